This is an optimization exercise on Yosys and OpenROAD, whose aim is small area, not a production implementation.
Where RTL was checked, it was by simulation tests only, not by an equivalence proof against the original.
Runs are listed by start time; runs that overlapped did not see each other's results, and the first one shown may already differ from the original design.
The series may have gaps, and a smaller design here may also do less where the tests do not look.
No functional check of the RTL was part of runs 3 to 6, 11 and 13.
No activity file was given, so power comes from the tool's default toggle rates.

**design/flow/design.v**
```verilog
`timescale 1ns / 1ps
module controller (
    input     [31:0] IR,                 
    input            Overflow_out,       
    output           Jump,               
    output           Extend_sel,         
    output           Rd_addr_sel,        
    output           Rt_addr_sel,        
    output reg       ALU_Shift_sel,      
    output           Shift_amount_sel,   
    output     [1:0] B_in_sel,           
    output reg [3:0] ALU_op,             
    output reg [1:0] Shift_op,           
    output reg [2:0] condition,          
    output     [3:0] Rd_byte_w_en,       
    output           Rd_in_sel,           
    output           mem_w_en
);
wire [5:0] Op = IR[31:26];     
wire [5:0] Func = IR[5:0];   
parameter ALU   = 6'b000000;   
parameter BLG   = 6'b000001;   
parameter BEQ   = 6'b000100;   
parameter BNE   = 6'b000101;   
parameter BLE   = 6'b000110;   
parameter BGT   = 6'b000111;
parameter JMP   = 6'b000010;
parameter ADDI  = 6'b001000;   
parameter ADDIU = 6'b001001;   
parameter SLTI  = 6'b001010;   
parameter SLTIU = 6'b001011;   
parameter ANDI  = 6'b001100;   
parameter ORI   = 6'b001101;   
parameter XORI  = 6'b001110;   
parameter LUI   = 6'b001111;
parameter CLZ   = 6'b011100;   
parameter SE    = 6'b011111;   
parameter LW    = 6'b100011;
parameter SW    = 6'b101011;
parameter FUNC_ADD   = 6'b100000;
parameter FUNC_ADDU  = 6'b100001;
parameter FUNC_SUB   = 6'b100010;
parameter FUNC_SUBU  = 6'b100011;
parameter FUNC_AND   = 6'b100100;
parameter FUNC_OR    = 6'b100101;
parameter FUNC_XOR   = 6'b100110;
parameter FUNC_NOR   = 6'b100111;
parameter FUNC_SLT   = 6'b101010;
parameter FUNC_SLTU  = 6'b101011;
parameter FUNC_TLT   = 6'b110010;
parameter FUNC_TLTU  = 6'b110011;
parameter FUNC_CLZ   = 6'b100000;
parameter FUNC_CLO   = 6'b100001;
parameter FUNC_SEB   = 6'b100000;
parameter FUNC_SEH   = 6'b100000;
parameter FUNC_SLL   = 6'b000000;
parameter FUNC_SLLV  = 6'b000100;
parameter FUNC_SRA   = 6'b000011;
parameter FUNC_SRAV  = 6'b000111;
parameter FUNC_SRL   = 6'b000010;   
parameter FUNC_SRLV  = 6'b000110;   
parameter FUNC_ROTR  = 6'b000010;   
parameter FUNC_ROTRV = 6'b000110;   
wire [1:0] Rd_byte_en_sel;
assign Rd_byte_en_sel[1] = ((Op == ALU) && {Func[5:2], Func[0]})   
                           || (Op == LW)
                           || (Op == ADDI);   
assign Rd_byte_en_sel[0] = (Op[5:2] == 4'b0001)   
                           || (Op == BLG)         
                           || (Op == SW)
                           || (Op == JMP);        
assign Rd_byte_w_en = {4{Rd_byte_en_sel[1] & Overflow_out}}   
                    | {4{!Rd_byte_en_sel[1] & Rd_byte_en_sel[0]}};   
always @(Op, IR) begin
    case (Op)
    BLG: condition = {!IR[16], 1'b1, IR[16]};   
    BNE: condition = 3'b010;                    
    BEQ: condition = 3'b001;                    
    BLE: condition = 3'b101;                    
    BGT: condition = 3'b100;                    
    default: condition = 3'b000;                
    endcase
end
wire is_arith = !(|Op);
wire [5:0] arith_op_masked = is_arith ? Func : Op;
always @(arith_op_masked, IR[21], IR[6]) begin
    case (arith_op_masked)
    FUNC_SLL : Shift_op = 2'b00;
    FUNC_SLLV: Shift_op = 2'b00;
    FUNC_SRA : Shift_op = 2'b10;
    FUNC_SRAV: Shift_op = 2'b10;
    FUNC_SRL : Shift_op = {IR[21], 1'b1};   
    FUNC_SRLV: Shift_op = {IR[6],  1'b1};   
    default: Shift_op = 6'bxxxxxx;
    endcase
end
always @(*) begin
    case (arith_op_masked)
    FUNC_ADD:  ALU_op = 4'b1110;   
    FUNC_ADDU: ALU_op = 4'b0000;   
    FUNC_SUB:  ALU_op = 4'b1111;   
    FUNC_SUBU: ALU_op = (Op == LW) ? 4'b0000 : 4'b0001;   
    FUNC_AND:  ALU_op = 4'b0100;   
    FUNC_OR:   ALU_op = 4'b0110;   
    FUNC_XOR:  ALU_op = 4'b1001;   
    FUNC_NOR:  ALU_op = 4'b1000;   
    FUNC_SLT:  ALU_op = 4'b0101;   
    FUNC_SLTU: ALU_op = (Op == SW) ? 4'b0000 : 4'b0111;   
    FUNC_TLT:  ALU_op = 4'b0001;   
    FUNC_TLTU: ALU_op = 4'b0001;   
    BLG:       ALU_op = 4'b0001;   
    BEQ:       ALU_op = 4'b0001;   
    BNE:       ALU_op = 4'b0001;   
    BGT:       ALU_op = 4'b0001;   
    BLE:       ALU_op = 4'b0001;   
    ADDI:      ALU_op = 4'b1110;   
    ADDIU:     ALU_op = 4'b0000;   
    SLTI:      ALU_op = 4'b0101;   
    SLTIU:     ALU_op = 4'b0111;   
    ANDI:      ALU_op = 4'b0100;   
    ORI:       ALU_op = 4'b0110;   
    XORI:      ALU_op = 4'b1001;   
    LUI:       ALU_op = 4'b0000;   
    CLZ:       ALU_op = {3'b001, Func[0]};   
    SE:        ALU_op = {3'b101, IR[9]};     
    default:   ALU_op = 4'b0000;
    endcase
end
wire is_lui = &Op[2:0];   
assign B_in_sel = (Op == SW || Op == LW) ? 2'b01 :
                  (Op[5:3] != 3'b001) ? 2'b00 :   
                  (is_lui) ? 2'b10 :              
                  2'b01;                          
assign Shift_amount_sel = Func[2];
wire is_mem = Op == LW || Op == SW;
wire is_shift = !(|Func[5:3]);
wire is_arith_i = Op[5:3] == 3'b001;
wire is_alu = is_arith || is_arith_i || Op == CLZ || Op == SE || is_mem;
always @(*) begin
    case ({is_alu, is_shift & !is_arith_i & !is_mem})
    2'b00: ALU_Shift_sel = 1'bx;
    2'b01: ALU_Shift_sel = 1'bx;
    2'b10: ALU_Shift_sel = 1'b0;
    2'b11: ALU_Shift_sel = 1'b1;
    default: ALU_Shift_sel = 1'bx;
    endcase
end
assign Rt_addr_sel = (Op == BLG);   
assign Rd_addr_sel = (Op[4] || !Op[3]) && !is_mem;
assign Extend_sel = (Op[5:2] == 4'b0010) ||  
                    (Op[5:3] == 3'b001)  ||  
                    (Op == BLG)          ||  
                    (Op == SW)           ||  
                    (Op == LW);              
assign Jump = (Op[5:1] == 5'b00001);
assign Rd_in_sel = (Op == LW);
assign mem_w_en = (Op == SW);
endmodule
`timescale 1ns / 1ps
module mips32_adder #(parameter DATAWIDTH = 32) (
    input [DATAWIDTH - 1:0] A_in,
    input [DATAWIDTH - 1:0] B_in,
    input Cin,
    output Zero,
    output Carry,
    output Overflow,
    output Negative,
    output [DATAWIDTH - 1:0] O_out
);
reg [DATAWIDTH:0] result;
always @(A_in or B_in or Cin) begin
    result = {1'b0, A_in} + {1'b0, B_in} + Cin;
end
assign O_out = result[DATAWIDTH - 1:0];
assign Zero = ~(|O_out);
assign Carry = result[DATAWIDTH];
assign Overflow = ((~A_in[DATAWIDTH - 1]) & (~B_in[DATAWIDTH - 1]) & O_out[DATAWIDTH - 1])
                | (A_in[DATAWIDTH - 1] & B_in[DATAWIDTH - 1] & (~O_out[DATAWIDTH - 1]));
assign Negative = O_out[DATAWIDTH - 1];
endmodule
`timescale 1ns / 1ps
module clz #(parameter DATAWIDTH = 32, WIDTH = $clog2(DATAWIDTH)) (
    input [DATAWIDTH - 1:0] in,
    output [DATAWIDTH - 1:0] cnt
);
wire [WIDTH:0] count;
wire [DATAWIDTH - 1:0] x [WIDTH - 1:0];
wire [DATAWIDTH - 1:0] n [WIDTH - 1:0];
genvar i;
generate
    for (i = 0; i < WIDTH; i = i + 1) begin
        if (i == WIDTH - 1) begin
            assign x[i] = in[DATAWIDTH - 1 : 2**i];
            assign count[i] = (x[i] == 0);
            assign n[i-1] = (x[i] == 0) ? in[2**i - 1 : 0] : x[i]; 
        end
        else if (i == 0) begin
            assign x[i] = n[i][2**(i+1) - 1 : 2**i];
            assign count[i] = (x[i] == 0);
        end
        else begin
            assign x[i] = n[i][2**(i+1) - 1 : 2**i];
            assign count[i] = (x[i] == 0);
            assign n[i - 1] = (x[i] == 0) ? n[i][2**i - 1 : 0] : x[i];
        end
    end
endgenerate
assign count[WIDTH] = 1'b0;
assign cnt = (in == 0) ? 6'd32 : count;
endmodule
`timescale 1ns / 1ps
module mips32_alu_ctrl (
    input [3:0] ALU_op,
    output [2:0] ALU_ctr
);
assign ALU_ctr[2] = (!ALU_op[3] & !ALU_op[1]) | (!ALU_op[3] & ALU_op[2] & ALU_op[0]) | (ALU_op[3] & ALU_op[1]);
assign ALU_ctr[1] = (!ALU_op[3] & !ALU_op[2] & !ALU_op[1]) | (ALU_op[3] & !ALU_op[2] & !ALU_op[0]) | (ALU_op[2] & ALU_op[1] & !ALU_op[0]) | (ALU_op[3] & ALU_op[1]);
assign ALU_ctr[0] = (!ALU_op[2] & !ALU_op[1]) | (!ALU_op[3] & ALU_op[2] & ALU_op[0]) | (ALU_op[3] & ALU_op[2] & ALU_op[1]);
endmodule
`timescale 1ns / 1ps
module mips32_alu #(parameter DATAWIDTH = 32, SEB = 0, SEH = 1, WIDTH = $clog2(DATAWIDTH)) (
    input [3:0] ALU_op,
    input [DATAWIDTH - 1:0] A_in,
    input [DATAWIDTH - 1:0] B_in,
    output Zero,
    output Less,
    output Overflow_out,
    output reg [DATAWIDTH - 1:0] ALU_out
);
wire Negative, Overflow, Carry;
wire [DATAWIDTH - 1:0] Adder_out;
mips32_adder adder (
    .A_in(A_in),
    .B_in(B_in ^ {DATAWIDTH{ALU_op[0]}}),
    .Cin(ALU_op[0]),
    .Zero(Zero),
    .Negative(Negative),
    .Overflow(Overflow),
    .Carry(Carry),
    .O_out(Adder_out)
);
assign Overflow_out = &{ALU_op[3:1], Overflow};
wire less_out, less_sw;
assign less_sw = ~ALU_op[3] & ALU_op[2] & ALU_op[1] & ALU_op[0];
assign Less = less_sw ? ~Carry : (Overflow ^ Negative);
assign less_out = Less ? 32'd1 : 32'd0;
reg [DATAWIDTH - 1:0] sign_extend;
always @(ALU_op or B_in) begin
    case (ALU_op[0])
    SEB: sign_extend = {{(DATAWIDTH - DATAWIDTH / 4){B_in[DATAWIDTH / 4 - 1]}}, B_in[DATAWIDTH / 4 - 1:0]};
    SEH: sign_extend = {{(DATAWIDTH - DATAWIDTH / 2){B_in[DATAWIDTH / 2 - 1]}}, B_in[DATAWIDTH / 2 - 1:0]}; 
    endcase
end
wire [DATAWIDTH - 1:0] and_out, or_out, xor_out, nor_out;
assign and_out = A_in & B_in;
assign or_out = A_in | B_in;
assign xor_out = A_in ^ B_in;
assign nor_out = ~or_out;
wire [DATAWIDTH - 1:0] cntlz;
clz z0 (
    .in(A_in ^ {DATAWIDTH{ALU_op[0]}}),
    .cnt(cntlz)
);
wire [2:0] ALU_ctr;
mips32_alu_ctrl c0 (
    .ALU_op(ALU_op),
    .ALU_ctr(ALU_ctr)
);
always @(ALU_ctr or cntlz or and_out or or_out or xor_out or nor_out or Adder_out or sign_extend or less_out) begin
    case (ALU_ctr)
       3'd0: ALU_out = cntlz;
       3'd1: ALU_out = xor_out;
       3'd2: ALU_out = or_out;
       3'd3: ALU_out = nor_out;
       3'd4: ALU_out = and_out;
       3'd5: ALU_out = less_out;
       3'd6: ALU_out = sign_extend;
       3'd7: ALU_out = Adder_out;
    endcase
end
endmodule
`timescale 1ns / 1ps
module mips32_shift_mux #(parameter DATAWIDTH = 32) (
    input [1:0] switch,
    input [DATAWIDTH - 1:0] shift0,
    input [DATAWIDTH - 1:0] shift1,
    input [DATAWIDTH - 1:0] shift2,
    input [DATAWIDTH - 1:0] shift3,
    output reg [DATAWIDTH - 1:0] shift_out
);
always @(switch or shift0 or shift1 or shift2 or shift3)
begin
    case (switch)
        4'b00: 
            begin
                shift_out = shift0;
            end
        4'b01:
            begin
                shift_out = shift1;
            end
        4'b10:
            begin
                shift_out = shift2;
            end
        4'b11:
            begin
                shift_out = shift3;
            end
    endcase
end
endmodule
`timescale 1ns / 1ps
module mips32_shift (
    input [31:0] shift_in,
    input [4:0] shift_amount,
    input [1:0] shift_op,
    output [31:0] shift_out
);
wire [1:0] s [4:0];
wire [1:0] op;
wire [31:0] temp_result [5:0];
assign op = {shift_op[0] || shift_op[1], shift_op[0] ^~ shift_op[1]};
assign s[0]  = {op & {2{shift_amount[0]}}};
assign s[1]  = {op & {2{shift_amount[1]}}};
assign s[2]  = {op & {2{shift_amount[2]}}};
assign s[3]  = {op & {2{shift_amount[3]}}};
assign s[4] = {op & {2{shift_amount[4]}}};
reg sign;
always @(shift_op or shift_in)
begin
    case (shift_op)
        2'b10: sign = shift_in[31];
        default: sign = 1'b0;
    endcase
end
assign temp_result[0] = shift_in;
genvar i;
generate
    for (i = 0; i < 5; i = i + 1) begin
        mips32_shift_mux inst (
            .switch(s[i]),
            .shift0(temp_result[i]),
            .shift1({temp_result[i][32 - 1 - 2**i : 0], {2**i{1'b0}}}),
            .shift2({{2**i{sign}}, temp_result[i][32 - 1 : 2**i]}),
            .shift3({temp_result[i][2**i - 1 : 0], temp_result[i][32 - 1 : 2**i]}),
            .shift_out(temp_result[i + 1])
        );
    end
endgenerate
assign shift_out = temp_result[5];
endmodule
`timescale 1ns / 1ps
module register_mips32
#(parameter DATA_WIDTH=32, parameter ADDR_WIDTH=5)
(
    input [(ADDR_WIDTH-1):0] Rs_addr, Rt_addr, Rd_addr,
    input [(DATA_WIDTH-1):0] Rd_in,
    input [3:0] Rd_Byte_w_en,
    input clk,
    output [(DATA_WIDTH-1):0] Rs_out, Rt_out
);
    reg [DATA_WIDTH-1:0] register[2**ADDR_WIDTH-1:0];
    always @ (posedge clk) begin
        if (Rd_addr != 0) begin
            if (Rd_Byte_w_en[3] == 0) register[Rd_addr][31:24] <= Rd_in[31:24];
            if (Rd_Byte_w_en[2] == 0) register[Rd_addr][23:16] <= Rd_in[23:16];
            if (Rd_Byte_w_en[1] == 0) register[Rd_addr][15:8] <= Rd_in[15:8];
            if (Rd_Byte_w_en[0] == 0) register[Rd_addr][7:0] <= Rd_in[7:0];
        end
    end
    assign Rs_out = (Rs_addr == 0) ? {DATA_WIDTH{1'b0}} : register[Rs_addr];
    assign Rt_out = (Rt_addr == 0) ? {DATA_WIDTH{1'b0}} : register[Rt_addr];
endmodule
`timescale 1ns / 1ps
module misp_cpu_top (
    input clk,
    input reset,
    output [31:0] outp,
    output [31:0] pc_p,
    input  [31:0] instr,
    output [31:0] dmem_addr,
    output [31:0] dmem_wdata,
    output        dmem_we,
    input  [31:0] dmem_rdata
);
reg [31:0] PC;   
wire [31:0] PC_in;
always @(posedge clk or posedge reset)
    if (reset == 1)
        PC <= 32'd0;
    else
        PC <= PC_in;
assign pc_p = PC;
wire [31:0] IR = instr;    
wire [4:0] Rd_instr = IR[15:11];
wire [4:0] Rt_instr = IR[20:16];
wire [4:0] Rs_instr = IR[25:21];
wire Jump, Extend_sel, Rd_addr_sel, Rt_addr_sel, ALU_Shift_sel, Shift_amount_sel, Rd_in_sel, mem_w_en;
wire [1:0] B_in_sel, Shift_op;
wire [2:0] condition;
wire [3:0] ALU_op, Rd_byte_w_en;
wire Overflow_out;   
controller ctrl (
    .IR(IR),                               
    .Overflow_out(Overflow_out),           
    .Jump(Jump),                           
    .Extend_sel(Extend_sel),               
    .Rd_addr_sel(Rd_addr_sel),             
    .Rt_addr_sel(Rt_addr_sel),             
    .ALU_Shift_sel(ALU_Shift_sel),         
    .Shift_amount_sel(Shift_amount_sel),   
    .B_in_sel(B_in_sel),                   
    .ALU_op(ALU_op),                       
    .Shift_op(Shift_op),                   
    .condition(condition),                 
    .Rd_byte_w_en(Rd_byte_w_en),           
    .Rd_in_sel(Rd_in_sel),
    .mem_w_en(mem_w_en)
);
wire [4:0] Rt_real, Rd_real;
assign Rt_real = Rt_addr_sel ? 5'd0       
                             : Rt_instr;
assign Rd_real = Rd_addr_sel ? Rd_instr
                             : Rt_instr;  
wire [31:0] ALU_Shift_out,   
            Rs_out,
            Rt_out,
            mem_out,
            Rd_in;
assign Rd_in = Rd_in_sel ? mem_out : ALU_Shift_out;
register_mips32 regfile (
    .Rs_addr(Rs_instr),
    .Rt_addr(Rt_real),
    .Rd_addr(Rd_real),
    .Rd_in(Rd_in),   
    .Rd_Byte_w_en(Rd_byte_w_en),
    .clk(clk),
    .Rs_out(Rs_out),
    .Rt_out(Rt_out)
);
wire [31:0] Ex_offset = Extend_sel ? {{16{IR[15]}}, IR[15:0]}  
                                   : {16'd0, IR[15:0]};
wire [31:0] Imm_ex = {IR[15:0], 16'd0};   
reg [31:0] B_in;   
always @(B_in_sel, Rt_out, Ex_offset, Imm_ex) begin: select_b_in
    case (B_in_sel)
    2'd0: B_in = Rt_out;
    2'd1: B_in = Ex_offset;
    2'd2: B_in = Imm_ex;
    default: B_in = 32'dx;
    endcase
end
wire Less, Zero;
wire [31:0] ALU_out;
mips32_alu alu (
    .ALU_op(ALU_op),
    .A_in(Rs_out),
    .B_in(B_in),
    .Zero(Zero),
    .Less(Less),
    .Overflow_out(Overflow_out),
    .ALU_out(ALU_out)
);
wire [31:0] Shift_out;
wire [4:0] Shift_amount = Shift_amount_sel ? Rs_out[4:0]   
                                                          : IR[10:6];     
mips32_shift shifter (
    .shift_in(Rt_out),
    .shift_amount(Shift_amount),
    .shift_op(Shift_op),
    .shift_out(Shift_out)
);
assign ALU_Shift_out = ALU_Shift_sel ? Shift_out : ALU_out;   
reg cond_en;
always @(condition, Less, Zero) begin: select_condition
    case (condition)
    3'd0: cond_en = 1'b0;             
    3'd1: cond_en = Zero;             
    3'd2: cond_en = !Zero;            
    3'd3: cond_en = !Less;            
    3'd4: cond_en = !(Less || Zero);  
    3'd5: cond_en = Less || Zero;     
    3'd6: cond_en = Less;             
    3'd7: cond_en = 1'b1;             
    default: cond_en = 1'bx;
    endcase
end
wire [31:0] PC_normal = PC + 4;
wire [31:0] PC_branch = PC_normal + {Ex_offset[29:0], 2'd0};
wire [31:0] PC_jmp = {PC[31:28], IR[25:0], 2'd0};
assign PC_in = Jump ? PC_jmp                 
                    : cond_en ? PC_branch    
                              : PC_normal;   
assign outp = ALU_Shift_out;
assign dmem_addr = ALU_out;
assign dmem_wdata = Rt_out;
assign dmem_we = mem_w_en;
assign mem_out = dmem_rdata;
endmodule
```
**design/flow/run.sh**
```bash
#!/bin/bash
# synth_recipe.tcl (not shown) runs the flow's synth.tcl, then flattens the netlist and writes it again
# the make line also repeats each setting of config.mk as NAME=value (left out here)
make -C /OpenROAD-flow-scripts/flow DESIGN_CONFIG=/design/flow/config.mk WORK_HOME=/design/flow/orfs CLKGATE_MAP_FILE= SYNTH_SCRIPT=/design/flow/synth_recipe.tcl finish
```
**design/flow/config.mk**
```make
export PLATFORM = sky130hd
export DESIGN_NAME = misp_cpu_top
export DESIGN_NICKNAME = misp_cpu_top
export VERILOG_FILES = /design/flow/design.v
export SDC_FILE = /design/flow/constraint.sdc
export NUM_CORES = 8
export LEC_CHECK = 0
export CAP_MARGIN = 20
export CORE_MARGIN = 2
export CORE_UTILIZATION = 40
export SETUP_SLACK_MARGIN = 0.3
export SLEW_MARGIN = 20
```
**design/flow/constraint.sdc**
```tcl
create_clock -name core_clock -period 11.0 [get_ports {clk}]
set_input_delay 2.2000 -clock core_clock [delete_from_list [all_inputs] [get_ports {clk}]]
set_output_delay 2.2000 -clock core_clock [all_outputs]
set_load 0.01 [all_outputs]
```
==> run notes, run 1 <==
status: complete, no violations
slew of the pin with the lowest slew margin: 1.122 ns
critical path data arrival time: 8.42 ns
startpoint of the most critical register-to-register path: regfile.register[11][1]
Area growth, synth to finish: 27.49%
P per Cell Area: 187.3 nW/um^2
Avg Synthesized Cell Area: 12.48 sq um
Reg2Reg Capture Point: PC[2]
cell class contributing the biggest share of worst-path delay: buffers and inverters
Die Y: 399.1 microns
most used flip-flop cell after synthesis: edfxtp_1
gate count of the mapped netlist: 5,003
number of warnings issued by yosys: 8
standard cell with the maximum stage delay on the critical path: mux4_2
via density per instance: 6.551
gr usage total: 0.3387
hold_buf cts: 0
register-to-register path setup slack: 2.72 ns
critical hold path startpoint: PC[31]
# placed instances: 7,795
post-detailed-route DRC marker count: 0
post-route minimum period: 10.62 ns
Post-DP HPWL: 200,100 microns
startpoint-to-endpoint class of the critical path: in -> out
WP depth: 25
share of the clock period used by the worst path: 0.9658
CP Data Required Time: 8.80 ns
nets: 6,114
number of DRC markers after the initial detailed-route iteration: 6,987
static leakage power: 0.02897 uW
core box area: 155,700 sq um
num rows: 145
sequential cell area fraction in the yosys report: 0.5039
startpoint kind of the worst setup timing path: input port
share of post-route cells with drive strength above 1: 0.3015
most common library cell in the layout ignoring fill and taps: edfxtp_1
maximum net fanout on the critical path: 37
source of the critical timing path: instr[26]
number of setup violations in the final report: 0
routed length per instance: 34.13 microns
Detail Route Antenna Nets: 0
number of H-tree levels: 3
wire length of the first global-routing pass: 382,800 microns
commonest non-fill, non-tap cells in the layout: edfxtp_1 (1,023), buf_4 (803), nand2_1 (409)
r2r worst-path depth: 39
worst ir drop on vdd: 145.2 uV
number of global-route vias before repair: 50,970
x dimension of the die: 399.1 microns
total number of clock tree sinks: 1,053
Fmax: 94.13 MHz
number of max-cap violations: 0
synth top area cells: edfxtp_1 (49%), mux4_2 (13%), mux2i_1 (3.8%)
Reg clk slew, reported paths: 0.06 ns
number of CTS-inserted buffers: 112
total grt overflow: 0
clock buffer depth: 3
iteration count of the initial detailed-routing pass: 9
worst skew pair latency: 0.77 ns
number of storage elements in the synthesis netlist: 1,053
number of slew-limit violations in the final report: 0
starting density of the core: 0.4012
worst min path class: reg -> reg
most frequent cell on the critical path: buf_12
cell at the root of the clock tree: clkbuf_16
maximum number of pins on one net before global-route repair: 73
cell type with the largest total area after synthesis: edfxtp_1
die area: 159,300 sq um
fraction of registers with async set/reset: 0.02849
aggregate routed wire length: 275,700 microns
top cell type's share of synthesized area: 0.4919
final RePlAce weighted congestion: 1.019
final-report hold violation count: 0
Critical path destination: outp[17]
count of different cell masters after synthesis: 97
crit path buf inv count: 8
setup repair after global routing missed its margin: true
TritonCTS clock tree: built
via count: 52,910
Max-slew headroom: 0.2405
initial antenna violation count: 5
cell count of the worst hold path: 1
Critical Path Sink Type: primary output
Total Neg Setup Slack: 0 ns
post-layout util: 0.5115
Layout Skew: 0.07981 ns
final hold slack: 0.4815 ns
longest individual stage delay on the worst path: 0.58 ns
Post-Synthesis Cell Area: 62,450 sq um
count of placed standard cells in the final layout, fillers left out: 8,077
Total Power: 14,910 uW
PortBufs: 192
I/O Pins: 195
number of enable flip-flop cells after synthesis: 1,023
## cell families after synthesis
group / share of synthesized area
adders and majority gates: 0.02661
buffers and inverters: 0.03747
xor gates and xnor gates: 0.01416
other: 0.00006005
and+or+nand+nor: 0.08186
AOI/OAI and AO/OA: 0.1522
DFF: 0.5039
muxes: 0.1837
## power by group
| part | internal, uW | switching [uW] |
|---|---|---|
| Sequential | 5290 | 147 |
| Clock | 2210 | 1700 |
| Combinational | 2190 | 3370 |
## per-stage QoR
step	area (sq um)	setup slack, ns
2_1_floorplan	62590	0.3218
5_1_grt	79600	0.2511
3_3_place_gp	74500	-0.8201
6_report	79620	0.3764
3_5_place_dp	74500	-0.9761
4_1_cts	78950	0.1940
## how the worst min path moves through the flow
stage / slack [ns] / to
final: 0.48 / PC[31]
after CTS: 0.48 / PC[31]
after detailed placement: 0.47 / PC[31]
after global routing: 0.51 / PC[31]
after global placement: 0.48 / PC[31]
after floorplan: 0.51 / PC[31]
## routing by layer
layer	up-vias	wire (microns)	global-route usage
li1	21830	-	-
met1	26500	100800	0.4265
met2	3688	123000	0.5226
met3	895	30820	0.08100
met4	4	20970	0.2200
met5	-	31	0
## synthesized netlist by cell type, types with 12 or more instances
cell and count:
xnor2_1 82, o311ai_0 12, a22oi_1 22, buf_2 102, nand4_1 19, nor4_1 16, o32ai_1 14, a221o_1 26
o21ai_0 195, clkbuf_1 222, a31oi_1 45, mux2i_1 238, and2_1 26, a221oi_1 71, dfrtp_1 30, a21o_1 43
mux4_1 12, nor2_1 325, and3_1 28, nor3_1 70, nor2b_1 45, nand2b_1 24, mux2_2 66, edfxtp_1 1023
a2bb2oi_1 79, or3_1 25, xor2_1 19, o211ai_1 99, nand2_1 413, o221ai_1 68, nand3_1 83, o21a_1 34
ha_1 128, inv_1 160, o211a_1 18, a211o_1 13, a21oi_1 280, o22ai_1 81, mux4_2 356, a211oi_1 88
buf_1 50, o31ai_1 28, or2_2 18
## cell type report
class / count / area, sq um
diodes: 6 / 15.01
clock buffers: 129 / 2867
clock inverters: 81 / 913.4
fillers: 13360 / 76040
inverters: 162 / 608.1
multi-input cells: 3426 / 29990
flip-flops and latches: 1053 / 31470
well taps: 2058 / 2575
repair buffers: 1162 / 11180
## state kept, by name (all words and copies together) (netlist names)
register          count
regfile.register   1023
PC                   30
## repair_timing
item,CTS,global route
setup buffers,34,27
setup endpoints to repair,62,67
pin swaps,33,71
hold endpoints to repair,0,0
cloned,2,2
gates resized for setup,90,107
==> run 2: changes to the inputs <==
==> design/flow/design.v (replaced) <==
`timescale 1ns / 1ps
module controller (
    input  [31:0] IR,
    output        b_rt,
    output        b_imm,
    output        b_lui,
    output        inv,        
    output        uns,        
    output        k_sum,
    output        k_log,
    output        k_slt,
    output        k_sh,
    output        k_clz,
    output        k_ld,
    output [1:0]  lf,         
    output        lf_nor,
    output        wen_base,
    output        ovf_chk,
    output        wa_rd,
    output        sh_var,
    output        left,
    output        arith,
    output        rotf,
    output        is_se,
    output        is_j,
    output        is_br,
    output        mem_we
);
wire [5:0] op = IR[31:26];
wire [5:0] fn = IR[5:0];
wire op_R   = ~op[5] & ~op[3] & ~op[2] & ~op[1] & ~op[0];    
wire op_imm = ~op[5] & ~op[4] & op[3];                       
wire op_clz = op[4] & ~op[0];                                
assign is_se = op[4] & op[0];                                
wire op_lui = op_imm & op[2] & op[1] & op[0];                
wire r_sum = fn[5] & ~fn[3] & ~fn[2];     
wire r_log = fn[5] & ~fn[3] &  fn[2];     
wire r_slt = fn[5] &  fn[3];              
assign b_rt  = ~op[3] & ~op[5];
assign b_imm = (op_imm & ~op_lui) | op[5];
assign b_lui = op_lui;
assign inv = op_R   ? (fn[1] & ~fn[2]) :
             op_imm ? (op[1] & ~op[2]) :
             (op_clz & fn[0]);
assign uns = op_R ? fn[0] : op[0];
assign k_sum = (op_R & r_sum) | (op_imm & ~op[2] & ~op[1]);
assign k_slt = (op_R & r_slt) | (op_imm & ~op[2] &  op[1]);
assign k_log = (op_R & r_log) | (op_imm & op[2]);
assign k_sh  = (op_R & ~fn[5]) | is_se;
assign k_clz = op_clz;
assign k_ld  = op[5];
assign lf     = op_R ? fn[1:0] : op[1:0];
assign lf_nor = op_R;
assign wen_base = op[5] ? ~op[3] : (op[3] | (op[2:0] == 3'b000));
assign ovf_chk  = (op_R & fn[5] & ~fn[3] & ~fn[2] & ~fn[0]) |
                  (op_imm & ~op[2] & ~op[1] & ~op[0]);
assign wa_rd    = op[4] | ~(op[3] | op[5]);
assign sh_var = fn[2];
assign left   = ~fn[1] & ~op[4];
assign arith  = fn[0];
assign rotf   = fn[1] & ~fn[0] & (fn[2] ? IR[6] : IR[21]);
assign is_j   = ~op[5] & ~op[3] & ~op[2] & op[1];
assign is_br  = ~op[5] & ~op[3] & (op[2] | op[0]);
assign mem_we = op[5] & op[3];
endmodule
`timescale 1ns / 1ps
module mips32_adder (
    input  [31:0] g,
    input  [31:0] p,
    input         cin,
    output [32:0] c
);
assign c[0] = cin;
genvar i;
generate
    for (i = 0; i < 32; i = i + 1) begin : ch
        assign c[i+1] = g[i] | (p[i] & c[i]);
    end
endgenerate
endmodule
`timescale 1ns / 1ps
module clz (
    input  [31:0] in,
    output [5:0]  cnt
);
wire [15:0] z1;
wire [15:0] c1;
genvar i;
generate
    for (i = 0; i < 16; i = i + 1) begin : l1
        assign z1[i] = ~in[2*i+1] & ~in[2*i];
        assign c1[i] = ~in[2*i+1];
    end
endgenerate
wire [7:0] z2;
wire [15:0] c2;
generate
    for (i = 0; i < 8; i = i + 1) begin : l2
        assign z2[i] = z1[2*i+1] & z1[2*i];
        assign c2[2*i+1:2*i] = z1[2*i+1] ? {1'b1, c1[2*i]} : {1'b0, c1[2*i+1]};
    end
endgenerate
wire [3:0] z3;
wire [11:0] c3;
generate
    for (i = 0; i < 4; i = i + 1) begin : l3
        assign z3[i] = z2[2*i+1] & z2[2*i];
        assign c3[3*i+2:3*i] = z2[2*i+1] ? {1'b1, c2[4*i+1:4*i]} : {1'b0, c2[4*i+3:4*i+2]};
    end
endgenerate
wire [1:0] z4;
wire [7:0] c4;
generate
    for (i = 0; i < 2; i = i + 1) begin : l4
        assign z4[i] = z3[2*i+1] & z3[2*i];
        assign c4[4*i+3:4*i] = z3[2*i+1] ? {1'b1, c3[6*i+2:6*i]} : {1'b0, c3[6*i+5:6*i+3]};
    end
endgenerate
wire z5 = z4[1] & z4[0];
wire [4:0] c5 = z4[1] ? {1'b1, c4[3:0]} : {1'b0, c4[7:4]};
assign cnt = {z5, c5 & {5{~z5}}};
endmodule
`timescale 1ns / 1ps
`timescale 1ns / 1ps
module mips32_alu (
    input  [31:0] A,
    input  [31:0] B,
    input         inv,
    input         uns,
    input  [1:0]  lf,
    input         lf_nor,
    output [31:0] sum,
    output [31:0] logic_out,
    output        less,
    output        ovf,
    output [5:0]  cnt,
    output        eq
);
wire [31:0] Bx = B ^ {32{inv}};
wire [31:0] p = A ^ Bx;
wire [31:0] g = A & Bx;
wire [32:0] c;
mips32_adder add (
    .g(g),
    .p(p),
    .cin(inv),
    .c(c)
);
assign sum = p ^ c[31:0];
wire [31:0] o = p | g;
assign logic_out = (lf == 2'b00) ? g :
                   (lf == 2'b10) ? p :
                   (o ^ {32{lf[1] & lf[0] & lf_nor}});
assign less = p[31] ? ~c[31] : (A[31] ^ uns);
assign ovf  = ~p[31] & (c[31] ^ A[31]);
clz z (
    .in(p),
    .cnt(cnt)
);
assign eq = cnt[5];
endmodule
`timescale 1ns / 1ps
`timescale 1ns / 1ps
module mips32_shift (
    input  [31:0] shift_in,
    input  [4:0]  rot_amt,
    input  [4:0]  mask_t,
    input         left,
    input         keep_all,
    input         fill,
    output [31:0] shift_out
);
wire [31:0] s0 = rot_amt[0] ? {shift_in[0],    shift_in[31:1]}  : shift_in;
wire [31:0] s1 = rot_amt[1] ? {s0[1:0],   s0[31:2]}  : s0;
wire [31:0] s2 = rot_amt[2] ? {s1[3:0],   s1[31:4]}  : s1;
wire [31:0] s3 = rot_amt[3] ? {s2[7:0],   s2[31:8]}  : s2;
wire [31:0] s4 = rot_amt[4] ? {s3[15:0],  s3[31:16]} : s3;
wire [31:0] t;
genvar i;
generate
    for (i = 0; i < 32; i = i + 1) begin : m
        assign t[i] = (i <= mask_t);
    end
endgenerate
generate
    for (i = 0; i < 32; i = i + 1) begin : o
        wire keep = keep_all | (left ? t[31-i] : t[i]);
        assign shift_out[i] = keep ? s4[i] : fill;
    end
endgenerate
endmodule
`timescale 1ns / 1ps
module regfile_aoi3 (
    input  [2:0] s,
    input  [2:0] d,
    output       y
);
assign y = ~|(s & d);
endmodule
module regfile_rbit (
    input  [31:1] sel,
    input  [31:1] d,
    output        y
);
wire [10:0] n;
genvar j;
generate
    for (j = 0; j < 10; j = j + 1) begin : g
        regfile_aoi3 a (.s(sel[3*j+3:3*j+1]), .d(d[3*j+3:3*j+1]), .y(n[j]));
    end
endgenerate
assign n[10] = ~(sel[31] & d[31]);
assign y = ~&n;
endmodule
module register_mips32 (
    input         clk,
    input  [4:0]  ra1,
    input  [4:0]  ra2,
    input  [4:0]  wa,
    input         we,
    input  [31:0] wd,
    output [31:0] rd1,
    output [31:0] rd2
);
reg  [31:0] data [31:1];
wire [31:1] s1, s2;
genvar k, b;
generate
    for (k = 1; k < 32; k = k + 1) begin : r
        always @(posedge clk)
            if (we && wa == k)
                data[k] <= wd;
        assign s1[k] = (ra1 == k);
        assign s2[k] = (ra2 == k);
    end
    for (b = 0; b < 32; b = b + 1) begin : c
        wire [31:1] col;
        for (k = 1; k < 32; k = k + 1) begin : e
            assign col[k] = data[k][b];
        end
        regfile_rbit p1 (.sel(s1), .d(col), .y(rd1[b]));
        regfile_rbit p2 (.sel(s2), .d(col), .y(rd2[b]));
    end
endgenerate
endmodule
`timescale 1ns / 1ps
module misp_cpu_top (
    input clk,
    input reset,
    output [31:0] outp,
    output [31:0] pc_p,
    input  [31:0] instr,
    output [31:0] dmem_addr,
    output [31:0] dmem_wdata,
    output        dmem_we,
    input  [31:0] dmem_rdata
);
wire [31:0] IR = instr;
reg  [29:0] W;
wire [29:0] W_next;
always @(posedge clk or posedge reset)
    if (reset)
        W <= 30'd0;
    else
        W <= W_next;
assign pc_p = {W, 2'b00};
wire b_rt, b_imm, b_lui, inv, uns, k_sum, k_log, k_slt, k_sh, k_clz, k_ld;
wire [1:0] lf;
wire lf_nor, wen_base, ovf_chk, wa_rd, sh_var, left, arith, rotf, is_se;
wire is_j, is_br, mem_we;
controller ctrl (
    .IR(IR), .b_rt(b_rt), .b_imm(b_imm), .b_lui(b_lui), .inv(inv), .uns(uns),
    .k_sum(k_sum), .k_log(k_log), .k_slt(k_slt), .k_sh(k_sh), .k_clz(k_clz),
    .k_ld(k_ld), .lf(lf), .lf_nor(lf_nor), .wen_base(wen_base), .ovf_chk(ovf_chk),
    .wa_rd(wa_rd), .sh_var(sh_var), .left(left), .arith(arith), .rotf(rotf),
    .is_se(is_se), .is_j(is_j), .is_br(is_br), .mem_we(mem_we)
);
wire [31:0] A, T, res;
wire ovf;
wire [4:0] wa = wa_rd ? IR[15:11] : IR[20:16];
register_mips32 regfile (
    .clk(clk),
    .ra1(IR[25:21]),
    .ra2(IR[20:16]),
    .wa(wa),
    .we(wen_base & ~(ovf_chk & ovf)),
    .wd(res),
    .rd1(A),
    .rd2(T)
);
wire [31:0] B = ({32{b_rt}} & T) |
                ({32{b_imm}} & {{16{IR[15]}}, IR[15:0]}) |
                ({32{b_lui}} & {IR[15:0], 16'd0});
wire [31:0] sum, logic_out;
wire less, eq;
wire [5:0] cnt;
mips32_alu alu (
    .A(A), .B(B), .inv(inv), .uns(uns), .lf(lf), .lf_nor(lf_nor),
    .sum(sum), .logic_out(logic_out), .less(less), .ovf(ovf), .cnt(cnt), .eq(eq)
);
wire [4:0] sh = sh_var ? A[4:0] : IR[10:6];
wire [4:0] sh_r = left ? (5'd0 - sh) : sh;
wire [4:0] rot_amt = is_se ? 5'd0 : sh_r;
wire [4:0] mask_t = ~(sh ^ {1'b0, is_se, 3'b000});
wire fill = arith ? T[31] : is_se & (IR[9] ? T[15] : T[7]);
wire [31:0] sh_out;
mips32_shift shifter (
    .shift_in(T),
    .rot_amt(rot_amt),
    .mask_t(mask_t),
    .left(left),
    .keep_all(rotf),
    .fill(fill),
    .shift_out(sh_out)
);
assign res = ({32{k_sum}} & sum) |
             ({32{k_log}} & logic_out) |
             ({32{k_sh}}  & sh_out) |
             ({32{k_ld}}  & dmem_rdata) |
             {26'd0, {6{k_clz}} & cnt} |
             {31'd0, k_slt & less};
wire sign = A[31];
wire cond = IR[28] ? ((IR[27] ? (sign | eq) : eq) ^ IR[26]) : (sign ^ IR[16]);
wire taken = is_br & cond;
wire [29:0] inc = W + 30'd1;
wire [29:0] off = {{14{~IR[28] & IR[15]}}, IR[15:0]};
wire [29:0] tgt = W + off + 30'd1;
assign W_next = is_j  ? {W[29:26], IR[25:0]} :
                taken ? tgt : inc;
assign outp = res;
assign dmem_addr = sum;
assign dmem_wdata = T;
assign dmem_we = mem_we;
endmodule
--- a/design/flow/config.mk
+++ b/design/flow/config.mk
@@ -10,3 +10,4 @@
 export CORE_UTILIZATION = 40
 export SETUP_SLACK_MARGIN = 0.3
 export SLEW_MARGIN = 20
+export SYNTH_HIERARCHICAL = 1
==> run notes, run 2 <==
share of post-route cells with drive strength above 1: 0.2159
hold_buf cts: 0
static leakage power: 0.02202 uW
final RePlAce weighted congestion: 0.9695
die area: 129,000 sq um
final hold slack: 0.5511 ns
status: complete, no violations
via count: 44,100
starting density of the core: 0.4023
startpoint of the most critical register-to-register path: regfile.data[25][19]
nets: 4,520
Die Y: 359.2 microns
initial antenna violation count: 10
register name with the most flops: regfile.data
gate count of the mapped netlist: 3,687
cell at the root of the clock tree: clkbuf_16
aggregate routed wire length: 224,500 microns
number of global-route vias before repair: 41,030
largest registers ranked by flip-flop count: regfile.data: 992 flops, W: 30 flops
Post-Synthesis Cell Area: 50,450 sq um
commonest non-fill, non-tap cells in the layout: edfxtp_1 (992), a222oi_1 (645), buf_4 (418)
x dimension of the die: 359.2 microns
gr usage total: 0.3318
TritonCTS clock tree: built
Reg clk slew, reported paths: 0.07 ns
worst skew pair latency: 0.75 ns
slew of the pin with the lowest slew margin: 1.177 ns
number of H-tree levels: 3
Area growth, synth to finish: 25.35%
proportion of total power due to net switching: 0.3194
logic gate share of total power: 0.285
part of the power in registers: 0.404
# placed instances: 5,787
iteration count of the initial detailed-routing pass: 11
total grt overflow: 0
post-detailed-route DRC marker count: 0
via density per instance: 7.209
PortBufs: 192
number of DRC markers after the initial detailed-route iteration: 11,310
number of warnings issued by yosys: 9
source of the critical timing path: instr[22]
number of CTS-inserted buffers: 104
wire length of the first global-routing pass: 308,200 microns
critical hold path startpoint: W[28]
startpoint kind of the worst setup timing path: input port
final-report hold violation count: 0
internal power: 7845 uW
I/O Pins: 195
share of the clock period used by the worst path: 0.9605
Area after DPL: 58,180 sq um
number of max-cap violations: 0
Detail Route Antenna Nets: 0
core box area: 125,400 sq um
count of placed standard cells in the final layout, fillers left out: 6,117
Avg Synthesized Cell Area: 13.68 sq um
Post-DP HPWL: 144,700 microns
flip-flop count of the largest register, all copies and words added: 992
switching power of the nets: 3681 uW
critical path data arrival time: 8.37 ns
number of setup violations in the final report: 0
number of slew-limit violations in the final report: 0
num rows: 130
post-route cell area: 63,240 sq um
P per Cell Area: 182.3 nW/um^2
maximum net fanout on the critical path: 30
Layout Skew: 0.07879 ns
setup repair after global routing missed its margin: true
routed length per instance: 36.70 microns
clock buffer depth: 3
Fmax: 94.65 MHz
clock group share of total power: 0.311
worst ir drop on vdd: 143.5 uV
maximum number of pins on one net before global-route repair: 86
startpoint-to-endpoint class of the critical path: in -> out
Critical Path Sink Type: primary output
most common library cell in the layout ignoring fill and taps: edfxtp_1
Max-slew headroom: 0.2074
CP Data Required Time: 8.80 ns
total number of clock tree sinks: 1,022
post-route minimum period: 10.57 ns
post-layout util: 0.5043
worst min path class: reg -> reg
==> run 2: layout make-up <==
type                    count  area (sq um)
clock buffers             127          2689
multi-input cells        2451         20060
diodes                      7         17.52
repair buffers            699          6765
inverters                  93         349.1
flip-flops and latches   1022         30540
fillers                 10710         62160
well taps                1650          2064
clock inverters            68         760.7
==> run 2: worst max-delay path, cell delays in order <==
cell	delay [ns]
clkdlybuf4s50_1	0.40
buf_4	0.18
nand3b_1	0.14
buf_12	0.16
nor2_4	0.06
buf_4	0.26
a222oi_1	0.61
nand4_1	0.16
buf_4	0.20
a2111o_1	0.47
mux2i_2	0.21
buf_4	0.32
nand3_1	0.11
nand2_1	0.09
xnor2_1	0.11
nor2_1	0.05
buf_4	0.21
or2_2	0.44
o22ai_1	0.21
a211oi_1	0.09
mux2_2	0.32
a22oi_1	0.39
nand2_1	0.20
buf_4	0.24
clkdlybuf4s50_1	0.49
==> run 2: routing by layer <==
layer,up-vias,part of all wire,global-route usage
met1,21610,0.35,0.4268
met3,639,0.15,0.1040
li1,17900,-,-
met2,3941,0.43,0.4863
met4,8,0.071,0.2080
met5,-,0.00021,0
==> run 2: final timing paths <==
kind                       cells after the start  slack (ns)                   to
max reg2reg                                   25        3.80  regfile.data[5][16]
min in group asynchronous                      3        1.88                W[27]
max                                           25        0.43             outp[25]
min                                            1        0.55                W[28]
max in group asynchronous                      3        8.76                 W[4]
min reg2reg                                    1        0.55                W[28]
==> run 2: through the flow <==
step                power (uW)  setup WS (ns)  TNS, ns
detailed placement        7832        -0.5391  -0.5557
global placement          7818        -0.6017  -0.7937
CTS                      11400         0.1532        0
global route             11840         0.2397        0
finish                   11530         0.4347        0
floorplan                 6282          1.063        0
==> run 2: power groups by stage <==
| stage | Sequential [uW] | Combinational [uW] | Clock (uW) |
|---|---|---|---|
| 2_1_floorplan | 4710 | 1570 | 0 |
| 4_1_cts | 4650 | 3150 | 3600 |
| 5_1_grt | 4670 | 3430 | 3750 |
| 3_5_place_dp | 4740 | 3100 | 0 |
| 6_report | 4660 | 3280 | 3590 |
| 3_3_place_gp | 4730 | 3080 | 0 |
==> run 2: timing repair <==
action	CTS	global route
gates cloned	20	3
resized for setup	43	50
buffers inserted	55	49
endpoints found under the setup margin	27	37
pin swaps	42	53
==> run 3: changes to the inputs <==
==> design/flow/design.v (replaced) <==
`timescale 1ns / 1ps
`timescale 1ns / 1ps
module mips32_adder (
    input  [31:0] g,
    input  [31:0] p,
    input         cin,
    output [32:0] c
);
assign c[0] = cin;
genvar i;
generate
    for (i = 0; i < 32; i = i + 1) begin : ch
        assign c[i+1] = g[i] | (p[i] & c[i]);
    end
endgenerate
endmodule
`timescale 1ns / 1ps
`timescale 1ns / 1ps
`timescale 1ns / 1ps
`timescale 1ns / 1ps
`timescale 1ns / 1ps
`timescale 1ns / 1ps
module regfile_aoi3 (
    input  [2:0] s,
    input  [2:0] d,
    output       y
);
assign y = ~|(s & d);
endmodule
module regfile_rbit (
    input  [31:1] sel,
    input  [31:1] d,
    output        y
);
wire [10:0] n;
genvar j;
generate
    for (j = 0; j < 10; j = j + 1) begin : g
        regfile_aoi3 a (.s(sel[3*j+3:3*j+1]), .d(d[3*j+3:3*j+1]), .y(n[j]));
    end
endgenerate
assign n[10] = ~(sel[31] & d[31]);
assign y = ~&n;
endmodule
module register_mips32 (
    input         clk,
    input  [4:0]  ra1,
    input  [4:0]  ra2,
    input  [4:0]  wa,
    input         we,
    input  [31:0] wd,
    output [31:0] rd1,
    output [31:0] rd2
);
reg  [31:0] data [31:1];
wire [31:1] s1, s2;
genvar k, b;
generate
    for (k = 1; k < 32; k = k + 1) begin : r
        always @(posedge clk)
            if (we && wa == k)
                data[k] <= wd;
        assign s1[k] = (ra1 == k);
        assign s2[k] = (ra2 == k);
    end
    for (b = 0; b < 32; b = b + 1) begin : c
        wire [31:1] col;
        for (k = 1; k < 32; k = k + 1) begin : e
            assign col[k] = data[k][b];
        end
        regfile_rbit p1 (.sel(s1), .d(col), .y(rd1[b]));
        regfile_rbit p2 (.sel(s2), .d(col), .y(rd2[b]));
    end
endgenerate
endmodule
`timescale 1ns / 1ps
module misp_cpu_top (
    input clk,
    input reset,
    output [31:0] outp,
    output [31:0] pc_p,
    input  [31:0] instr,
    output [31:0] dmem_addr,
    output [31:0] dmem_wdata,
    output        dmem_we,
    input  [31:0] dmem_rdata
);
wire [31:0] IR = instr;
wire [5:0] op = IR[31:26];
wire [5:0] fn = IR[5:0];
reg  [29:0] W;
wire [29:0] W_next;
always @(posedge clk or posedge reset)
    if (reset)
        W <= 30'd0;
    else
        W <= W_next;
assign pc_p = {W, 2'b00};
wire op_R   = ~op[5] & ~op[3] & ~op[2] & ~op[1] & ~op[0];    
wire op_imm = ~op[5] & ~op[4] & op[3];                       
wire op_clz = op[4] & ~op[0];                                
wire is_se  = op[4] & op[0];                                 
wire op_lui = op_imm & op[2] & op[1] & op[0];                
wire r_sum = fn[5] & ~fn[3] & ~fn[2];     
wire r_log = fn[5] & ~fn[3] &  fn[2];     
wire r_slt = fn[5] &  fn[3];              
wire b_rt  = ~op[3] & ~op[5];
wire b_imm = (op_imm & ~op_lui) | op[5];
wire b_lui = op_lui;
wire inv = op_R   ? (fn[1] & ~fn[2]) :
           op_imm ? (op[1] & ~op[2]) :
           (op_clz & fn[0]);
wire uns = op_R ? fn[0] : op[0];
wire k_sum = (op_R & r_sum) | (op_imm & ~op[2] & ~op[1]);
wire k_slt = (op_R & r_slt) | (op_imm & ~op[2] &  op[1]);
wire k_log = (op_R & r_log) | (op_imm & op[2]);
wire k_sh  = (op_R & ~fn[5]) | is_se;
wire k_clz = op_clz;
wire k_ld  = op[5];
wire [1:0] lf = op_R ? fn[1:0] : op[1:0];
wire lf_nor = op_R & lf[1] & lf[0];
wire wen_base = op[5] ? ~op[3] : (op[3] | (op[2:0] == 3'b000));
wire ovf_chk  = (op_R & fn[5] & ~fn[3] & ~fn[2] & ~fn[0]) |
                (op_imm & ~op[2] & ~op[1] & ~op[0]);
wire wa_rd    = op[4] | ~(op[3] | op[5]);
wire is_j  = ~op[5] & ~op[3] & ~op[2] & op[1];
wire is_br = ~op[5] & ~op[3] & (op[2] | op[0]);
wire [31:0] A, T, res;
wire ovf;
register_mips32 regfile (
    .clk(clk),
    .ra1(IR[25:21]),
    .ra2(IR[20:16]),
    .wa(wa_rd ? IR[15:11] : IR[20:16]),
    .we(wen_base & ~(ovf_chk & ovf)),
    .wd(res),
    .rd1(A),
    .rd2(T)
);
wire [31:0] B = ({32{b_rt}} & T) |
                ({32{b_imm}} & {{16{IR[15]}}, IR[15:0]}) |
                ({32{b_lui}} & {IR[15:0], 16'd0});
wire [31:0] Bx = B ^ {32{inv}};
wire [31:0] p = A ^ Bx;
wire [31:0] g = A & Bx;
genvar i;
wire [32:0] c;
mips32_adder add (
    .g(g),
    .p(p),
    .cin(inv),
    .c(c)
);
wire [31:0] sum = p ^ c[31:0];
wire [31:0] o = p | g;
wire [31:0] logic_out = (lf == 2'b00) ? g :
                        (lf == 2'b10) ? p :
                        (o ^ {32{lf_nor}});
wire less = p[31] ? ~c[31] : (A[31] ^ uns);
assign ovf = ~p[31] & (c[31] ^ A[31]);
wire [15:0] z1, c1;
generate
    for (i = 0; i < 16; i = i + 1) begin : lz1
        assign z1[i] = ~p[2*i+1] & ~p[2*i];
        assign c1[i] = ~p[2*i+1];
    end
endgenerate
wire [7:0] z2;
wire [15:0] c2;
generate
    for (i = 0; i < 8; i = i + 1) begin : lz2
        assign z2[i] = z1[2*i+1] & z1[2*i];
        assign c2[2*i+1:2*i] = z1[2*i+1] ? {1'b1, c1[2*i]} : {1'b0, c1[2*i+1]};
    end
endgenerate
wire [3:0] z3;
wire [11:0] c3;
generate
    for (i = 0; i < 4; i = i + 1) begin : lz3
        assign z3[i] = z2[2*i+1] & z2[2*i];
        assign c3[3*i+2:3*i] = z2[2*i+1] ? {1'b1, c2[4*i+1:4*i]} : {1'b0, c2[4*i+3:4*i+2]};
    end
endgenerate
wire [1:0] z4;
wire [7:0] c4;
generate
    for (i = 0; i < 2; i = i + 1) begin : lz4
        assign z4[i] = z3[2*i+1] & z3[2*i];
        assign c4[4*i+3:4*i] = z3[2*i+1] ? {1'b1, c3[6*i+2:6*i]} : {1'b0, c3[6*i+5:6*i+3]};
    end
endgenerate
wire z5 = z4[1] & z4[0];
wire [4:0] c5 = z4[1] ? {1'b1, c4[3:0]} : {1'b0, c4[7:4]};
wire [5:0] cnt = {z5, c5 & {5{~z5}}};
wire eq = z5;
wire sh_var = fn[2];
wire left   = ~fn[1] & ~op[4];
wire arith  = fn[0];
wire rotf   = fn[1] & ~fn[0] & (fn[2] ? IR[6] : IR[21]);
wire [4:0] sh = sh_var ? A[4:0] : IR[10:6];
wire [4:0] sh_r = left ? (5'd0 - sh) : sh;
wire [4:0] ra = is_se ? 5'd0 : sh_r;
wire [4:0] mask_t = ~(sh ^ {1'b0, is_se, 3'b000});
wire fill = arith ? T[31] : is_se & (IR[9] ? T[15] : T[7]);
wire [31:0] s0 = ra[0] ? {T[0],     T[31:1]}   : T;
wire [31:0] s1 = ra[1] ? {s0[1:0],  s0[31:2]}  : s0;
wire [31:0] s2 = ra[2] ? {s1[3:0],  s1[31:4]}  : s1;
wire [31:0] s3 = ra[3] ? {s2[7:0],  s2[31:8]}  : s2;
wire [31:0] s4 = ra[4] ? {s3[15:0], s3[31:16]} : s3;
wire [31:0] tm, sh_out;
generate
    for (i = 0; i < 32; i = i + 1) begin : msk
        assign tm[i] = (i <= mask_t);
    end
    for (i = 0; i < 32; i = i + 1) begin : sho
        wire keep = rotf | (left ? tm[31-i] : tm[i]);
        assign sh_out[i] = keep ? s4[i] : fill;
    end
endgenerate
assign res = ({32{k_sum}} & sum) |
             ({32{k_log}} & logic_out) |
             ({32{k_sh}}  & sh_out) |
             ({32{k_ld}}  & dmem_rdata) |
             {26'd0, {6{k_clz}} & cnt} |
             {31'd0, k_slt & less};
wire sign = A[31];
wire cond = op[2] ? ((op[1] ? (sign | eq) : eq) ^ op[0]) : (sign ^ IR[16]);
wire taken = is_br & cond;
wire sx = ~op[2] & IR[15];
wire [16:0] inc_lo = {1'b0, W[15:0]} + 17'd1;
wire [16:0] tgt_lo = {1'b0, W[15:0]} + {1'b0, IR[15:0]} + 17'd1;
wire [13:0] w_hi = W[29:16];
wire [13:0] w_up = w_hi + 14'd1;
wire [13:0] w_dn = w_hi - 14'd1;
wire up = taken ? (tgt_lo[16] & ~sx) : inc_lo[16];
wire dn = taken & ~tgt_lo[16] & sx;
assign W_next = is_j  ? {W[29:26], IR[25:0]} :
                {up ? w_up : dn ? w_dn : w_hi, taken ? tgt_lo[15:0] : inc_lo[15:0]};
assign outp = res;
assign dmem_addr = sum;
assign dmem_wdata = T;
assign dmem_we = op[5] & op[3];
endmodule
==> design/flow/flow/run.sh (new file) <==
#!/bin/bash
# Standard layout, with plain buffers on the ports instead of the delay cells
# buffer_ports picks by default. Every port still gets its own buffer.
set -e
export BUFFER_PORTS_ARGS="-buffer_cell sky130_fd_sc_hd__buf_2"
bash standard.sh > standard.log 2>&1
==> design/flow/standard.sh (new file) <==
#!/bin/bash
# synth_recipe.tcl (not shown) runs the flow's synth.tcl, then flattens the netlist and writes it again
# the make line also repeats each setting of config.mk as NAME=value (left out here)
make -C /OpenROAD-flow-scripts/flow DESIGN_CONFIG=/design/flow/config.mk WORK_HOME=/design/flow/orfs CLKGATE_MAP_FILE= SYNTH_SCRIPT=/design/flow/synth_recipe.tcl "${@:-finish}"
removed: design/flow/run.sh
==> run notes, run 3 <==
aggregate routed wire length: 211,700 microns
startpoint-to-endpoint class of the critical path: in -> out
I/O Pins: 195
final hold slack: 0.4713 ns
worst skew pair latency: 0.73 ns
post-layout util: 0.4800
gr usage total: 0.3258
starting density of the core: 0.4015
Area growth, synth to finish: 19.55%
core box area: 121,400 sq um
total of fill cells in the finished design: 10,580
number of H-tree levels: 3
Area after DPL: 54,560 sq um
commonest non-fill, non-tap cells in the layout: edfxtp_1 (992), a222oi_1 (643), buf_4 (269)
post-route minimum period: 10.79 ns
Detail Route Antenna Nets: 0
Post-Synthesis Cell Area: 48,750 sq um
Reg clk slew, reported paths: 0.06 ns
gate count of the mapped netlist: 3,450
largest registers ranked by flip-flop count: regfile.data: 992 flops, W: 30 flops
worst min path class: reg -> reg
worst ir drop on vdd: 139.7 uV
number of setup violations in the final report: 0
Total Neg Setup Slack: 0 ns
total number of clock tree sinks: 1,022
register name with the most flops: regfile.data
share of post-route cells with drive strength above 1: 0.2062
nets: 4,102
routed length per instance: 37.32 microns
Max-slew headroom: 0.1145
TritonCTS clock tree: built
number of global-route vias before repair: 38,090
number of CTS-inserted buffers: 105
critical path data arrival time: 8.59 ns
via density per instance: 7.259
final-report hold violation count: 0
maximum net fanout on the critical path: 22
share of the clock period used by the worst path: 0.9806
CP Data Required Time: 8.80 ns
number of max-cap violations: 0
initial antenna violation count: 11
PortBufs: 192
post-detailed-route DRC marker count: 0
total grt overflow: 0
most common library cell in the layout ignoring fill and taps: edfxtp_1
slew of the pin with the lowest slew margin: 1.325 ns
setup repair after global routing missed its margin: true
via count: 41,160
flip-flop count of the largest register, all copies and words added: 992
Post-DP HPWL: 140,900 microns
post-route cell area: 58,270 sq um
Layout Skew: 0.05356 ns
clock buffer depth: 3
static leakage power: 0.02020 uW
number of DRC markers after the initial detailed-route iteration: 9,835
startpoint kind of the worst setup timing path: input port
num rows: 128
cell at the root of the clock tree: clkbuf_16
wire length of the first global-routing pass: 290,500 microns
die area: 124,700 sq um
final RePlAce weighted congestion: 1.020
Critical Path Sink Type: primary output
P per Cell Area: 187.4 nW/um^2
hold_buf cts: 0
Total Power: 10,920 uW
number of slew-limit violations in the final report: 0
maximum number of pins on one net before global-route repair: 67
iteration count of the initial detailed-routing pass: 13
status: complete, no violations
Avg Synthesized Cell Area: 14.13 sq um
Fmax: 92.70 MHz
x dimension of the die: 353.1 microns
Die Y: 353.1 microns
number of warnings issued by yosys: 9
run 3: where the power goes:
group	leakage [uW]	internal, uW	total, uW	switching (uW)
clock	0.00168	2020	3580	1560
sequential	0.00939	4570	4690	115
combinational	0.00913	874	2650	1780
total	0.0202	7470	10900	3450
run 3: cell type report:
type                            instances  area, sq um  share of cell area
Sequential cell                      1022        30540              0.5241
Multi-Input combinational cell       2237        18270              0.3135
Timing Repair Buffer                  496         3646             0.06257
Clock buffer                          130         2794             0.04795
Tap cell                             1625         2033             0.03489
Clock inverter                         67        646.9             0.01110
Inverter                               87        329.1            0.005647
Antenna cell                            7        17.52           0.0003006
run 3: critical path, cell delays in order:
cell and delay [ns]:
buf_2 0.23, nand3b_1 0.34, nor2_4 0.24, buf_4 0.26
a222oi_1 0.43, nand4_1 0.37, a2111o_2 0.61, a22o_1 0.24
xnor2_1 0.21, inv_1 0.07, ha_1 0.38, o21ai_1 0.17
o21ai_2 0.14, a21oi_4 0.24, o31ai_1 0.13, a21o_1 0.21
a21o_1 0.22, a221o_1 0.36, a21o_1 0.19, xor2_1 0.20
a221oi_2 0.45, nand3_2 0.26, buf_6 0.24, buf_2 0.17
run 3: worst paths after layout:
| check | start | endpoint | slack (ns) | cells after the start |
|---|---|---|---|---|
| min | W[29] | W[29] | 0.47 | 1 |
| max | instr[18] | outp[19] | 0.21 | 24 |
| max reg2reg | regfile.data[25][16] | regfile.data[16][9] | 3.64 | 22 |
| max in group asynchronous | reset | W[26] | 9.09 | 3 |
| min reg2reg | W[29] | W[29] | 0.47 | 1 |
| min in group asynchronous | reset | W[7] | 1.57 | 3 |
run 3: layer usage:
metal | up-vias | routed length (microns) | track usage
met5 | - | 47 | 0
met4 | 8 | 16240 | 0.2150
met3 | 638 | 32060 | 0.09860
met2 | 3720 | 89440 | 0.4762
met1 | 20280 | 73870 | 0.4189
li1 | 16520 | - | -
run 3: repair_timing:
action / in CTS / in global routing
pin swaps: 0 / 18
resized for setup: 4 / 19
hold endpoints to repair: 0 / 0
buffers inserted: 0 / 15
cloned: 0 / 1
setup endpoints to repair: 3 / 5
run 3: per-stage QoR:
| step | instances | setup slack [ns] |
|---|---|---|
| after floorplan | 3451 | 1.024 |
| after detailed placement | 5451 | 0.06444 |
| after global placement | 5451 | 0.1119 |
| after global routing | 5665 | 0.2600 |
| after CTS | 5648 | 0.2275 |
| final | 5671 | 0.2130 |
==> run 4: changes to the inputs <==
==> design/flow/flow/run.sh (replaced) <==
#!/bin/bash
# Standard layout with: plain buffers on the ports (every port still gets its
# own buffer), and a clock tree with larger sink clusters and no dummy loads.
set -e
export BUFFER_PORTS_ARGS="-buffer_cell sky130_fd_sc_hd__buf_2"
export CTS_ARGS="-sink_clustering_enable -repair_clock_nets -sink_clustering_size 30 -sink_clustering_max_diameter 100 -sink_buffer_max_cap_derate 1.0 -buf_list sky130_fd_sc_hd__clkbuf_16 -dont_use_dummy_load"
bash standard.sh > standard.log 2>&1
==> run notes, run 4 <==
x dimension of the die: 353.1 microns
post-route minimum period: 10.71 ns
startpoint kind of the worst setup timing path: input port
CP Data Required Time: 8.80 ns
starting density of the core: 0.4015
share of the clock period used by the worst path: 0.9732
clock group share of total power: 0.203
Total Neg Setup Slack: 0 ns
Fmax: 93.41 MHz
die area: 124,700 sq um
most common library cell in the layout ignoring fill and taps: edfxtp_1
Post-DP HPWL: 140,900 microns
post-detailed-route DRC marker count: 0
# placed instances: 5,451
Area growth, synth to finish: 14.69%
flip-flop count of the largest register, all copies and words added: 992
via count: 40,340
P per Cell Area: 164.4 nW/um^2
logic gate share of total power: 0.288
core box area: 121,400 sq um
aggregate routed wire length: 209,200 microns
Reg clk slew, reported paths: 0.11 ns
setup repair after global routing missed its margin: true
startpoint-to-endpoint class of the critical path: in -> out
Die Y: 353.1 microns
gr usage total: 0.3214
number of global-route vias before repair: 37,290
routed length per instance: 37.90 microns
part of the power in registers: 0.509
share of post-route cells with drive strength above 1: 0.1862
post-route cell area: 55,900 sq um
worst min path class: reg -> reg
worst skew pair latency: 0.70 ns
slew of the pin with the lowest slew margin: 1.270 ns
switching power of the nets: 3051 uW
nets: 4,038
number of warnings issued by yosys: 9
cell at the root of the clock tree: clkbuf_16
maximum number of pins on one net before global-route repair: 67
Avg Synthesized Cell Area: 14.13 sq um
number of max-cap violations: 0
number of CTS-inserted buffers: 43
number of H-tree levels: 2
number of setup violations in the final report: 0
proportion of total power due to net switching: 0.3318
initial antenna violation count: 12
critical path data arrival time: 8.51 ns
commonest non-fill, non-tap cells in the layout: edfxtp_1 (992), a222oi_1 (643), buf_4 (266)
PortBufs: 192
Detail Route Antenna Nets: 0
wire length of the first global-routing pass: 286,900 microns
setup slack after layout: 0.2948 ns
register name with the most flops: regfile.data
clock buffer depth: 3
status: complete, no violations
number of slew-limit violations in the final report: 0
Post-Synthesis Cell Area: 48,750 sq um
num rows: 128
I/O Pins: 195
Critical Path Sink Type: primary output
total grt overflow: 0
internal power: 6142 uW
iteration count of the initial detailed-routing pass: 12
final RePlAce weighted congestion: 1.020
Max-slew headroom: 0.1514
final-report hold violation count: 0
Layout Skew: 0.1025 ns
Area after DPL: 54,560 sq um
number of DRC markers after the initial detailed-route iteration: 9,433
Post-Place Setup Slack: 0.06444 ns
total number of clock tree sinks: 1,022
maximum net fanout on the critical path: 26
TritonCTS clock tree: built
worst ir drop on vdd: 113.7 uV
via density per instance: 7.308
gate count of the mapped netlist: 3,450
static leakage power: 0.01904 uW
count of placed standard cells in the final layout, fillers left out: 5,520
largest registers ranked by flip-flop count: regfile.data: 992 flops, W: 30 flops
[run 4: path summary, 6_finish.rpt]
check / start / to / slack [ns] / cells after the start
max reg2reg: regfile.data[13][4] / regfile.data[16][16] / 3.64 / 22
max: instr[16] / outp[19] / 0.29 / 23
min reg2reg: W[29] / W[29] / 0.48 / 1
min in group asynchronous: reset / W[29] / 1.65 / 3
min: W[29] / W[29] / 0.48 / 1
max in group asynchronous: reset / W[13] / 9.01 / 3
[run 4: critical path, cell delays in order]
cell	delay (ns)
buf_2	0.23
or3b_1	0.43
nor2_4	0.85
a222oi_1	0.30
nand4_1	0.39
a2111o_1	0.34
a22o_1	0.21
xnor2_1	0.14
inv_1	0.07
ha_1	0.37
buf_4	0.19
o2111a_1	0.17
a21oi_4	0.20
o31ai_1	0.13
a21o_1	0.21
a21o_1	0.22
a221o_1	0.36
a21o_1	0.19
xor2_1	0.20
a221oi_2	0.42
nand3_2	0.25
buf_6	0.24
buf_2	0.17
[run 4: per-layer routing]
metal  track usage  part of all wire  up-vias
li1              -                 -    16290
met1        0.4137              0.35    20020
met2        0.4756              0.43     3471
met3       0.09953              0.15      553
met4        0.1950             0.074        4
met5             0           0.00037        -
[run 4: through the flow]
stage               hold WS, ns  total power [uW]    util
global placement         0.4552              7291  0.4495
finish                   0.4776              9193  0.4605
global route             0.5067              9467  0.4603
detailed placement       0.4697              7307  0.4495
floorplan                0.5066              6135       -
CTS                      0.4848              9103  0.4584
[run 4: final cells by class]
cell class	instances	area, sq um
repair buffers	494	3643
fillers	10760	65490
well taps	1625	2033
diodes	12	30.03
multi-input cells	2237	18250
flip-flops and latches	1022	30540
inverters	87	329.1
clock buffers	43	1076
[run 4: power by group through the flow]
stage                     registers (uW)  clock network, uW  logic, uW
final                               4680               1870       2640
after global routing                4690               2000       2770
after CTS                           4670               1870       2560
after detailed placement            4760                  0       2540
after global placement              4760                  0       2530
after floorplan                     4760                  0       1370
[run 4: timing repair]
| action | 4_1_cts | 5_1_grt |
|---|---|---|
| setup endpoints to repair | 3 | 6 |
| hold buffers | 0 | 0 |
| hold endpoints to repair | 0 | 0 |
| resized for setup | 3 | 17 |
| setup buffers | 0 | 13 |
| cloned | 0 | 1 |
| pin swaps | 0 | 17 |
==> run 5: changes to the inputs <==
==> design/flow/flow/run.sh (replaced) <==
#!/bin/bash
set -e
export BUFFER_PORTS_ARGS="-buffer_cell sky130_fd_sc_hd__buf_1"
export CTS_ARGS="-sink_clustering_enable -repair_clock_nets -sink_clustering_size 16 -sink_clustering_max_diameter 60 -sink_buffer_max_cap_derate 1.0 -buf_list sky130_fd_sc_hd__clkbuf_8 -dont_use_dummy_load"
bash standard.sh > standard.log 2>&1
==> run notes, run 5 <==
I/O Pins: 195
Detail Route Antenna Nets: 0
maximum number of pins on one net before global-route repair: 67
via density per instance: 7.372
register name with the most flops: regfile.data
post-route cell area: 56,100 sq um
number of setup violations in the final report: 0
Total Neg Setup Slack: 0 ns
via count: 41,330
setup slack after layout: 0.2863 ns
Seq. cell area: 30,540 sq um
x dimension of the die: 353.1 microns
count of placed standard cells in the final layout, fillers left out: 5,606
worst min path class: reg -> reg
Area growth, synth to finish: 15.10%
CP Data Required Time: 8.80 ns
commonest non-fill, non-tap cells in the layout: edfxtp_1 (992), a222oi_1 (643), buf_4 (299)
Die Y: 353.1 microns
share of the clock period used by the worst path: 0.9740
total of fill cells in the finished design: 10,920
TritonCTS clock tree: built
flip-flop count of the largest register, all copies and words added: 992
largest registers ranked by flip-flop count: regfile.data: 992 flops, W: 30 flops
static leakage power: 0.01877 uW
routed length per instance: 38.46 microns
Avg Synthesized Cell Area: 14.13 sq um
# placed instances: 5,464
area occupied by multi-input gates: 18,350 sq um
die area: 124,700 sq um
final-report hold violation count: 0
initial antenna violation count: 12
nets: 4,122
maximum net fanout on the critical path: 11
slew of the pin with the lowest slew margin: 1.288 ns
PortBufs: 192
total grt overflow: 0
iteration count of the initial detailed-routing pass: 22
number of max-cap violations: 0
number of CTS-inserted buffers: 88
Fmax: 93.34 MHz
clock buffer depth: 3
post-detailed-route DRC marker count: 0
critical path data arrival time: 8.51 ns
total number of clock tree sinks: 1,022
final RePlAce weighted congestion: 1.032
status: complete, no violations
standard cell with the maximum stage delay on the critical path: a2111o_1
Reg clk slew, reported paths: 0.05 ns
core box area: 121,400 sq um
wire length of the first global-routing pass: 287,800 microns
starting density of the core: 0.4015
Area after DPL: 54,380 sq um
CP cell instances: buf_1, nand2b_2, nor2_4, buf_4, a222oi_1, nand4_1, a2111o_1, inv_1, ha_2, a21oi_1, o21ai_1, a21oi_2, o211ai_2, a41o_1, a221o_1, a31o_1, a21o_1, xor2_1, a221oi_1, nand3_1, buf_12, buf_1
gate count of the mapped netlist: 3,450
Critical Path Sink Type: primary output
cell at the root of the clock tree: clkbuf_8
post-route minimum period: 10.71 ns
number of H-tree levels: 3
Post-DP HPWL: 145,100 microns
worst ir drop on vdd: 103.0 uV
Post-Place Setup Slack: 0.1696 ns
startpoint-to-endpoint class of the critical path: in -> out
aggregate routed wire length: 215,600 microns
setup repair after global routing missed its margin: false
most common library cell in the layout ignoring fill and taps: edfxtp_1
Max-slew headroom: 0.1404
longest individual stage delay on the worst path: 0.71 ns
number of warnings issued by yosys: 9
Layout Skew: 0.1334 ns
most frequent cell on the critical path: buf_1
share of post-route cells with drive strength above 1: 0.1603
gr usage total: 0.3236
num rows: 128
worst skew pair latency: 0.80 ns
number of slew-limit violations in the final report: 0
P per Cell Area: 165.4 nW/um^2
startpoint kind of the worst setup timing path: input port
number of global-route vias before repair: 37,070
number of DRC markers after the initial detailed-route iteration: 10,220
Post-Synthesis Cell Area: 48,750 sq um
run 5: metal layers:
| metal | share of wire | GRT usage | up-vias |
|---|---|---|---|
| met3 | 0.15 | 0.09700 | 607 |
| li1 | - | - | 16460 |
| met5 | 0.00024 | 0 | - |
| met2 | 0.42 | 0.4705 | 3777 |
| met1 | 0.35 | 0.4274 | 20470 |
| met4 | 0.074 | 0.1922 | 8 |
run 5: critical path: cells and delay by family:
family                     cells  cell delay (ns)
adders and majority gates      1             0.32
xor gates and xnor gates       1             0.17
AOI/OAI and AO/OA             11             3.26
buffers and inverters          5             1.08
and+or+nand+nor                4             1.43
run 5: cell type report:
cell class,instances,share of cell area
Tap cell,1625,0.03624
Sequential cell,1022,0.5443
Inverter,87,0.005865
Timing Repair Buffer,522,0.06427
Antenna cell,14,0.0006244
Multi-Input combinational cell,2248,0.3271
Clock buffer,88,0.02159
run 5: path summary, 6_finish.rpt:
path | from | to | slack, ns | cells past startpoint
min in group asynchronous | reset | W[17] | 1.56 | 3
max in group asynchronous | reset | W[8] | 9.08 | 3
hold / removal | W[29] | W[29] | 0.47 | 1
setup reg to reg | regfile.data[28][9] | regfile.data[18][3] | 3.34 | 22
setup / recovery | instr[24] | outp[31] | 0.29 | 22
hold reg to reg | W[29] | W[29] | 0.47 | 1
run 5: stage by stage:
step	hold slack [ns]	power, uW	utilization
after global routing	0.4838	9521	0.4620
after floorplan	0.5066	6135	-
after detailed placement	0.4636	7292	0.4479
after global placement	0.4579	7274	0.4479
after CTS	0.4717	9162	0.4584
final	0.4685	9277	0.4622
run 5: timing repair:
item,CTS,global route
cloned,2,10
hold buffers,0,0
endpoints found under the setup margin,3,14
pin swaps,9,41
gates resized for setup,7,39
buffers inserted,4,24
run 5: power by group:
part	internal (uW)	leakage, uW	switching, uW
combinational	846	0.00875	1810
clock	712	0.000633	1220
sequential	4560	0.00939	118
==> run 6: changes to the inputs <==
==> design/flow/flow/run.sh (replaced) <==
#!/bin/bash
# Standard layout with: plain buffers on the ports (every port still gets its
# own buffer), and a clock tree with larger sink clusters and no dummy loads.
set -e
export BUFFER_PORTS_ARGS="-buffer_cell sky130_fd_sc_hd__buf_2"
export CTS_ARGS="-sink_clustering_enable -repair_clock_nets -sink_clustering_size 26 -sink_clustering_max_diameter 100 -sink_buffer_max_cap_derate 1.0 -buf_list sky130_fd_sc_hd__clkbuf_16 -dont_use_dummy_load"
bash standard.sh > standard.log 2>&1
--- a/design/flow/config.mk
+++ b/design/flow/config.mk
@@ -7,7 +7,7 @@
 export LEC_CHECK = 0
 export CAP_MARGIN = 20
 export CORE_MARGIN = 2
-export CORE_UTILIZATION = 40
-export SETUP_SLACK_MARGIN = 0.3
+export CORE_UTILIZATION = 55
+export SETUP_SLACK_MARGIN = 0.1
 export SLEW_MARGIN = 20
 export SYNTH_HIERARCHICAL = 1
==> run notes, run 6 <==
maximum number of pins on one net before global-route repair: 67
nets: 4,030
Fmax: 92.60 MHz
slew of the pin with the lowest slew margin: 1.322 ns
post-layout util: 0.6278
post-detailed-route DRC marker count: 0
via density per instance: 8.184
number of warnings issued by yosys: 9
Total Power: 9223 uW
worst ir drop on vdd: 183.8 uV
setup repair after global routing missed its margin: true
num rows: 109
number of H-tree levels: 2
Reg clk slew, reported paths: 0.11 ns
flip-flop count of the largest register, all copies and words added: 992
wire length of the first global-routing pass: 283,300 microns
iteration count of the initial detailed-routing pass: 14
PortBufs: 192
startpoint-to-endpoint class of the critical path: in -> out
startpoint kind of the worst setup timing path: input port
total number of clock tree sinks: 1,022
number of global-route vias before repair: 38,200
gr usage total: 0.4387
CP Data Required Time: 8.80 ns
number of setup violations in the final report: 0
Die Y: 301.7 microns
initial antenna violation count: 11
die area: 91,030 sq um
final-report hold violation count: 0
Post-DP HPWL: 142,800 microns
Area after DPL: 54,070 sq um
static leakage power: 0.01904 uW
post-route cell area: 55,310 sq um
maximum net fanout on the critical path: 13
Total Neg Setup Slack: 0 ns
Max-slew headroom: 0.1178
hold_buf cts: 0
number of CTS-inserted buffers: 46
Layout Skew: 0.07389 ns
final RePlAce weighted congestion: 1.079
share of the clock period used by the worst path: 0.9817
I/O Pins: 195
core box area: 88,100 sq um
total of fill cells in the finished design: 6,714
number of DRC markers after the initial detailed-route iteration: 11,980
status: complete, no violations
total grt overflow: 0
clock buffer depth: 3
most common library cell in the layout ignoring fill and taps: edfxtp_1
register name with the most flops: regfile.data
Critical Path Sink Type: primary output
cell at the root of the clock tree: clkbuf_16
worst skew pair latency: 0.66 ns
Detail Route Antenna Nets: 0
number of slew-limit violations in the final report: 0
aggregate routed wire length: 206,000 microns
largest registers ranked by flip-flop count: regfile.data: 992 flops, W: 30 flops
Avg Synthesized Cell Area: 14.13 sq um
Post-Synthesis Cell Area: 48,750 sq um
Area growth, synth to finish: 13.46%
number of max-cap violations: 0
gate count of the mapped netlist: 3,450
TritonCTS clock tree: built
post-route minimum period: 10.80 ns
share of post-route cells with drive strength above 1: 0.1837
starting density of the core: 0.5533
routed length per instance: 40.86 microns
commonest non-fill, non-tap cells in the layout: edfxtp_1 (992), a222oi_1 (643), buf_4 (246)
P per Cell Area: 166.8 nW/um^2
x dimension of the die: 301.7 microns
via count: 41,270
critical path data arrival time: 8.60 ns
worst min path class: reg -> reg
==> run 6: final cells by class <==
class                      instances  area, sq um  share of cell area
sequential                      1022        30540              0.5522
antenna                            3        7.507           0.0001357
multi-input combinational       2236        18110              0.3274
clock buffer                      46         1151             0.02081
timing repair buffer             484         3714             0.06714
inverter                          87        329.1            0.005950
tap                             1165         1458             0.02636
==> run 6: worst max-delay path: stages <==
cell      delay, ns
clkbuf_4       0.22
nand2b_2       0.22
buf_4          0.23
nor2_4         0.17
buf_4          0.28
a222oi_1       0.35
nand4_1        0.48
a2111o_1       0.61
a22o_1         0.25
xnor2_1        0.23
inv_1          0.09
ha_1           0.39
o21ai_1        0.15
o21ai_1        0.15
a21oi_2        0.28
o31ai_1        0.15
a21o_1         0.22
a21o_1         0.22
a221o_1        0.39
a21o_1         0.21
xor2_1         0.15
a221oi_1       0.32
nand3_2        0.32
buf_2          0.28
==> run 6: report_power, final <==
group	switching, uW	internal (uW)	total, uW
sequential	118	4560	4680
clock	1150	750	1900
combinational	1780	863	2640
==> run 6: timing repair <==
item | CTS | global route
gates resized for setup | 0 | 12
setup endpoints to repair | 0 | 7
setup buffers | 0 | 2
hold endpoints to repair | 0 | 0
==> run 6: stage by stage <==
stage	hold slack (ns)	instances	setup WS (ns)
2_1_floorplan	0.5066	3451	1.024
3_3_place_gp	0.4610	4991	0.4531
3_5_place_dp	0.4936	4992	0.3650
4_1_cts	0.5080	5038	0.3567
5_1_grt	0.5375	5040	0.07947
6_report	0.4968	5043	0.2010
==> run 6: final timing paths <==
path	start	to	slack, ns	cells after the start
worst max-delay path	instr[20]	outp[19]	0.20	24
worst min-delay path	W[29]	W[29]	0.50	1
worst max register to register	regfile.data[19][19]	regfile.data[22][16]	3.84	22
worst min register to register	W[29]	W[29]	0.50	1
max in group asynchronous	reset	W[1]	9.02	3
min in group asynchronous	reset	W[29]	1.61	3
==> run 6: metal layers <==
layer	global-route usage	wire, microns
met2	0.6363	86210
met3	0.1398	33730
met5	0	98
met1	0.5792	69920
met4	0.2640	16080
==> run 7: changes to the inputs <==
--- a/design/flow/design.v
+++ b/design/flow/design.v
@@ -229,13 +229,19 @@
 wire sx = ~op[2] & IR[15];
 wire [16:0] inc_lo = {1'b0, W[15:0]} + 17'd1;
 wire [16:0] tgt_lo = {1'b0, W[15:0]} + {1'b0, IR[15:0]} + 17'd1;
-wire [13:0] w_hi = W[29:16];
-wire [13:0] w_up = w_hi + 14'd1;
-wire [13:0] w_dn = w_hi - 14'd1;
 wire up = taken ? (tgt_lo[16] & ~sx) : inc_lo[16];
 wire dn = taken & ~tgt_lo[16] & sx;
+wire [13:0] w_hi = W[29:16];
+wire [14:0] hc;
+assign hc[0] = up | dn;
+generate
+    for (i = 0; i < 14; i = i + 1) begin : hic
+        assign hc[i+1] = (w_hi[i] ^ dn) & hc[i];
+    end
+endgenerate
+wire [13:0] n_hi = w_hi ^ hc[13:0];
 assign W_next = is_j  ? {W[29:26], IR[25:0]} :
-                {up ? w_up : dn ? w_dn : w_hi, taken ? tgt_lo[15:0] : inc_lo[15:0]};
+                {n_hi, taken ? tgt_lo[15:0] : inc_lo[15:0]};
 assign outp = res;
 assign dmem_addr = sum;
 assign dmem_wdata = T;
--- a/design/flow/config.mk
+++ b/design/flow/config.mk
@@ -8,6 +8,6 @@
 export CAP_MARGIN = 20
 export CORE_MARGIN = 2
 export CORE_UTILIZATION = 55
-export SETUP_SLACK_MARGIN = 0.1
+export SETUP_SLACK_MARGIN = 0.2
 export SLEW_MARGIN = 20
 export SYNTH_HIERARCHICAL = 1
==> run notes, run 7 <==
startpoint of the most critical register-to-register path: regfile.data[28][16]
maximum number of pins on one net before global-route repair: 39
x dimension of the die: 301.4 microns
WL met1: 68,070 microns
Max-slew headroom: 0.1527
Critical Path Sink Type: primary output
core box area: 87,970 sq um
worst ir drop on vdd: 170.3 uV
number of H-tree levels: 2
static leakage power: 0.01888 uW
via density per instance: 8.202
num rows: 109
proportion of total power due to net switching: 0.3260
total grt overflow: 0
final RePlAce weighted congestion: 1.025
post-detailed-route DRC marker count: 0
I/O Pins: 195
share of post-route cells with drive strength above 1: 0.1754
TritonCTS clock tree: built
share of the clock period used by the worst path: 0.9818
Total Neg Setup Slack: 0 ns
wire length on met3: 33,480 microns
logic gate share of total power: 0.283
Detail Route Antenna Nets: 0
register name with the most flops: regfile.data
clock group share of total power: 0.209
internal power: 6151 uW
P per Cell Area: 166.3 nW/um^2
worst skew pair latency: 0.65 ns
Die Y: 301.4 microns
number of DRC markers after the initial detailed-route iteration: 11,070
register-to-register path setup slack: 3.40 ns
PortBufs: 192
Layout Skew: 0.08084 ns
post-route minimum period: 10.80 ns
# placed instances: 4,884
critical path data arrival time: 8.60 ns
most common library cell in the layout ignoring fill and taps: edfxtp_1
Reg2Reg Capture Point: regfile.data[3][16]
total number of clock tree sinks: 1,022
aggregate routed wire length: 209,100 microns
worst min path class: reg -> reg
commonest non-fill, non-tap cells in the layout: edfxtp_1 (992), a222oi_1 (668), buf_4 (207)
startpoint-to-endpoint class of the critical path: in -> out
number of warnings issued by yosys: 9
source of the critical timing path: instr[19]
die area: 90,840 sq um
startpoint kind of the worst setup timing path: input port
clock buffer depth: 3
nets: 3,934
setup repair after global routing missed its margin: false
wire length on met2: 88,370 microns
routed length per instance: 42.22 microns
Avg Synthesized Cell Area: 14.34 sq um
number of max-cap violations: 0
Post-DP HPWL: 136,500 microns
post-layout util: 0.6237
Post-Synthesis Cell Area: 48,640 sq um
final-report hold violation count: 0
iteration count of the initial detailed-routing pass: 16
Critical path destination: outp[31]
part of the power in registers: 0.509
number of global-route vias before repair: 38,270
Reg clk slew, reported paths: 0.10 ns
largest registers ranked by flip-flop count: regfile.data: 992 flops, W: 30 flops
number of CTS-inserted buffers: 46
number of slew-limit violations in the final report: 0
via count: 40,620
gr usage total: 0.4479
slew of the pin with the lowest slew margin: 1.268 ns
Area growth, synth to finish: 12.78%
hold_buf cts: 0
number of setup violations in the final report: 0
highest signal layer in the routed design: met5
switching power of the nets: 2975 uW
initial antenna violation count: 7
flip-flop count of the largest register, all copies and words added: 992
Fmax: 92.59 MHz
r2r worst-path depth: 22
starting density of the core: 0.5530
cell at the root of the clock tree: clkbuf_16
CP Data Required Time: 8.80 ns
wire length of the first global-routing pass: 287,300 microns
status: complete, no violations
maximum net fanout on the critical path: 32
count of placed standard cells in the final layout, fillers left out: 4,952
gate count of the mapped netlist: 3,393
==> run 7: layout make-up <==
type / instances / area, sq um
clock buffer: 46 / 1151
timing repair buffer: 442 / 3331
inverter: 87 / 326.6
multi-input combinational: 2184 / 18040
fill: 6571 / 33100
sequential: 1022 / 30540
tap: 1165 / 1458
antenna: 6 / 15.01
==> run 7: per-stage QoR <==
| step | hold WS, ns | total power, uW | setup WS (ns) | cell area (sq um) |
|---|---|---|---|---|
| 2_1_floorplan | 0.5073 | 6092 | 0.9550 | 48650 |
| 3_3_place_gp | 0.4555 | 7157 | 0.1885 | 53470 |
| 3_5_place_dp | 0.4741 | 7192 | 0.2396 | 53470 |
| 4_1_cts | 0.4918 | 9020 | 0.2013 | 54620 |
| 5_1_grt | 0.5103 | 9374 | 0.1889 | 54850 |
| 6_report | 0.4867 | 9126 | 0.1997 | 54860 |
==> run 7: worst min-delay path by stage <==
stage,start,end,slack (ns),cells past startpoint
6_report,W[29],W[29],0.49,1
5_1_grt,W[29],W[29],0.51,1
4_1_cts,W[29],W[29],0.49,1
3_5_place_dp,W[29],W[29],0.47,1
3_3_place_gp,W[29],W[29],0.46,1
2_1_floorplan,W[29],W[29],0.51,1
==> run 7: what timing repair did <==
item / in CTS / in global routing
setup endpoints to repair: 0 / 12
buffers inserted: 0 / 10
resized for setup: 0 / 13
==> run 7: metal layers <==
layer / vias up / global-route usage
li1: 15940 / -
met1: 19580 / 0.5690
met2: 4182 / 0.6545
met3: 913 / 0.1348
met4: 10 / 0.3228
met5: - / 0
==> run 7: critical path, stage by stage <==
cell and delay, ns:
buf_2 0.25, nand3b_1 0.28, buf_4 0.23, nor2_4 0.86, a222oi_1 0.21, nand4_1 0.39
a2111o_1 0.23, a221o_1 0.19, xnor2_1 0.16, inv_1 0.07, ha_1 0.35, a21o_1 0.21
a221oi_1 0.35, a22o_1 0.21, o211ai_2 0.12, a41o_1 0.26, a221o_1 0.38, a31o_1 0.28
a21o_1 0.27, xor2_1 0.19, a222oi_1 0.31, o211ai_1 0.19, buf_4 0.22, buf_2 0.15
==> run 7: power by group through the flow <==
stage | Clock [uW] | Sequential [uW] | Combinational, uW
6_report | 1900 | 4640 | 2580
5_1_grt | 2020 | 4650 | 2700
4_1_cts | 1910 | 4640 | 2480
3_5_place_dp | 0 | 4720 | 2470
3_3_place_gp | 0 | 4720 | 2440
2_1_floorplan | 0 | 4740 | 1360
==> run 8: changes to the inputs <==
--- a/design/flow/flow/run.sh
+++ b/design/flow/flow/run.sh
@@ -4,4 +4,5 @@
 set -e
 export BUFFER_PORTS_ARGS="-buffer_cell sky130_fd_sc_hd__buf_2"
 export CTS_ARGS="-sink_clustering_enable -repair_clock_nets -sink_clustering_size 26 -sink_clustering_max_diameter 100 -sink_buffer_max_cap_derate 1.0 -buf_list sky130_fd_sc_hd__clkbuf_16 -dont_use_dummy_load"
+export RECOVER_POWER=50
 bash standard.sh > standard.log 2>&1
==> run notes, run 8 <==
aggregate routed wire length: 208,600 microns
hold_buf cts: 0
Critical Path Sink Type: primary output
total grt overflow: 0
number of DRC markers after the initial detailed-route iteration: 11,150
Detail Route Antenna Nets: 0
Avg Synthesized Cell Area: 14.34 sq um
startpoint-to-endpoint class of the critical path: in -> out
source of the critical timing path: instr[17]
Area growth, synth to finish: 12.14%
Fmax: 91.96 MHz
via density per instance: 8.170
final RePlAce weighted congestion: 1.025
Die Y: 301.4 microns
cell at the root of the clock tree: clkbuf_16
number of H-tree levels: 2
register name with the most flops: regfile.data
maximum net fanout on the critical path: 31
core box area: 87,970 sq um
number of slew-limit violations in the final report: 448
post-detailed-route DRC marker count: 0
startpoint of the most critical register-to-register path: regfile.data[22][1]
number of CTS-inserted buffers: 46
r2r worst-path depth: 22
number of max-cap violations: 14
Post-Synthesis Cell Area: 48,640 sq um
worst min path class: reg -> reg
status: complete, but fails checks
clock buffer depth: 3
Reg2Reg Capture Point: regfile.data[3][16]
number of setup violations in the final report: 0
Post-DP HPWL: 136,500 microns
final hold slack: 0.4876 ns
Max-slew headroom: -0.2822
commonest non-fill, non-tap cells in the layout: edfxtp_1 (992), a222oi_1 (668), nand2_1 (176)
Total Neg Setup Slack: 0 ns
Layout Skew: 0.07903 ns
TritonCTS clock tree: built
PortBufs: 192
post-route cell area: 54,550 sq um
number of warnings issued by yosys: 9
gate count of the mapped netlist: 3,393
layout check failures: capacitance limit, slew limit
number of global-route vias before repair: 38,270
largest registers ranked by flip-flop count: regfile.data: 992 flops, W: 30 flops
maximum number of pins on one net before global-route repair: 39
iteration count of the initial detailed-routing pass: 15
post-route minimum period: 10.87 ns
Total Power: 9083 uW
num rows: 109
gr usage total: 0.4479
critical path data arrival time: 8.67 ns
register-to-register path setup slack: 3.37 ns
x dimension of the die: 301.4 microns
slew of the pin with the lowest slew margin: 1.923 ns
P per Cell Area: 166.5 nW/um^2
via count: 40,450
nets: 3,934
flip-flop count of the largest register, all copies and words added: 992
Critical path destination: outp[31]
CP Data Required Time: 8.80 ns
Reg clk slew, reported paths: 0.10 ns
share of post-route cells with drive strength above 1: 0.1460
initial antenna violation count: 8
setup repair after global routing missed its margin: false
static leakage power: 0.01852 uW
startpoint kind of the worst setup timing path: input port
final-report hold violation count: 0
worst ir drop on vdd: 172.0 uV
Area after DPL: 53,470 sq um
I/O Pins: 195
most common library cell in the layout ignoring fill and taps: edfxtp_1
wire length of the first global-routing pass: 287,300 microns
share of the clock period used by the worst path: 0.9886
starting density of the core: 0.5530
routed length per instance: 42.12 microns
worst skew pair latency: 0.65 ns
total number of clock tree sinks: 1,022
die area: 90,840 sq um
-- run 8: power by group --
part / internal (uW) / total, uW / switching [uW]
clock: 750 / 1900 / 1150
combinational: 810 / 2520 / 1710
sequential: 4560 / 4660 / 101
-- run 8: metal layers --
layer,routed length (microns),global-route usage
met5,184,0
met4,19530,0.3228
met3,33640,0.1348
met2,87530,0.6545
met1,67680,0.5690
-- run 8: worst min-delay path by stage --
stage	start	endpoint	slack [ns]	cells after the start
5_1_grt	W[29]	W[29]	0.51	1
3_5_place_dp	W[29]	W[29]	0.47	1
4_1_cts	W[29]	W[29]	0.49	1
2_1_floorplan	W[29]	W[29]	0.51	1
6_report	W[29]	W[29]	0.49	1
3_3_place_gp	W[29]	W[29]	0.46	1
-- run 8: layout make-up --
class	count	area (sq um)
Multi-Input combinational cell	2184	17990
Sequential cell	1022	30540
Inverter	87	326.6
Fill cell	6650	33420
Clock buffer	46	1151
Timing Repair Buffer	442	3069
Antenna cell	5	12.51
Tap cell	1165	1458
-- run 8: worst max-delay path, stage by stage --
cell and delay [ns]:
buf_2 0.18, nand2_4 0.19, buf_4 0.26, nor2_2 0.08
buf_6 0.25, a222oi_1 0.48, nand4_1 0.38, a2111o_2 0.61
a22o_1 0.24, xnor2_1 0.21, inv_1 0.08, ha_1 0.29
o21ai_0 0.28, o21ai_1 0.21, a21oi_2 0.31, o211ai_2 0.16
a41o_1 0.25, a221o_1 0.38, a31o_1 0.28, a21o_1 0.27
xor2_1 0.19, a222oi_1 0.31, o211ai_1 0.18, buf_4 0.22
buf_2 0.15
-- run 8: stage by stage --
stage	cells	utilization	worst slack (ns)
after floorplan	3394	-	0.9550
after CTS	4930	0.6210	0.2013
after detailed placement	4884	0.6079	0.2396
after global routing	4946	0.6200	0.1219
after global placement	4884	0.6078	0.1885
final	4951	0.6201	0.1252
-- run 8: timing repair --
| item | in CTS | in global routing |
|---|---|---|
| gates resized for setup | 0 | 13 |
| setup buffers | 0 | 10 |
| hold endpoints to repair | 0 | 0 |
| endpoints found under the setup margin | 0 | 12 |
==> run 9: changes to the inputs <==
==> design/flow/flow/run.sh (replaced) <==
#!/bin/bash
# Standard layout with: plain buffers on the ports (every port still gets its
# own buffer), a clock tree with larger sink clusters and no dummy loads,
# and abc run with
# flow/abc.script (see flow/synth.tcl).
set -e
export BUFFER_PORTS_ARGS="-buffer_cell sky130_fd_sc_hd__buf_2"
export CTS_ARGS="-sink_clustering_enable -repair_clock_nets -sink_clustering_size 26 -sink_clustering_max_diameter 100 -sink_buffer_max_cap_derate 1.0 -buf_list sky130_fd_sc_hd__clkbuf_16 -dont_use_dummy_load"
export FLOW_ABC_SCRIPT=$PWD/flow/abc.script
bash standard.sh SYNTH_SCRIPT=$PWD/flow/synth.tcl finish > standard.log 2>&1
==> design/flow/flow/abc.script (new file) <==
&get -n
&st
&dch
&nf 
&st
&syn2
&if -g -K 6
&synch2
&nf 
&st
&syn2
&if -g -K 6
&synch2
&nf 
&st
&syn2
&if -g -K 6
&synch2
&nf 
&st
&syn2
&if -g -K 6
&synch2
&nf 
&st
&syn2
&if -g -K 6
&synch2
&nf 
&put
topo
stime -c
==> design/flow/flow/synth.tcl (new file) <==
# The standard synthesis (synth_recipe.tcl), with one change: abc maps
# with flow/abc.script instead of ORFS's speed script. Registers are mapped
# before abc, so they are the same as the standard synthesis's.
proc synth {args} { yosys synth -nofsm -noshare {*}$args }
proc abc {args} {
  set i [lsearch -exact $args -script]
  if {$i >= 0} { set args [lreplace $args [expr {$i+1}] [expr {$i+1}] $::env(FLOW_ABC_SCRIPT)] }
  yosys abc {*}$args
}
source $::env(SCRIPTS_DIR)/synth.tcl
# left out here: clear keep_hierarchy, flatten, clean up, hide names made inside functions, write 1_2_yosys.v
==> run notes, run 9 <==
area occupied by multi-input gates: 18,120 sq um
initial antenna violation count: 14
routed length per instance: 41.89 microns
post-detailed-route DRC marker count: 0
startpoint of the most critical register-to-register path: regfile.data[13][9]
flip-flop count of the largest register, all copies and words added: 992
via count: 41,610
startpoint-to-endpoint class of the critical path: in -> out
critical path data arrival time: 8.57 ns
Reg2Reg Capture Point: regfile.data[19][18]
maximum number of pins on one net before global-route repair: 39
num rows: 108
total number of clock tree sinks: 1,022
total of fill cells in the finished design: 6,363
P per Cell Area: 165.9 nW/um^2
Critical Path Sink Type: primary output
register-to-register path setup slack: 3.49 ns
Post-DP HPWL: 146,900 microns
share of post-route cells with drive strength above 1: 0.1909
slew of the pin with the lowest slew margin: 1.256 ns
critical hold path startpoint: W[29]
Seq. cell area: 30,540 sq um
Max-slew headroom: 0.1589
static leakage power: 0.01926 uW
maximum net fanout on the critical path: 13
x dimension of the die: 300.0 microns
count of placed standard cells in the final layout, fillers left out: 5,079
number of setup violations in the final report: 0
TritonCTS clock tree: built
number of max-cap violations: 0
share of the clock period used by the worst path: 0.9792
starting density of the core: 0.5555
register name with the most flops: regfile.data
number of CTS-inserted buffers: 46
Die Y: 300.0 microns
final-report hold violation count: 0
worst ir drop on vdd: 130.7 uV
Reg clk slew, reported paths: 0.09 ns
Total Neg Setup Slack: 0 ns
post-layout util: 0.6432
# placed instances: 4,995
most common library cell in the layout ignoring fill and taps: edfxtp_1
I/O Pins: 195
Post-Synthesis Cell Area: 48,190 sq um
Avg Synthesized Cell Area: 14.63 sq um
gr usage total: 0.4554
aggregate routed wire length: 212,700 microns
clock buffer depth: 3
final RePlAce weighted congestion: 1.046
iteration count of the initial detailed-routing pass: 14
commonest non-fill, non-tap cells in the layout: edfxtp_1 (992), a222oi_1 (668), buf_4 (346)
worst min path class: reg -> reg
CP Data Required Time: 8.80 ns
status: complete, no violations
hold_buf cts: 0
number of warnings issued by yosys: 9
startpoint kind of the worst setup timing path: input port
Total Power: 9257 uW
worst skew pair latency: 0.67 ns
r2r worst-path depth: 23
total grt overflow: 0
cell at the root of the clock tree: clkbuf_16
Area growth, synth to finish: 15.80%
Detail Route Antenna Nets: 0
post-route minimum period: 10.77 ns
gate count of the mapped netlist: 3,293
via density per instance: 8.192
core box area: 86,750 sq um
number of global-route vias before repair: 37,700
nets: 4,067
wire length of the first global-routing pass: 289,600 microns
number of DRC markers after the initial detailed-route iteration: 11,940
post-route cell area: 55,800 sq um
PortBufs: 192
capture endpoint of the worst hold path: W[29]
Fmax: 92.84 MHz
largest registers ranked by flip-flop count: regfile.data: 992 flops, W: 30 flops
number of slew-limit violations in the final report: 0
number of H-tree levels: 2
Area after DPL: 54,260 sq um
die area: 90,000 sq um
cell count of the worst hold path: 1
setup repair after global routing missed its margin: false
Layout Skew: 0.1355 ns
-- run 9: worst max-delay path: stages --
cell      delay (ns)
clkbuf_4        0.21
nand3b_1        0.28
buf_4           0.20
buf_4           0.16
nor2_2          0.97
a222oi_1        0.25
nand4_1         0.28
a2111o_1        0.27
a22o_1          0.20
xnor2_1         0.14
clkinv_1        0.10
ha_1            0.44
nand2_1         0.12
or4_1           0.50
o211ai_1        0.27
a41o_1          0.29
a221o_1         0.20
a31o_1          0.21
a21o_1          0.18
nand2_1         0.06
o21ai_0         0.10
o221ai_1        0.17
a311o_1         0.45
buf_12          0.17
buf_2           0.13
-- run 9: power breakdown --
group	switching (uW)	leakage [uW]	internal (uW)
logic	1820	0.00930	908
registers	94.8	0.00939	4540
clock network	1140	0.000567	750
-- run 9: worst max path at each step --
stage              start        to  cells after the start
3_3_place_gp   instr[16]  outp[31]                     24
3_5_place_dp   instr[19]  outp[31]                     25
5_1_grt        instr[18]   outp[0]                     27
4_1_cts        instr[17]  outp[31]                     25
6_report       instr[16]   outp[0]                     25
2_1_floorplan  instr[29]  outp[31]                     18
-- run 9: cell type report --
cell class	count	share of cell area
inverters	87	0.005875
flip-flops and latches	1022	0.5473
well taps	1155	0.02590
diodes	10	0.0004485
clock buffers	46	0.02063
multi-input cells	2188	0.3247
repair buffers	571	0.07518
-- run 9: timing repair --
| action | 4_1_cts | 5_1_grt |
|---|---|---|
| resized for setup | 2 | 35 |
| cloned | 2 | 4 |
| buffers inserted | 0 | 20 |
| pin swaps | 2 | 26 |
| hold endpoints to repair | 0 | 0 |
| endpoints found under the setup margin | 1 | 12 |
-- run 9: per-stage QoR --
step	hold slack (ns)	worst slack [ns]
2_1_floorplan	0.5073	0.3474
3_3_place_gp	0.4599	0.1351
3_5_place_dp	0.5037	0.1837
4_1_cts	0.5217	0.2457
5_1_grt	0.5520	0.1893
6_report	0.5206	0.2293
-- run 9: routing by layer --
metal  routed length (microns)  GRT usage  up-vias
li1                          -          -    16220
met1                     71510     0.6017    20340
met2                     88760     0.6671     4247
met3                     35200     0.1419      792
met4                     17160     0.2643       14
met5                       101          0        -
==> run 10: changes to the inputs <==
==> design/flow/flow/abc.script (replaced) <==
&get -n
&st
&dch
&nf -R 1000
&st
&syn2
&if -g -K 6
&synch2
&nf -R 1000
&st
&syn2
&if -g -K 6
&synch2
&nf -R 1000
&st
&syn2
&if -g -K 6
&synch2
&nf -R 1000
&st
&syn2
&if -g -K 6
&synch2
&nf -R 1000
&st
&syn2
&if -g -K 6
&synch2
&nf -R 1000
&put
topo
stime -c
==> run notes, run 10 <==
starting density of the core: 0.5539
Area growth, synth to finish: 14.32%
core box area: 86,480 sq um
via count: 40,640
cell at the root of the clock tree: clkbuf_16
logic gate share of total power: 0.285
PortBufs: 192
post-detailed-route DRC marker count: 0
number of warnings issued by yosys: 9
Fmax: 92.21 MHz
worst min path class: reg -> reg
maximum number of pins on one net before global-route repair: 55
number of setup violations in the final report: 0
clock group share of total power: 0.207
setup slack after layout: 0.1557 ns
switching power of the nets: 3035 uW
share of the clock period used by the worst path: 0.9858
share of post-route cells with drive strength above 1: 0.1749
initial antenna violation count: 9
total number of clock tree sinks: 1,022
via density per instance: 8.172
post-route cell area: 54,770 sq um
worst ir drop on vdd: 174.8 uV
critical path data arrival time: 8.64 ns
Max-slew headroom: 0.1678
P per Cell Area: 167.2 nW/um^2
status: complete, no violations
slew of the pin with the lowest slew margin: 1.243 ns
proportion of total power due to net switching: 0.3314
wire length on met2: 89,480 microns
clock buffer depth: 3
Reg clk slew, reported paths: 0.10 ns
static leakage power: 0.01874 uW
num rows: 108
aggregate routed wire length: 209,700 microns
total grt overflow: 0
post-route minimum period: 10.84 ns
Total Neg Setup Slack: 0 ns
Critical Path Sink Type: primary output
Total Power: 9157 uW
routed length per instance: 42.18 microns
worst skew pair latency: 0.67 ns
CP Data Required Time: 8.80 ns
number of global-route vias before repair: 37,590
setup repair after global routing missed its margin: true
number of max-cap violations: 0
wire length of the first global-routing pass: 287,100 microns
gate count of the mapped netlist: 3,283
number of DRC markers after the initial detailed-route iteration: 11,230
number of slew-limit violations in the final report: 0
flip-flop count of the largest register, all copies and words added: 992
area occupied by multi-input gates: 17,900 sq um
WL met1: 68,190 microns
die area: 89,480 sq um
most common library cell in the layout ignoring fill and taps: edfxtp_1
I/O Pins: 195
gr usage total: 0.4535
part of the power in registers: 0.509
Post-DP HPWL: 138,400 microns
number of CTS-inserted buffers: 46
startpoint kind of the worst setup timing path: input port
Die Y: 299.1 microns
final-report hold violation count: 0
nets: 3,960
post-layout util: 0.6333
final RePlAce weighted congestion: 1.037
Avg Synthesized Cell Area: 14.59 sq um
highest signal layer in the routed design: met5
wire length on met3: 36,040 microns
Layout Skew: 0.1104 ns
x dimension of the die: 299.1 microns
iteration count of the initial detailed-routing pass: 14
total of fill cells in the finished design: 6,383
Detail Route Antenna Nets: 0
Post-Synthesis Cell Area: 47,910 sq um
number of H-tree levels: 2
startpoint-to-endpoint class of the critical path: in -> out
Post-Place Setup Slack: -0.2073 ns
internal power: 6122 uW
largest registers ranked by flip-flop count: regfile.data: 992 flops, W: 30 flops
hold_buf cts: 0
TritonCTS clock tree: built
Seq. cell area: 30,540 sq um
register name with the most flops: regfile.data
commonest non-fill, non-tap cells in the layout: edfxtp_1 (992), a222oi_1 (670), buf_4 (257)
Area after DPL: 52,930 sq um
maximum net fanout on the critical path: 29
-- run 10: cell type report --
cell class	instances	share of cell area
Sequential cell	1022	0.5576
Multi-Input combinational cell	2181	0.3269
Timing Repair Buffer	476	0.06194
Tap cell	1155	0.02639
Clock buffer	46	0.02102
Inverter	82	0.005620
Antenna cell	11	0.0005026
-- run 10: repair_timing --
action	in CTS	in global routing
gates resized for setup	19	66
setup buffers	10	27
cloned	4	1
pin swaps	13	56
endpoints found under the setup margin	7	11
-- run 10: critical path, stage by stage --
cell	delay, ns
clkbuf_4	0.19
nand2b_4	0.19
buf_6	0.17
nor2_2	0.08
buf_6	0.21
a222oi_1	0.36
nand4_1	0.52
a2111o_1	0.74
a221o_1	0.44
xnor2_2	0.17
clkinv_1	0.10
ha_2	0.31
o21ai_1	0.14
nand2b_1	0.09
o21ai_2	0.09
nor2_1	0.06
nand4_1	0.11
o311ai_2	0.13
a41o_1	0.30
nand2_1	0.14
nand2b_1	0.10
a21o_1	0.19
xor2_1	0.19
a222oi_1	0.57
o211ai_1	0.19
buf_4	0.20
clkbuf_16	0.19
buf_2	0.17
-- run 10: layer usage --
layer | GRT usage | vias up
met1 | 0.5815 | 19690
li1 | - | 15920
met4 | 0.2605 | 4
met2 | 0.6722 | 4308
met5 | 0 | -
met3 | 0.1592 | 712
-- run 10: power by group through the flow --
stage	logic (uW)	registers (uW)	clock network [uW]
3_3_place_gp	2390	4730	0
6_report	2610	4660	1890
4_1_cts	2450	4650	1880
2_1_floorplan	1260	4750	0
5_1_grt	2700	4670	2010
3_5_place_dp	2430	4740	0
-- run 10: stage by stage --
stage / hold WS [ns] / std cells
final: 0.4967 / 4973
after global placement: 0.4514 / 4872
after CTS: 0.5002 / 4933
after floorplan: 0.5039 / 3284
after detailed placement: 0.4821 / 4873
after global routing: 0.5187 / 4966
-- run 10: path summary, 6_finish.rpt --
path                                      startpoint              endpoint  depth (start not counted)  slack (ns)
worst min-delay path                           W[29]                 W[29]                          1        0.50
max in group asynchronous                      reset                  W[0]                          3        8.97
worst max-delay path                       instr[17]              outp[27]                         28        0.16
worst max register to register  regfile.data[21][18]  regfile.data[12][11]                         27        3.29
min in group asynchronous                      reset                 W[18]                          2        1.54
worst min register to register                 W[29]                 W[29]                          1        0.50
==> run 11: changes to the inputs <==
--- a/design/flow/design.v
+++ b/design/flow/design.v
@@ -41,6 +41,27 @@
 endgenerate
 assign n[10] = ~(sel[31] & d[31]);
 assign y = ~&n;
+endmodule
+module regfile_rgroup (
+    input  [3:0]   hn,
+    input  [7:0]   ln,
+    input  [247:0] d,       
+    output [7:0]   y
+);
+wire [31:1] sel;
+genvar k, b;
+generate
+    for (k = 1; k < 32; k = k + 1) begin : s
+        assign sel[k] = ~(hn[k/8] | ln[k%8]);
+    end
+    for (b = 0; b < 8; b = b + 1) begin : c
+        wire [31:1] col;
+        for (k = 1; k < 32; k = k + 1) begin : e
+            assign col[k] = d[8*(k-1)+b];
+        end
+        regfile_rbit r (.sel(sel), .d(col), .y(y[b]));
+    end
+endgenerate
 endmodule
 module register_mips32 (
     input         clk,
@@ -53,23 +74,32 @@
     output [31:0] rd2
 );
 reg  [31:0] data [31:1];
-wire [31:1] s1, s2;
-genvar k, b;
+genvar k, q, j;
 generate
     for (k = 1; k < 32; k = k + 1) begin : r
         always @(posedge clk)
             if (we && wa == k)
                 data[k] <= wd;
-        assign s1[k] = (ra1 == k);
-        assign s2[k] = (ra2 == k);
-    end
-    for (b = 0; b < 32; b = b + 1) begin : c
-        wire [31:1] col;
+    end
+endgenerate
+wire [3:0] hn1, hn2;
+wire [7:0] ln1, ln2;
+generate
+    for (j = 0; j < 4; j = j + 1) begin : ph
+        assign hn1[j] = ~(ra1[4:3] == j);
+        assign hn2[j] = ~(ra2[4:3] == j);
+    end
+    for (j = 0; j < 8; j = j + 1) begin : pl
+        assign ln1[j] = ~(ra1[2:0] == j);
+        assign ln2[j] = ~(ra2[2:0] == j);
+    end
+    for (q = 0; q < 4; q = q + 1) begin : grp
+        wire [247:0] dq;
         for (k = 1; k < 32; k = k + 1) begin : e
-            assign col[k] = data[k][b];
+            assign dq[8*(k-1)+7:8*(k-1)] = data[k][8*q+7:8*q];
         end
-        regfile_rbit p1 (.sel(s1), .d(col), .y(rd1[b]));
-        regfile_rbit p2 (.sel(s2), .d(col), .y(rd2[b]));
+        regfile_rgroup p1 (.hn(hn1), .ln(ln1), .d(dq), .y(rd1[8*q+7:8*q]));
+        regfile_rgroup p2 (.hn(hn2), .ln(ln2), .d(dq), .y(rd2[8*q+7:8*q]));
     end
 endgenerate
 endmodule
==> design/flow/flow/run.sh (replaced) <==
#!/bin/bash
# Standard layout with: plain buffers on the ports (every port still gets its
# own buffer), and a clock tree with larger sink clusters and no dummy loads.
set -e
export BUFFER_PORTS_ARGS="-buffer_cell sky130_fd_sc_hd__buf_2"
export CTS_ARGS="-sink_clustering_enable -repair_clock_nets -sink_clustering_size 26 -sink_clustering_max_diameter 100 -sink_buffer_max_cap_derate 1.0 -buf_list sky130_fd_sc_hd__clkbuf_16 -dont_use_dummy_load"
bash standard.sh > standard.log 2>&1
removed: design/flow/flow/abc.script
removed: design/flow/flow/synth.tcl
==> run notes, run 11 <==
Critical Path Sink Type: primary output
CP Data Required Time: 8.80 ns
post-detailed-route DRC marker count: 0
final RePlAce weighted congestion: 1.062
aggregate routed wire length: 214,600 microns
Fmax: 92.34 MHz
post-route cell area: 55,680 sq um
starting density of the core: 0.5531
P per Cell Area: 166.6 nW/um^2
gate count of the mapped netlist: 3,784
worst skew pair latency: 0.70 ns
wire length of the first global-routing pass: 295,700 microns
hold_buf cts: 0
logic gate share of total power: 0.292
gr usage total: 0.4421
x dimension of the die: 307.2 microns
proportion of total power due to net switching: 0.3376
Post-DP HPWL: 155,900 microns
share of post-route cells with drive strength above 1: 0.1383
number of max-cap violations: 0
most common library cell in the layout ignoring fill and taps: edfxtp_1
number of setup violations in the final report: 0
largest registers ranked by flip-flop count: regfile.data: 992 flops, W: 30 flops
flip-flop count of the largest register, all copies and words added: 992
Total Neg Setup Slack: 0 ns
startpoint-to-endpoint class of the critical path: in -> out
PortBufs: 192
total of fill cells in the finished design: 6,988
highest signal layer in the routed design: met5
num rows: 111
wire length on met3: 34,420 microns
WL met1: 72,580 microns
nets: 4,224
core box area: 91,390 sq um
status: complete, no violations
part of the power in registers: 0.501
TritonCTS clock tree: built
setup repair after global routing missed its margin: false
number of DRC markers after the initial detailed-route iteration: 12,040
static leakage power: 0.01884 uW
Die Y: 307.2 microns
cell at the root of the clock tree: clkbuf_16
initial antenna violation count: 16
worst min path class: reg -> reg
I/O Pins: 195
slew of the pin with the lowest slew margin: 1.163 ns
number of H-tree levels: 2
number of warnings issued by yosys: 9
via density per instance: 8.263
wire length on met2: 90,340 microns
via count: 43,470
routed length per instance: 40.78 microns
number of slew-limit violations in the final report: 0
number of CTS-inserted buffers: 46
internal power: 6143 uW
Area growth, synth to finish: 10.16%
Reg clk slew, reported paths: 0.10 ns
Post-Synthesis Cell Area: 50,540 sq um
Area after DPL: 54,430 sq um
iteration count of the initial detailed-routing pass: 14
critical path data arrival time: 8.63 ns
Max-slew headroom: 0.2250
commonest non-fill, non-tap cells in the layout: edfxtp_1 (992), a222oi_1 (666), nor2_1 (368)
maximum number of pins on one net before global-route repair: 60
post-route minimum period: 10.83 ns
die area: 94,340 sq um
share of the clock period used by the worst path: 0.9845
clock buffer depth: 3
number of global-route vias before repair: 40,210
maximum net fanout on the critical path: 16
Layout Skew: 0.09493 ns
clock group share of total power: 0.207
total grt overflow: 0
register name with the most flops: regfile.data
Avg Synthesized Cell Area: 13.36 sq um
switching power of the nets: 3131 uW
total number of clock tree sinks: 1,022
worst ir drop on vdd: 157.6 uV
final-report hold violation count: 0
Detail Route Antenna Nets: 0
startpoint kind of the worst setup timing path: input port
-- run 11: timing repair --
action	4_1_cts	5_1_grt
pin swaps	0	12
setup endpoints to repair	1	2
buffers inserted	0	2
gates cloned	0	0
resized for setup	1	9
-- run 11: final timing paths --
kind,slack (ns),startpoint,depth (start not counted),endpoint
min,0.48,W[29],1,W[29]
max,0.17,instr[16],23,outp[31]
max in group asynchronous,9.11,reset,3,W[25]
min in group asynchronous,1.58,reset,3,W[9]
min reg2reg,0.48,W[29],1,W[29]
max reg2reg,3.36,regfile.data[25][3],22,regfile.data[2][19]
-- run 11: cell type report --
| cell class | count | area (sq um) | area share |
|---|---|---|---|
| antenna | 4 | 10.01 | 0.0001798 |
| clock buffer | 46 | 1151 | 0.02067 |
| inverter | 121 | 454.2 | 0.008157 |
| multi-input combinational | 2489 | 19150 | 0.3440 |
| sequential | 1022 | 30540 | 0.5485 |
| tap | 1186 | 1484 | 0.02665 |
| timing repair buffer | 393 | 2888 | 0.05186 |
-- run 11: through the flow --
stage          instances  utilization  setup WS [ns]  hold slack (ns)  power, uW
2_1_floorplan       3785            -         0.7225           0.5068       6137
3_3_place_gp        5208       0.5956         0.2395           0.4608       7257
3_5_place_dp        5208       0.5956         0.1338           0.4686       7315
4_1_cts             5254       0.6083         0.2588           0.4830       9145
5_1_grt             5259       0.6092         0.2126           0.5096       9497
6_report            5261       0.6093         0.1701           0.4804       9274
-- run 11: critical path: stages --
cell and delay, ns:
buf_2 0.21, or3b_1 0.20, buf_12 0.27, nor2_1 0.21
a222oi_1 0.70, nand4_1 0.16, a2111o_1 0.46, a22o_1 0.25
xnor2_1 0.22, inv_1 0.08, ha_1 0.39, o21a_1 0.25
o2111a_1 0.26, a21oi_2 0.31, o211ai_2 0.16, a41o_1 0.29
a221o_1 0.40, a31o_1 0.28, a21o_1 0.24, xor2_1 0.17
a222oi_1 0.31, o211ai_1 0.35, buf_2 0.26
-- run 11: power by group through the flow --
stage               logic (uW)  clock network [uW]  registers, uW
floorplan                 1400                   0           4730
global route              2810                2030           4660
CTS                       2590                1910           4640
detailed placement        2580                   0           4730
finish                    2700                1920           4650
global placement          2540                   0           4720
-- run 11: per-layer routing --
metal,global-route usage,up-vias
li1,-,17120
met1,0.5702,21170
met2,0.6476,4367
met3,0.1451,810
met4,0.2736,12
met5,0,-
==> run 12: changes to the inputs <==
--- a/design/flow/design.v
+++ b/design/flow/design.v
@@ -41,27 +41,6 @@
 endgenerate
 assign n[10] = ~(sel[31] & d[31]);
 assign y = ~&n;
-endmodule
-module regfile_rgroup (
-    input  [3:0]   hn,
-    input  [7:0]   ln,
-    input  [247:0] d,       
-    output [7:0]   y
-);
-wire [31:1] sel;
-genvar k, b;
-generate
-    for (k = 1; k < 32; k = k + 1) begin : s
-        assign sel[k] = ~(hn[k/8] | ln[k%8]);
-    end
-    for (b = 0; b < 8; b = b + 1) begin : c
-        wire [31:1] col;
-        for (k = 1; k < 32; k = k + 1) begin : e
-            assign col[k] = d[8*(k-1)+b];
-        end
-        regfile_rbit r (.sel(sel), .d(col), .y(y[b]));
-    end
-endgenerate
 endmodule
 module register_mips32 (
     input         clk,
@@ -74,32 +53,23 @@
     output [31:0] rd2
 );
 reg  [31:0] data [31:1];
-genvar k, q, j;
+wire [31:1] s1, s2;
+genvar k, b;
 generate
     for (k = 1; k < 32; k = k + 1) begin : r
         always @(posedge clk)
             if (we && wa == k)
                 data[k] <= wd;
-    end
-endgenerate
-wire [3:0] hn1, hn2;
-wire [7:0] ln1, ln2;
-generate
-    for (j = 0; j < 4; j = j + 1) begin : ph
-        assign hn1[j] = ~(ra1[4:3] == j);
-        assign hn2[j] = ~(ra2[4:3] == j);
-    end
-    for (j = 0; j < 8; j = j + 1) begin : pl
-        assign ln1[j] = ~(ra1[2:0] == j);
-        assign ln2[j] = ~(ra2[2:0] == j);
-    end
-    for (q = 0; q < 4; q = q + 1) begin : grp
-        wire [247:0] dq;
+        assign s1[k] = (ra1 == k);
+        assign s2[k] = (ra2 == k);
+    end
+    for (b = 0; b < 32; b = b + 1) begin : c
+        wire [31:1] col;
         for (k = 1; k < 32; k = k + 1) begin : e
-            assign dq[8*(k-1)+7:8*(k-1)] = data[k][8*q+7:8*q];
+            assign col[k] = data[k][b];
         end
-        regfile_rgroup p1 (.hn(hn1), .ln(ln1), .d(dq), .y(rd1[8*q+7:8*q]));
-        regfile_rgroup p2 (.hn(hn2), .ln(ln2), .d(dq), .y(rd2[8*q+7:8*q]));
+        regfile_rbit p1 (.sel(s1), .d(col), .y(rd1[b]));
+        regfile_rbit p2 (.sel(s2), .d(col), .y(rd2[b]));
     end
 endgenerate
 endmodule
--- a/design/flow/config.mk
+++ b/design/flow/config.mk
@@ -5,9 +5,9 @@
 export SDC_FILE = /design/flow/constraint.sdc
 export NUM_CORES = 8
 export LEC_CHECK = 0
-export CAP_MARGIN = 20
+export CAP_MARGIN = 5
 export CORE_MARGIN = 2
 export CORE_UTILIZATION = 55
 export SETUP_SLACK_MARGIN = 0.2
-export SLEW_MARGIN = 20
+export SLEW_MARGIN = 5
 export SYNTH_HIERARCHICAL = 1
==> run notes, run 12 <==
static leakage power: 0.01884 uW
register name with the most flops: regfile.data
Critical Path Sink Type: primary output
largest registers ranked by flip-flop count: regfile.data: 992 flops, W: 30 flops
PortBufs: 192
Max-slew headroom: 0.1390
most common library cell in the layout ignoring fill and taps: edfxtp_1
share of post-route cells with drive strength above 1: 0.1750
routed length per instance: 42.39 microns
final RePlAce weighted congestion: 1.025
flip-flop count of the largest register, all copies and words added: 992
Avg Synthesized Cell Area: 14.34 sq um
initial antenna violation count: 6
startpoint kind of the worst setup timing path: input port
number of warnings issued by yosys: 9
Total Neg Setup Slack: 0 ns
Layout Skew: 0.08857 ns
Reg clk slew, reported paths: 0.10 ns
I/O Pins: 195
maximum net fanout on the critical path: 31
number of global-route vias before repair: 38,110
worst ir drop on vdd: 133.4 uV
commonest non-fill, non-tap cells in the layout: edfxtp_1 (992), a222oi_1 (668), buf_4 (204)
maximum number of pins on one net before global-route repair: 39
total of fill cells in the finished design: 6,544
Area growth, synth to finish: 12.72%
CP Data Required Time: 8.80 ns
via count: 40,610
setup repair after global routing missed its margin: false
die area: 90,840 sq um
Post-DP HPWL: 136,500 microns
nets: 3,930
hold_buf cts: 0
number of slew-limit violations in the final report: 0
startpoint-to-endpoint class of the critical path: in -> out
P per Cell Area: 166.5 nW/um^2
aggregate routed wire length: 209,600 microns
Post-Synthesis Cell Area: 48,640 sq um
Die Y: 301.4 microns
number of CTS-inserted buffers: 46
status: complete, no violations
longest individual stage delay on the worst path: 0.61 ns
wire length of the first global-routing pass: 286,400 microns
worst min path class: reg -> reg
final hold slack: 0.4857 ns
post-detailed-route DRC marker count: 0
worst skew pair latency: 0.67 ns
standard cell with the maximum stage delay on the critical path: a2111o_2
iteration count of the initial detailed-routing pass: 23
via density per instance: 8.213
slew of the pin with the lowest slew margin: 1.288 ns
count of placed standard cells in the final layout, fillers left out: 4,945
area occupied by multi-input gates: 18,090 sq um
Area after DPL: 53,470 sq um
number of setup violations in the final report: 0
Fmax: 92.37 MHz
num rows: 109
crit path buf inv count: 6
Seq. cell area: 30,540 sq um
core box area: 87,970 sq um
gr usage total: 0.4470
# placed instances: 4,884
cell class contributing the biggest share of worst-path delay: compound AO/OA/AOI/OAI gates
clock buffer depth: 3
Detail Route Antenna Nets: 0
gate count of the mapped netlist: 3,393
post-route cell area: 54,830 sq um
total number of clock tree sinks: 1,022
number of max-cap violations: 0
x dimension of the die: 301.4 microns
number of H-tree levels: 2
cell at the root of the clock tree: clkbuf_16
share of the clock period used by the worst path: 0.9841
number of DRC markers after the initial detailed-route iteration: 11,580
total grt overflow: 0
starting density of the core: 0.5530
critical path data arrival time: 8.63 ns
final-report hold violation count: 0
TritonCTS clock tree: built
post-route minimum period: 10.83 ns
## run 12: cell types whose count changed in the layout (fill, tap and decap cells not counted), moves of 12 or more
cell | before | now
nor2_1 | 368 | 111
mux2i_1 | 72 | 141
buf_4 | 164 | 204
a211oi_1 | 41 | 4
nor3_1 | 55 | 18
inv_1 | 120 | 87
nor2_2 | 1 | 34
a2111oi_0 | 32 | 0
o22ai_1 | 52 | 22
nor2_4 | 40 | 65
a21oi_1 | 111 | 95
nand2_1 | 164 | 176
## run 12: final timing paths
| path | from | slack [ns] | cells after the start | end |
|---|---|---|---|---|
| setup / recovery | instr[17] | 0.17 | 25 | outp[31] |
| hold reg to reg | W[29] | 0.49 | 1 | W[29] |
| hold / removal | W[29] | 0.49 | 1 | W[29] |
| max in group asynchronous | reset | 8.96 | 3 | W[0] |
| min in group asynchronous | reset | 1.63 | 3 | W[27] |
| setup reg to reg | regfile.data[28][16] | 3.47 | 22 | regfile.data[3][23] |
## run 12: area by class of cell
class,count,area share
tap,1165,0.02658
clock buffer,46,0.02099
inverter,87,0.005956
sequential,1022,0.5570
timing repair buffer,436,0.05949
multi-input combinational,2186,0.3299
antenna,3,0.0001369
## run 12: worst reg2reg max path, stage by stage (launching register included)
cell and delay [ns]:
edfxtp_1 0.41, a222oi_1 0.37, nand4_1 0.41, a2111o_1 0.54, a221o_1 0.37, xnor2_1 0.23, inv_1 0.07, ha_1 0.34
a21o_1 0.21, a221oi_1 0.31, a22o_1 0.21, o211ai_2 0.12, a41o_1 0.25, a221o_1 0.37, a31o_1 0.29, a21o_4 0.26
xnor2_1 0.26, nor3_1 0.08, nor3_1 0.29, buf_4 0.26, or4b_1 0.63, nor2_4 0.56, buf_12 0.33
## run 12: layer usage
layer / global-route usage / vias to the layer above / share of wire
li1: - / 15930 / -
met1: 0.5628 / 19620 / 0.32
met2: 0.6560 / 4199 / 0.42
met3: 0.1404 / 857 / 0.16
met4: 0.3185 / 6 / 0.093
met5: 0 / - / 0.00020
## run 12: power by group
| part | switching (uW) | total (uW) | internal (uW) |
|---|---|---|---|
| Combinational | 1720 | 2580 | 862 |
| Clock | 1160 | 1910 | 749 |
| Sequential | 101 | 4640 | 4540 |
## run 12: repair_timing
item / 4_1_cts / 5_1_grt
gates resized for setup: 3 / 21
endpoints found under the setup margin: 2 / 7
endpoints found under the hold margin: 0 / 0
setup buffers: 0 / 8
pin swaps: 0 / 29
cloned: 0 / 4
## run 12: stage by stage
step | util | total power [uW] | setup WS, ns
floorplan | - | 6092 | 0.9550
global placement | 0.6078 | 7157 | 0.1885
detailed placement | 0.6078 | 7192 | 0.06695
CTS | 0.6211 | 9010 | 0.2396
global route | 0.6233 | 9375 | 0.1893
finish | 0.6233 | 9132 | 0.1744
==> run 13: changes to the inputs <==
--- a/design/flow/design.v
+++ b/design/flow/design.v
@@ -6,13 +6,90 @@
     input         cin,
     output [32:0] c
 );
-assign c[0] = cin;
+wire [31:0] G0 = {g[31:1], g[0] | (p[0] & cin)};
+wire [31:0] P0 = p;
+wire [31:0] G1, P1, G2, P2, G3, P3, G4, P4, G5, P5;
 genvar i;
 generate
-    for (i = 0; i < 32; i = i + 1) begin : ch
-        assign c[i+1] = g[i] | (p[i] & c[i]);
-    end
-endgenerate
+    for (i = 0; i < 32; i = i + 1) begin : up
+        if (i % 2 == 1) begin
+            assign G1[i] = G0[i] | (P0[i] & G0[i-1]);
+            assign P1[i] = P0[i] & P0[i-1];
+        end else begin
+            assign G1[i] = G0[i]; assign P1[i] = P0[i];
+        end
+        if (i % 4 == 3) begin
+            assign G2[i] = G1[i] | (P1[i] & G1[i-2]);
+            assign P2[i] = P1[i] & P1[i-2];
+        end else begin
+            assign G2[i] = G1[i]; assign P2[i] = P1[i];
+        end
+        if (i % 8 == 7) begin
+            assign G3[i] = G2[i] | (P2[i] & G2[i-4]);
+            assign P3[i] = P2[i] & P2[i-4];
+        end else begin
+            assign G3[i] = G2[i]; assign P3[i] = P2[i];
+        end
+        if (i % 16 == 15) begin
+            assign G4[i] = G3[i] | (P3[i] & G3[i-8]);
+            assign P4[i] = P3[i] & P3[i-8];
+        end else begin
+            assign G4[i] = G3[i]; assign P4[i] = P3[i];
+        end
+        if (i == 31) begin
+            assign G5[i] = G4[i] | (P4[i] & G4[i-16]);
+            assign P5[i] = P4[i] & P4[i-16];
+        end else begin
+            assign G5[i] = G4[i]; assign P5[i] = P4[i];
+        end
+    end
+endgenerate
+wire [31:0] D4, D3, D2, D1, H;
+generate
+    for (i = 0; i < 32; i = i + 1) begin : dn
+        if (i % 16 == 7 && i > 16) begin
+            assign D4[i] = G5[i] | (P5[i] & G5[i-8]);
+        end else if (i == 23) begin
+            assign D4[i] = G5[i] | (P5[i] & G5[15]);
+        end else begin
+            assign D4[i] = G5[i];
+        end
+    end
+endgenerate
+generate
+    for (i = 0; i < 32; i = i + 1) begin : d3
+        if (i % 8 == 3 && i > 8) begin
+            assign D3[i] = D4[i] | (P3[i] & D4[i-4]);
+        end else begin
+            assign D3[i] = D4[i];
+        end
+    end
+    for (i = 0; i < 32; i = i + 1) begin : d2
+        if (i % 4 == 1 && i > 4) begin
+            assign D2[i] = D3[i] | (P2[i] & D3[i-2]);
+        end else begin
+            assign D2[i] = D3[i];
+        end
+    end
+    for (i = 0; i < 32; i = i + 1) begin : d1
+        if (i % 2 == 0 && i > 0) begin
+            assign D1[i] = D2[i] | (P0[i] & D2[i-1]);
+        end else begin
+            assign D1[i] = D2[i];
+        end
+    end
+endgenerate
+assign H = D1;
+assign c = {H, cin};
+endmodule
+module mips32_adder_pg (
+    input  a,
+    input  b,
+    output p,
+    output g
+);
+assign p = a ^ b;
+assign g = a & b;
 endmodule
 `timescale 1ns / 1ps
 `timescale 1ns / 1ps
@@ -140,10 +217,14 @@
 wire [31:0] B = ({32{b_rt}} & T) |
                 ({32{b_imm}} & {{16{IR[15]}}, IR[15:0]}) |
                 ({32{b_lui}} & {IR[15:0], 16'd0});
+genvar i;
 wire [31:0] Bx = B ^ {32{inv}};
-wire [31:0] p = A ^ Bx;
-wire [31:0] g = A & Bx;
-genvar i;
+wire [31:0] p, g;
+generate
+    for (i = 0; i < 32; i = i + 1) begin : pgen
+        mips32_adder_pg pg (.a(A[i]), .b(Bx[i]), .p(p[i]), .g(g[i]));
+    end
+endgenerate
 wire [32:0] c;
 mips32_adder add (
     .g(g),
--- a/design/flow/config.mk
+++ b/design/flow/config.mk
@@ -5,9 +5,9 @@
 export SDC_FILE = /design/flow/constraint.sdc
 export NUM_CORES = 8
 export LEC_CHECK = 0
-export CAP_MARGIN = 5
+export CAP_MARGIN = 20
 export CORE_MARGIN = 2
 export CORE_UTILIZATION = 55
 export SETUP_SLACK_MARGIN = 0.2
-export SLEW_MARGIN = 5
+export SLEW_MARGIN = 20
 export SYNTH_HIERARCHICAL = 1
==> run notes, run 13 <==
status: complete, no violations
share of post-route cells with drive strength above 1: 0.1997
crit path buf inv count: 6
Fmax: 92.69 MHz
core box area: 88,370 sq um
largest registers ranked by flip-flop count: regfile.data: 992 flops, W: 30 flops
Area growth, synth to finish: 14.40%
post-layout util: 0.6350
critical hold path startpoint: W[29]
most common library cell in the layout ignoring fill and taps: edfxtp_1
via count: 42,930
Layout Skew: 0.09137 ns
maximum net fanout on the critical path: 19
starting density of the core: 0.5551
aggregate routed wire length: 218,800 microns
post-detailed-route DRC marker count: 0
number of slew-limit violations in the final report: 0
Detail Route Antenna Nets: 0
final RePlAce weighted congestion: 1.045
slew of the pin with the lowest slew margin: 1.271 ns
area occupied by multi-input gates: 18,880 sq um
PortBufs: 192
most frequent cell on the critical path: buf_4
clock buffer depth: 3
CP cell instances: buf_2, or3b_1, nor2_4, buf_12, a222oi_1, nand4_1, a2111o_1, a221oi_1, xnor2_1, ha_1, nor4_1, buf_4, nand4_1, nand2b_1, o21ai_0, a222oi_1, o21ai_0, buf_4, a2111oi_0, buf_4, a21oi_4, buf_2
commonest non-fill, non-tap cells in the layout: edfxtp_1 (992), a222oi_1 (653), buf_4 (258)
P per Cell Area: 166.8 nW/um^2
die area: 91,600 sq um
Total Power: 9359 uW
Max-slew headroom: 0.1519
number of max-cap violations: 0
longest individual stage delay on the worst path: 0.80 ns
standard cell with the maximum stage delay on the critical path: nor4_1
Die Y: 302.7 microns
maximum number of pins on one net before global-route repair: 37
setup repair after global routing missed its margin: false
hold_buf cts: 0
number of setup violations in the final report: 0
Avg Synthesized Cell Area: 14.00 sq um
x dimension of the die: 302.7 microns
Seq. cell area: 30,540 sq um
total of fill cells in the finished design: 6,567
iteration count of the initial detailed-routing pass: 15
startpoint of the most critical register-to-register path: regfile.data[28][17]
number of DRC markers after the initial detailed-route iteration: 12,690
WP depth: 22
number of H-tree levels: 2
cell at the root of the clock tree: clkbuf_16
number of CTS-inserted buffers: 46
final hold slack: 0.4902 ns
flip-flop count of the largest register, all copies and words added: 992
Critical Path Sink Type: primary output
critical path data arrival time: 8.59 ns
post-route cell area: 56,120 sq um
initial antenna violation count: 11
total number of clock tree sinks: 1,022
cell class contributing the biggest share of worst-path delay: simple AND/OR/NAND/NOR gates
share of the clock period used by the worst path: 0.9808
register name with the most flops: regfile.data
gate count of the mapped netlist: 3,505
source of the critical timing path: instr[19]
CP Data Required Time: 8.80 ns
final-report hold violation count: 0
startpoint kind of the worst setup timing path: input port
TritonCTS clock tree: built
wire length of the first global-routing pass: 300,800 microns
nets: 4,067
Post-Synthesis Cell Area: 49,060 sq um
static leakage power: 0.01857 uW
number of global-route vias before repair: 39,500
routed length per instance: 42.81 microns
I/O Pins: 195
worst ir drop on vdd: 184.3 uV
Post-DP HPWL: 145,900 microns
r2r worst-path depth: 23
worst skew pair latency: 0.66 ns
worst min path class: reg -> reg
startpoint-to-endpoint class of the critical path: in -> out
Area after DPL: 54,600 sq um
total grt overflow: 0
number of warnings issued by yosys: 9
number of diodes: 0
Reg clk slew, reported paths: 0.10 ns
gr usage total: 0.4657
post-route minimum period: 10.79 ns
num rows: 109
cell count of the worst hold path: 1
via density per instance: 8.399
## run 13: cell type report
class	count	area share
Clock buffer	46	0.02051
Inverter	27	0.001806
Multi-Input combinational cell	2344	0.3363
Sequential cell	1022	0.5442
Tap cell	1165	0.02597
Timing Repair Buffer	507	0.07121
## run 13: worst paths after layout
check | to | slack, ns
max in group asynchronous | W[2] | 9.06
setup reg to reg | regfile.data[15][28] | 3.69
min in group asynchronous | W[18] | 1.62
setup / recovery | outp[2] | 0.21
hold / removal | W[29] | 0.49
hold reg to reg | W[29] | 0.49
## run 13: layer usage
layer | track usage | vias to the layer above | wire length [microns]
li1 | - | 16730 | -
met1 | 0.6038 | 20550 | 70600
met2 | 0.6745 | 4717 | 90820
met3 | 0.1486 | 914 | 37520
met4 | 0.3085 | 18 | 19700
met5 | 0 | - | 173
## run 13: power by group
part / internal (uW) / switching [uW] / total (uW)
logic: 868 / 1910 / 2780
registers: 4580 / 101 / 4680
clock network: 750 / 1150 / 1900
## run 13: repair_timing
item / in CTS / in global routing
hold endpoints to repair: 0 / 0
setup buffers: 8 / 7
endpoints found under the setup margin: 3 / 11
resized for setup: 11 / 21
pin swaps: 8 / 10
gates cloned: 5 / 0
## run 13: per-stage QoR
step           std cells  worst slack (ns)  setup TNS [ns]
2_1_floorplan       3506            0.6242               0
3_3_place_gp        5042           0.05604               0
3_5_place_dp        5043          -0.02229        -0.02229
4_1_cts             5102            0.2729               0
5_1_grt             5111            0.2065               0
6_report            5111            0.2116               0

what the ideal ports hide:
The flow's constraints put no driver on any port. The routed layouts listed below were extracted and timed again, unchanged, in two steps.
Step 1, drivers: a clkbuf_16 drives clk and a buf_2 each remaining input, both assumed.
Step 2 moves the port delays by t, midway between the first and last clock arrival at a register: inputs arrive t later, outputs are due t later. That takes back most of the time a late clock gives input paths.
Slacks: ideal / step 1 / step 2; pairs: ideal / step 1.
run	t, ns	setup WS [ns]	hold slack, ns	worst setup path at the end
run 1	0.819	0.376 / 0.348 / -0.068	0.481 / 0.481 / 0.481	input to register
run 2	0.783	0.435 / 0.406 / 0.406	0.551 / 0.551 / 0.551	input to output
run 3	0.783	0.213 / 0.188 / 0.188	0.471 / 0.471 / 0.471	input to output
run 4	0.717	0.295 / 0.264 / 0.264	0.478 / 0.478 / 0.478	input to output
run 5	0.799	0.286 / 0.225 / 0.225	0.468 / 0.468 / 0.468	input to output
run 6	0.686	0.201 / 0.174 / 0.174	0.497 / 0.497 / 0.497	input to output
run 7	0.689	0.200 / 0.154 / 0.154	0.487 / 0.487 / 0.487	input to output
run 8	0.685	0.125 / 0.104 / 0.104	0.488 / 0.488 / 0.488	input to output
run 9	0.680	0.229 / 0.196 / 0.196	0.521 / 0.521 / 0.521	input to output
run 10	0.688	0.156 / 0.114 / 0.114	0.497 / 0.497 / 0.497	input to output
run 11	0.722	0.170 / 0.107 / 0.107	0.480 / 0.480 / 0.480	input to output
run 12	0.698	0.174 / 0.152 / 0.152	0.486 / 0.486 / 0.486	input to output
run 13	0.688	0.212 / 0.171 / 0.171	0.490 / 0.490 / 0.490	input to output
Met with ideal ports but missed after step 2: setup timing in run 1. For run 1, which loses most, drivers alone change the setup slack by -0.028 ns; drivers and shift together by -0.444 ns.
